This is an optimization exercise on Yosys and OpenROAD, whose aim is small area, not a production implementation.
Function was checked by simulation only, so behaviour that the tests miss may differ from the original.
Order is by start time. A run may have started before the one above it ended, and the first run may already hold edits.
Some runs may be left out. An edit can pass the tests and still lose a function that they never use.
Power is estimated from default activity; no workload was simulated.

**design/flow/config.mk**
```make
export PLATFORM = sky130hd
export DESIGN_NAME = scaler_SFFT
export DESIGN_NICKNAME = scaler_SFFT
export VERILOG_FILES = /design/flow/design.v
export SDC_FILE = /design/flow/constraint.sdc
export NUM_CORES = 4
export LEC_CHECK = 0
export CAP_MARGIN = 20
export CORE_MARGIN = 2
export CORE_UTILIZATION = 35
export SLEW_MARGIN = 20
```
**design/flow/constraint.sdc**
```tcl
create_clock -name core_clock -period 7.0 [get_ports {iClk}]
set_input_delay 1.4000 -clock core_clock [delete_from_list [all_inputs] [get_ports {iClk}]]
set_output_delay 1.4000 -clock core_clock [all_outputs]
set_load 0.01 [all_outputs]
```
**design/flow/design.v**
```verilog
module parallelcnt (
    input wire iA,
    input wire iB,
    output wire [1:0] PCout
);
    assign PCout = iA + iB;
endmodule
module uNSADD #(
    parameter BINPUT = 2
    ) (
    input wire iClk, 
    input wire iRstN,
    input wire iA, 
    input wire iB, 
    output wire oC
);
    wire [BINPUT-1:0] PCout;
    wire [BINPUT:0] PCout_s;
    reg [9:0] acc_pc;  
    reg [8:0] acc_off;
    reg [8:0] acc_out;
    reg [10:0] subOut;  
    wire [1:0] minOut;
    parallelcnt u_parallelcnt (
        .iA(iA),
        .iB(iB),
        .PCout(PCout)
    );
    assign PCout_s[2:0] = {PCout[1:0], 1'b0};  
    always@(posedge iClk or negedge iRstN) begin
        if(~iRstN) begin
            acc_pc <= 0;
        end else if(acc_off == 9'b011111111) begin
            acc_pc <= 0;
        end else begin 
            acc_pc <= acc_pc + PCout_s;
        end
    end
    always@(posedge iClk or negedge iRstN) begin
        if(~iRstN) begin
            acc_off <= 0;
        end else if(acc_off == 9'b011111111) begin
            acc_off <= 0;
        end else begin
            acc_off <= acc_off + 1;  
        end
    end
    always@(posedge iClk or negedge iRstN) begin
        if(~iRstN) begin
            subOut <= 0;
        end else if(acc_off == 9'b011111111)begin 
            subOut <= 0;
        end else begin 
            subOut <= acc_pc - acc_off;
        end
    end
    assign minOut = {(subOut > acc_out) & ~(subOut[10] == 1), 1'b0};
    always@(posedge iClk or negedge iRstN) begin
        if(~iRstN) begin
            acc_out <= 0;
        end else if(acc_off == 9'b011111111) begin
            acc_out <= 0;
        end else begin
            acc_out <= acc_out + minOut;
        end
    end
    assign oC = minOut[1];
endmodule
module cntwithen #(
    parameter BITWIDTH = 4  
) (
    input wire iClk,  
    input wire iRstN,  
    input wire iEn, 
    input wire iClr, 
    output reg [BITWIDTH - 1:0] oCnt
);
    always@(posedge iClk or negedge iRstN) begin
        if(~iRstN) begin
            oCnt <= 0;
        end else begin
            if(iClr) begin
                oCnt <= 0;
            end else begin
                oCnt <= oCnt + iEn;
            end
        end
    end
endmodule
module lsz # (
    parameter BITWIDTH = 4,
    parameter LOGBITWIDTH = $clog2(BITWIDTH)  
) (
    input wire [BITWIDTH - 1: 0] iGrey,  
    output wire [BITWIDTH - 1: 0] oOneHot,  
    output reg [LOGBITWIDTH - 1: 0] lszIdx  
);
    wire [BITWIDTH - 1: 0] tc;  
    genvar i;
    assign tc[0] = ~iGrey[0]; 
    generate 
        for (i = 1; i < BITWIDTH; i = i + 1) begin : g_tc
            assign tc[i] = tc[i - 1] | ~iGrey[i];
        end
    endgenerate
    genvar j;
    assign oOneHot[0] = tc[0];
    generate 
        for(j = 1; j < BITWIDTH; j = j + 1) begin : g_oOneHot
            assign oOneHot[j] = tc[j - 1] ^ tc[j];
        end
    endgenerate
    always@(*) begin
        case(oOneHot)
            'd1 : lszIdx = 'd0;
            'd2 : lszIdx = 'd1;
            'd4 : lszIdx = 'd2;
            'd8 : lszIdx = 'd3;
            'd16 : lszIdx = 'd4;
            'd32 : lszIdx = 'd5;
            'd64 : lszIdx = 'd6;
            'd128 : lszIdx = 'd7;
            'd256 : lszIdx = 'd8;
            'd512 : lszIdx = 'd9;
            default : lszIdx = 'd0;
        endcase
    end
endmodule
module sobolrng_core #(
    parameter BITWIDTH = 8
) (
    input wire iClk,  
    input wire iRstN,  
    input wire iEn,
    input wire iClr,
    input wire [BITWIDTH - 1: 0] iOneHot,  
    input wire [BITWIDTH*BITWIDTH - 1: 0] dirVec,
    output reg [BITWIDTH - 1: 0] oRand  
);
    wire [BITWIDTH * BITWIDTH - 1: 0] orVec;
    wire [BITWIDTH - 1: 0] vec;
    assign orVec[BITWIDTH - 1: 0] = iOneHot[0] ? dirVec[BITWIDTH - 1: 0] : 0;
    genvar i;
    generate 
        for(i = 1; i < BITWIDTH; i = i + 1) begin : g_orVec
            assign orVec[(i+1)*BITWIDTH-1:i*BITWIDTH] = orVec[i*BITWIDTH-1:(i-1)*BITWIDTH] | (iOneHot[i] ? dirVec[(i+1)*BITWIDTH-1 : i*BITWIDTH] : 0);
        end
    endgenerate
    assign vec = orVec[BITWIDTH*BITWIDTH - 1: (BITWIDTH-1)*BITWIDTH];
    always@(posedge iClk or negedge iRstN) begin
        if(~iRstN) begin
            oRand <= 0;
        end else begin
            if(iClr) begin
                oRand <= 0;
            end else begin
                if(iEn) begin
                    oRand <= oRand ^ vec;
                end else begin 
                    oRand <= oRand;
                end 
            end 
        end
    end
endmodule
module sobolrng #(
    parameter BITWIDTH = 8
) (
    input wire iClk,  
    input wire iRstN,  
    input wire iEn, 
    input wire iClr, 
    output wire [BITWIDTH - 1: 0] sobolseq
);
    wire [BITWIDTH - 1: 0] cntNum;
    wire [BITWIDTH - 1: 0] oneHot;
    wire [BITWIDTH*BITWIDTH - 1: 0] dirVec;
    cntwithen #(
        .BITWIDTH(BITWIDTH)
    ) u_cntwithen (
        .iClk(iClk),
        .iRstN(iRstN),
        .iEn(iEn),
        .iClr(iClr),
        .oCnt(cntNum)
    );
    lsz #(
        .BITWIDTH(BITWIDTH)
    ) u_lsz (
        .iGrey(cntNum),
        .oOneHot(oneHot),
        .lszIdx()
    );
        assign dirVec[1*BITWIDTH-1 : 0*BITWIDTH] = 'd128;
        assign dirVec[2*BITWIDTH-1 : 1*BITWIDTH] = 'd64;
        assign dirVec[3*BITWIDTH-1 : 2*BITWIDTH] = 'd32;
        assign dirVec[4*BITWIDTH-1 : 3*BITWIDTH] = 'd16;
        assign dirVec[5*BITWIDTH-1 : 4*BITWIDTH] = 'd8;
        assign dirVec[6*BITWIDTH-1 : 5*BITWIDTH] = 'd4;
        assign dirVec[7*BITWIDTH-1 : 6*BITWIDTH] = 'd2;
        assign dirVec[8*BITWIDTH-1 : 7*BITWIDTH] = 'd1;
    sobolrng_core #(
        .BITWIDTH(BITWIDTH)
    ) u_sobolrng_core (
        .iClk(iClk),
        .iRstN(iRstN),
        .iEn(iEn),
        .iClr(iClr),
        .iOneHot(oneHot),
        .dirVec(dirVec),
        .oRand(sobolseq)
    );
endmodule
module uMUL_bi #(
    parameter BITWIDTH = 8
) (
    input wire iClk,
    input wire iRstN,
    input wire iEn,
    input wire iA,
    input wire [BITWIDTH - 1: 0] iB,
    input wire loadB,
    input wire iClr,
    output reg oB,
    output reg oMult
);
    reg [BITWIDTH-1:0] iB_buff;  
    wire [BITWIDTH-1:0] sobolseqIn;
    wire [BITWIDTH-1:0] sobolseq;
    wire [BITWIDTH-1:0] sobolseqRan;
    wire andTop;
    wire andBot;
    wire iA_inv = ~iA;
    always@(posedge iClk or negedge iRstN) begin
        if(~iRstN) begin
            iB_buff <= 0;
        end else begin
            if(iEn) begin
                if(loadB) begin
                    iB_buff <= iB;
                end else begin
                    iB_buff <= iB_buff;
                end
            end else begin
                iB_buff <= iB_buff;
            end
        end
    end
    sobolrng #(
        .BITWIDTH(BITWIDTH)
    ) u_sobolrngTop (
        .iClk(iClk),
        .iRstN(iRstN),
        .iEn(iA_inv), 
        .iClr(iClr),
        .sobolseq(sobolseqIn)
    );
    sobolrng #(
        .BITWIDTH(BITWIDTH)
    ) u_sobolrngBot (
        .iClk(iClk),
        .iRstN(iRstN),
        .iEn(iA), 
        .iClr(iClr),
        .sobolseq(sobolseq)
    );
    sobolrng #(
        .BITWIDTH(BITWIDTH)
    ) u_sobolRandom (
        .iClk(iClk),
        .iRstN(iRstN),
        .iEn(iEn),
        .iClr(iClr),
        .sobolseq(sobolseqRan)
    );
    assign andTop = iA_inv & ~(iB_buff > sobolseqIn);
    assign andBot = iA & (iB_buff > sobolseq);
    always@(*) begin
        oMult <= andTop | andBot;
        oB <= (iB_buff > sobolseqRan); 
    end
endmodule
module uButterfly #(
    parameter BITWIDTH = 8,
    parameter BINPUT = 2
) (
    input wire iClk, iRstN, iEn, loadW, iClr,
    input wire iReal0, iImg0, iReal1, iImg1,
    input wire [BITWIDTH-1:0] iwReal, iwImg,   
    output wire oBReal, oBImg,
    output wire oReal0, oImg0, oReal1, oImg1
);
    wire eq_Real1_x_wReal;
    wire eq_Real1_x_wImg;
    wire eq_Img1_x_wReal;
    wire eq_Img1_x_wImg;
    wire scalerReal0;
    wire scalerImg0;
    wire real_eq;
    wire img_eq;
    uMUL_bi #(
        .BITWIDTH(BITWIDTH)
    )u_uMUL_bi_Real1_x_wReal (
        .iClk(iClk),
        .iRstN(iRstN),
        .iEn(iEn),
        .iA(iReal1),
        .iB(iwReal),
        .loadB(loadW),
        .iClr(iClr),
        .oB(oBReal),
        .oMult(eq_Real1_x_wReal)
    );
    uMUL_bi #(
        .BITWIDTH(BITWIDTH)
    ) u_uMUL_bi_Real1_x_wImg (
        .iClk(iClk),
        .iRstN(iRstN),
        .iEn(iEn),
        .iA(iReal1),
        .iB(iwImg),
        .loadB(loadW),
        .iClr(iClr),
        .oB(oBImg),
        .oMult(eq_Real1_x_wImg)
    );
    uMUL_bi #(
        .BITWIDTH(BITWIDTH)
    ) u_uMUL_bi_Img1_x_wReal (
        .iClk(iClk),
        .iRstN(iRstN),
        .iEn(iEn),
        .iA(iImg1),
        .iB(iwReal),
        .loadB(loadW),
        .iClr(iClr),
        .oMult(eq_Img1_x_wReal)
    );
    uMUL_bi #(
        .BITWIDTH(BITWIDTH)
    ) u_uMUL_bi_Img1_x_wImg (
        .iClk(iClk),
        .iRstN(iRstN),
        .iEn(iEn),
        .iA(iImg1),
        .iB(iwImg),
        .loadB(loadW),
        .iClr(iClr),
        .oMult(eq_Img1_x_wImg)
    );
    uNSADD #(
        .BINPUT(BINPUT)
    ) u_uSSUB_realeq (
        .iClk(iClk),
        .iRstN(iRstN),
        .iA(eq_Real1_x_wReal),
        .iB(~eq_Img1_x_wImg),
        .oC(real_eq)
    );
    uNSADD #(
        .BINPUT(BINPUT)
    ) u_uSADD_imgeq (
        .iClk(iClk),
        .iRstN(iRstN),
        .iA(eq_Real1_x_wImg),
        .iB(eq_Img1_x_wReal),
        .oC(img_eq) 
    );
    uNSADD #(
        .BINPUT(BINPUT)
    ) u_uNSADD_oReal0 (
        .iClk(iClk),
        .iRstN(iRstN),
        .iA(iReal0),
        .iB(real_eq),
        .oC(oReal0) 
    );
    uNSADD #(
        .BINPUT(BINPUT)
    ) u_uNSADD_oImg0 (
        .iClk(iClk),
        .iRstN(iRstN),
        .iA(iImg0),
        .iB(img_eq),
        .oC(oImg0) 
    );
    uNSADD #(
        .BINPUT(BINPUT)
    ) u_uNSSUB_oReal1 (
        .iClk(iClk),
        .iRstN(iRstN),
        .iA(iReal0),
        .iB(~real_eq),
        .oC(oReal1) 
    );
    uNSADD #(
        .BINPUT(BINPUT)
    ) u_uNSSUB_oImg1 (
        .iClk(iClk),
        .iRstN(iRstN),
        .iA(iImg0),
        .iB(~img_eq),
        .oC(oImg1) 
    );
endmodule
module scaler_SFFT #(
    parameter BITWIDTH = 8,
    parameter BINPUT = 2,
    parameter NUMINPUTS = 8,
    parameter LOG2N = $clog2(NUMINPUTS)
) (
    input wire iClk, iRstN, iEn, loadW, iClr,
    input wire [NUMINPUTS-1:0] iReal, iImg,
    output wire [NUMINPUTS*LOG2N-1:0] oB,  
    output wire [NUMINPUTS-1:0] oReal, oImg
);
    wire [(NUMINPUTS*LOG2N)-1:0] midReal, midImg;  
    reg [BITWIDTH-1:0] twiddle_mem [0:(NUMINPUTS*LOG2N)-1]; 
    initial begin 
        $readmemb("twiddle_factors.mem", twiddle_mem);
    end
    genvar b,i,j,stage;
    generate
        for(stage=0; stage<LOG2N; stage=stage+1) begin : g_stages
            for(b=2**(stage+1); b != -1; b = -1) begin : g_groupinputs
                for(i=0; i<NUMINPUTS; i=i+b) begin : g_totalinputs
                        for(j=0; j<(b/2); j=j+1) begin : g_step
                            if(stage == 0) begin
                                uButterfly #(
                                    .BITWIDTH(BITWIDTH), .BINPUT(BINPUT)
                                ) u_uButterfly_stage1 (
                                    .iClk(iClk), .iRstN(iRstN), .iEn(iEn), .loadW(loadW), .iClr(iClr),    
                                    .iReal0(iReal[i+j]), .iImg0(iImg[i+j]), .iReal1(iReal[i+j+b/2]), .iImg1(iImg[i+j+b/2]),
                                    .iwReal(twiddle_mem[i+j]), .iwImg(twiddle_mem[i+j+b/2]), .oBReal(oB[i+j]), .oBImg(oB[i+j+b/2]),
                                    .oReal0(midReal[(stage*NUMINPUTS)+i+j]), .oImg0(midImg[(stage*NUMINPUTS)+i+j]), .oReal1(midReal[(stage*NUMINPUTS)+i+j+b/2]), .oImg1(midImg[(stage*NUMINPUTS)+i+j+b/2]) 
                                );  
                            end else begin
                                uButterfly #(
                                    .BITWIDTH(BITWIDTH), .BINPUT(BINPUT)
                                ) u_uButterfly_stages (
                                    .iClk(iClk), .iRstN(iRstN), .iEn(iEn), .loadW(loadW), .iClr(iClr),    
                                    .iReal0(midReal[(stage*NUMINPUTS-NUMINPUTS)+i+j]), .iImg0(midImg[(stage*NUMINPUTS-NUMINPUTS)+i+j]), .iReal1(midReal[(stage*NUMINPUTS-NUMINPUTS)+i+j+b/2]), .iImg1(midImg[(stage*NUMINPUTS-NUMINPUTS)+i+j+b/2]),
                                    .iwReal(twiddle_mem[(stage*NUMINPUTS)+i+j]), .iwImg(twiddle_mem[(stage*NUMINPUTS)+i+j+b/2]), .oBReal(oB[(stage*NUMINPUTS)+i+j]), .oBImg(oB[(stage*NUMINPUTS)+i+j+b/2]),
                                    .oReal0(midReal[(stage*NUMINPUTS)+i+j]), .oImg0(midImg[(stage*NUMINPUTS)+i+j]), .oReal1(midReal[(stage*NUMINPUTS)+i+j+b/2]), .oImg1(midImg[(stage*NUMINPUTS)+i+j+b/2]) 
                                );  
                        end
                    end
                end 
                end       
            end
    endgenerate
    assign oReal = midReal[(NUMINPUTS*LOG2N)-1:(NUMINPUTS*LOG2N)-NUMINPUTS];
    assign oImg = midImg[(NUMINPUTS*LOG2N)-1:(NUMINPUTS*LOG2N)-NUMINPUTS];
endmodule
```
**design/flow/twiddle_factors.mem**
```
11111111 10000000
11111111 10000000
11111111 10000000
11111111 10000000
11111111 10000000
10000000 00000000
11111111 10000000
10000000 00000000
11111111 11011010
10000000 00100101
10000000 00100101
00000000 00100101
```
**design/flow/run.sh**
```bash
#!/bin/bash
# synth_recipe.tcl (not shown) runs the flow's synth.tcl, then flattens the netlist and writes it again
# the make line also repeats each setting of config.mk as NAME=value (left out here)
make -C /OpenROAD-flow-scripts/flow DESIGN_CONFIG=/design/flow/config.mk WORK_HOME=/design/flow/orfs CLKGATE_MAP_FILE= SYNTH_SCRIPT=/design/flow/synth_recipe.tcl finish
```
==> impl_metrics.tcl, run 1 <==
set metrics [dict create \
    status "complete, no violations" \
    cp_cell_sequence "inv_6 > buf_4 > ha_1 > and4b_1 > a2111oi_0 > clkdlybuf4s50_1" \
    drtAntennaViolNets 0 \
    path_clk_slew_ns 0.06 \
    worstPathArrival_ns 4.31 \
    period_minus_slack_ns 5.709 \
    maxCapViolations 0 \
    async_reset_ff_share_pct 100.0 \
    grt_overflow 0 \
    final_max_slew_viol_count 0 \
    rows 302 \
    yosys.area.top_type "dfrtp_1" \
    hold_path.class "in -> async" \
    area.sequential_um2 108700 \
    fillCellCount 66070 \
    synth_top_family_by_area "simple AND/OR/NAND/NOR gates" \
    synth_seq_cells 4345 \
    max_slew_margin_pct 28.86 \
    first_global_vias 166300 \
    drive_gt1_share_pct 5.421 \
    hold_viol_final 0 \
    ys_seq_area_share_pct 45.78 \
    die_area_um2 685200 \
    grt_max_degree 178 \
    die_h_um 827.8 \
    worst_skew_pair.late_latency_ns 1.05 \
    setup_viol 0 \
    hold_buffers 0 \
    synthFlopType "dfrtp_1" \
    rsz0062_at_grt "no" \
    syn_area_um2 237500 \
    vias 163100 \
    post-route-period-util_pct 81.56 \
    core_um2 676400 \
    critPathLaunchType "flip-flop" \
    multi_input_area_um2 119200 \
    crit_type "reg -> out" \
    wire_per_inst_um 13.47 \
    synthCells 24030 \
    drt_iter0_drc 7590 \
    drt-total-wl_um 451500 \
    syn_to_final_growth_pct 11.90 \
    critPathMaxFanout 25 \
    tightest_slew_ns 1.058 \
    ioPinCount 61 \
    finalHoldWorstSlack_ns 0.2831 \
    yosys_warnings 6 \
    cts_tree "done" \
    grt_pass1_wl_um 794400 \
    syn_area_per_cell_um2 9.884 \
    netlist.area_leader.share_pct 45.78 \
    power_mw 96.65 \
    drtPass1Iterations 7 \
    synthTopCellsByArea "dfrtp_1 (46%), ha_1 (12%), xnor2_1 (6.5%)" \
    synth-edff-count 0 \
    crit_family "buffers and inverters" \
    power.density_nw_per_um2 363.7 \
    cts_resized 0 \
    synth-xor-area-share_pct 9.157 \
    final.setup.tns_ns 0 \
    critPathMaxStageDelay_ns 0.67 \
    htree_levels 5 \
    synthAdderAreaFrac_pct 12.77 \
    drc 0 \
    vdd_drop_max_uv 270.1 \
    crit_required_ns 5.60 \
    worstRegToRegCells 17 \
    critPathBufInv 3 \
    die_x_um 827.8 \
    crit_path_top_delay_cell "dfrtp_4" \
    r2r_slack_ns 2.16 \
    clockRootBuffer "clkbuf_16" \
    start_util_pct 35.11 \
    cts_max_path_buffers 4 \
    yosys.area_share.simple_pct 18.27 \
    dpl.hpwl_um 313900 \
    post_cts_buffers 0 \
    placedCellCount 32620 \
    synthMuxAreaShare_pct 0.7539 \
    fin_cells 33530 \
    end_kind "primary output" \
    power_leakage_nw 117.8 \
    via_per_inst 4.865 \
    finClkSkew_ns 0.1006 \
    synth-compound-area-share_pct 9.186 \
    grt_usage_pct 13.20 \
    yosys.cell_types.count 80 \
    gp_congestion 0.7940 \
    cts.sinks 4345 \
    antenna_found_initial 12 \
    fmax_ghz 0.1752 \
    fin_nets 26500 \
    port_buffers 57 \
    tritoncts.num_buffers 482 \
]
how the worst max path moves through the flow:
stage / from / to / slack (ns) / depth (start not counted)
finish: flip-flop / oB[23] / 1.29 / 6
global route: flip-flop / oB[23] / 0.97 / 6
CTS: flip-flop / oB[23] / 1.05 / 6
detailed placement: iImg[3] / flip-flop / 2.13 / 13
global placement: iImg[3] / flip-flop / 2.13 / 13
floorplan: flip-flop / oB[23] / 0.19 / 6
through the flow:
stage	util [%]	cell area [µm²]	setup slack, ns
after floorplan	-	237500	0.1879
after CTS	39.28	265700	1.048
after global placement	36.79	248900	2.129
after detailed placement	36.80	248900	2.133
final	39.29	265800	1.291
after global routing	39.29	265700	0.9713
cell usage in the layout (no fill, tap or decap), types with 75 or more instances in the layout:
cell	n
a2111oi_0	124
a211oi_1	145
a21o_1	319
a21oi_1	1003
and2_1	90
and3_1	248
buf_4	166
clkbuf_1	100
clkbuf_16	484
clkbuf_8	119
clkinv_2	96
dfrtp_1	4344
fa_1	144
ha_1	2194
inv_1	1891
mux2_2	159
nand2_1	839
nand2b_1	118
nand3_1	1101
nand4_1	322
nand4b_1	130
nor2_1	3211
nor2b_1	997
nor3_1	385
nor3b_1	158
nor4_1	263
o21a_1	284
o21ai_0	1011
o21bai_1	76
o22ai_1	97
o31a_1	78
o41ai_1	75
or3_1	561
xnor2_1	1770
xor2_1	713
cell type report:
type | count | area share, %
Clock buffer | 703 | 5.315
Tap cell | 8968 | 4.222
Multi-Input combinational cell | 17150 | 44.86
Antenna cell | 8 | 0.007533
Sequential cell | 4345 | 40.91
Clock inverter | 193 | 1.020
Timing Repair Buffer | 261 | 0.9830
Inverter | 1897 | 2.682
cells by family after synthesis:
| logic type | Yosys count |
|---|---|
| AOI/OAI and AO/OA | 3477 |
| adders and majority gates | 2338 |
| xor gates and xnor gates | 2483 |
| other | 1 |
| DFF | 4345 |
| and+or+nand+nor | 8694 |
| muxes | 159 |
| buffers and inverters | 2531 |
synth_stat cells, drive strengths merged (130+ instances only):
master	count
dfrtp	4345
nor2	3212
ha	2194
inv	1894
xnor2	1770
nand3	1101
o21ai	1015
a21oi	1003
nor2b	997
nand2	839
xor2	713
clkbuf	567
or3	561
nor3	385
nand4	322
a21o	319
o21a	284
nor4	263
and3	248
a2111oi	170
a211oi	162
mux2	159
nor3b	158
fa	144
nand4b	130
power breakdown:
| group | switching, mW | internal [mW] | total (mW) | leakage (nW) |
|---|---|---|---|---|
| Combinational | 17.8 | 16.5 | 34.3 | 53.8 |
| Clock | 10.7 | 15.8 | 26.5 | 8.29 |
| Sequential | 4.74 | 31.1 | 35.8 | 55.7 |
| Total | 33.2 | 63.4 | 96.6 | 118 |
metal layers:
metal	track usage, %	vias up	routed length [µm]
met1	17.69	79070	216200
li1	-	82240	-
met5	0	-	13
met2	22.78	1163	212700
met4	3.095	2	10370
met3	1.580	660	12270
==> inputs of run 2 (changes only) <==
==> design/flow/design.v (replaced) <==
module sfft_nsadd (
    input  wire       iClk,
    input  wire       iRstN,
    input  wire       iWinClr,   
    input  wire       iEven,     
    input  wire       iAp,       
    input  wire       iBp,       
    output wire       oC
);
    reg       c;        
    reg [5:0] u_low;
    reg       l;
    wire [6:0] u = {~c, u_low};
    wire [2:0] s = {2'd0, l} + {2'd0, iAp} + {2'd0, iBp} + {2'd0, ~c} + {2'd0, ~iEven};
    wire up = s[2];               
    wire dn = ~s[2] & ~s[1];      
    wire [6:0] uc, dc;
    assign uc[0] = up;
    assign dc[0] = dn;
    genvar i;
    generate
        for (i = 1; i < 7; i = i + 1) begin : g_chain
            assign uc[i] = uc[i-1] & u[i-1];
            assign dc[i] = dc[i-1] & ~u[i-1];
        end
    endgenerate
    wire [6:0] un = u ^ (uc | dc);
    always @(posedge iClk or negedge iRstN) begin
        if (~iRstN)
            c <= 1'b0;
        else
            c <= ~iWinClr & ~un[6];
    end
    always @(posedge iClk) begin
        u_low <= iWinClr ? 6'h3F : un[5:0];
        l     <= iWinClr | s[0];
    end
    assign oC = c;
endmodule
module sfft_butterfly (
    input  wire       iClk, iRstN,
    input  wire       iWinClr, iEven,
    input  wire       iLoaded, iClr,
    input  wire [8:0] iT,           
    input  wire [8:0] iT170,        
    input  wire [8:0] iT341,        
    input  wire       iReal0, iImg0, iReal1, iImg1,
    input  wire [7:0] iwReal, iwImg,
    output wire       oReal0, oImg0, oReal1, oImg1
);
    function automatic [7:0] sob;
        input [8:0] n;
        integer q;
        reg [7:0] g;
        begin
            g = n[7:0] ^ n[8:1];
            for (q = 0; q < 8; q = q + 1) sob[q] = g[7 - q];
        end
    endfunction
    function automatic gt_top;
        input [7:0] w;
        input [8:0] n;
        begin
            gt_top = w > sob(n);
        end
    endfunction
    function automatic gt_bot;
        input [7:0] w;
        input [8:0] nt;
        input [8:0] t;
        input [8:0] t170;
        input [8:0] t341;
        reg [8:0] nb;
        begin
            nb = t - nt;
            if (w == 8'hFF)        
                gt_bot = ~((nt == t170) | (nt == t341));
            else if (w == 8'h80)   
                gt_bot = ~(nb[0] ^ nb[1]);
            else if (w == 8'h00)
                gt_bot = 1'b0;
            else
                gt_bot = w > sob(nb);
        end
    endfunction
    reg [8:0] ntR, ntI;
    always @(posedge iClk or negedge iRstN) begin
        if (~iRstN) begin
            ntR <= 9'd0;
            ntI <= 9'd0;
        end else if (iClr) begin
            ntR <= 9'd0;
            ntI <= 9'd0;
        end else begin
            ntR <= ntR + {8'd0, ~iReal1};
            ntI <= ntI + {8'd0, ~iImg1};
        end
    end
    wire [7:0] wR = iLoaded ? iwReal : 8'd0;
    wire [7:0] wI = iLoaded ? iwImg  : 8'd0;
    wire eqRR = iReal1 ? gt_bot(wR, ntR, iT, iT170, iT341) : ~gt_top(wR, ntR);
    wire eqRI = iReal1 ? gt_bot(wI, ntR, iT, iT170, iT341) : ~gt_top(wI, ntR);
    wire eqIR = iImg1  ? gt_bot(wR, ntI, iT, iT170, iT341) : ~gt_top(wR, ntI);
    wire eqII = iImg1  ? gt_bot(wI, ntI, iT, iT170, iT341) : ~gt_top(wI, ntI);
    wire real_eq, img_eq;
    reg pRR, pRI, pIR, pII, pR0, pI0, pReq, pIeq;
    always @(posedge iClk) begin
        pRR <= eqRR;  pRI <= eqRI;  pIR <= eqIR;  pII <= eqII;
        pR0 <= iReal0; pI0 <= iImg0; pReq <= real_eq; pIeq <= img_eq;
    end
    sfft_nsadd u_realeq (.iClk(iClk), .iRstN(iRstN), .iWinClr(iWinClr), .iEven(iEven), .iAp(pRR), .iBp(~pII), .oC(real_eq));
    sfft_nsadd u_imgeq  (.iClk(iClk), .iRstN(iRstN), .iWinClr(iWinClr), .iEven(iEven), .iAp(pRI), .iBp(pIR),  .oC(img_eq));
    sfft_nsadd u_oReal0 (.iClk(iClk), .iRstN(iRstN), .iWinClr(iWinClr), .iEven(iEven), .iAp(pR0), .iBp(pReq), .oC(oReal0));
    sfft_nsadd u_oImg0  (.iClk(iClk), .iRstN(iRstN), .iWinClr(iWinClr), .iEven(iEven), .iAp(pI0), .iBp(pIeq), .oC(oImg0));
    sfft_nsadd u_oReal1 (.iClk(iClk), .iRstN(iRstN), .iWinClr(iWinClr), .iEven(iEven), .iAp(pR0), .iBp(~pReq), .oC(oReal1));
    sfft_nsadd u_oImg1  (.iClk(iClk), .iRstN(iRstN), .iWinClr(iWinClr), .iEven(iEven), .iAp(pI0), .iBp(~pIeq), .oC(oImg1));
endmodule
module scaler_SFFT #(
    parameter BITWIDTH = 8,
    parameter BINPUT = 2,
    parameter NUMINPUTS = 8,
    parameter LOG2N = $clog2(NUMINPUTS)
) (
    input wire iClk, iRstN, iEn, loadW, iClr,
    input wire [NUMINPUTS-1:0] iReal, iImg,
    output wire [NUMINPUTS*LOG2N-1:0] oB,  
    output wire [NUMINPUTS-1:0] oReal, oImg
);
    reg [BITWIDTH-1:0] twiddle_mem [0:(NUMINPUTS*LOG2N)-1];
    initial begin
        $readmemb("twiddle_factors.mem", twiddle_mem);
    end
    reg [7:0] win;
    always @(posedge iClk or negedge iRstN) begin
        if (~iRstN) win <= 8'd0;
        else        win <= win + 8'd1;
    end
    wire winClr = (win == 8'hFF) | (win == 8'h00);
    wire even = ~win[0];
    reg loaded;
    always @(posedge iClk or negedge iRstN) begin
        if (~iRstN)              loaded <= 1'b0;
        else if (iEn & loadW)    loaded <= 1'b1;
    end
    reg [8:0] T, nB;
    always @(posedge iClk or negedge iRstN) begin
        if (~iRstN) begin
            T  <= 9'd0;
            nB <= 9'd0;
        end else if (iClr) begin
            T  <= 9'd0;
            nB <= 9'd0;
        end else begin
            T  <= T + 9'd1;
            nB <= nB + {8'd0, iEn};
        end
    end
    wire [8:0] T170 = T - 9'd170;
    wire [8:0] T341 = T - 9'd341;
    wire [7:0] gB = nB[7:0] ^ nB[8:1];
    wire [7:0] xB = {gB[0], gB[1], gB[2], gB[3], gB[4], gB[5], gB[6], gB[7]};
    genvar k;
    generate
        for (k = 0; k < NUMINPUTS*LOG2N; k = k + 1) begin : g_oB
            assign oB[k] = loaded & (twiddle_mem[k] > xB);
        end
    endgenerate
    wire [(NUMINPUTS*LOG2N)-1:0] midReal, midImg;
    genvar b, i, j, stage;
    generate
        for (stage = 0; stage < LOG2N; stage = stage + 1) begin : g_stages
            for (b = 2**(stage+1); b != -1; b = -1) begin : g_groupinputs
                for (i = 0; i < NUMINPUTS; i = i + b) begin : g_totalinputs
                    for (j = 0; j < (b/2); j = j + 1) begin : g_step
                        wire r0, i0, r1, i1;
                        if (stage == 0) begin : g_in
                            assign r0 = iReal[i+j];
                            assign i0 = iImg[i+j];
                            assign r1 = iReal[i+j+b/2];
                            assign i1 = iImg[i+j+b/2];
                        end else begin : g_in
                            assign r0 = midReal[(stage-1)*NUMINPUTS+i+j];
                            assign i0 = midImg[(stage-1)*NUMINPUTS+i+j];
                            assign r1 = midReal[(stage-1)*NUMINPUTS+i+j+b/2];
                            assign i1 = midImg[(stage-1)*NUMINPUTS+i+j+b/2];
                        end
                        sfft_butterfly u_bf (
                            .iClk(iClk), .iRstN(iRstN),
                            .iWinClr(winClr), .iEven(even),
                            .iLoaded(loaded), .iClr(iClr),
                            .iT(T), .iT170(T170), .iT341(T341),
                            .iReal0(r0), .iImg0(i0), .iReal1(r1), .iImg1(i1),
                            .iwReal(twiddle_mem[stage*NUMINPUTS+i+j]),
                            .iwImg(twiddle_mem[stage*NUMINPUTS+i+j+b/2]),
                            .oReal0(midReal[stage*NUMINPUTS+i+j]),
                            .oImg0(midImg[stage*NUMINPUTS+i+j]),
                            .oReal1(midReal[stage*NUMINPUTS+i+j+b/2]),
                            .oImg1(midImg[stage*NUMINPUTS+i+j+b/2])
                        );
                    end
                end
            end
        end
    endgenerate
    assign oReal = midReal[(NUMINPUTS*LOG2N)-1:(NUMINPUTS*LOG2N)-NUMINPUTS];
    assign oImg  = midImg[(NUMINPUTS*LOG2N)-1:(NUMINPUTS*LOG2N)-NUMINPUTS];
endmodule
==> run 2 against run 1 <==
  * Synthesized area shrank 76%
  * Core utilization shrank 0.11 points
  * Clock power shrank 78%
  * Total power shrank 73%
  * Sequential power shrank 72%
  * Final cell count shrank 75%
  * Via count shrank 76%
  * Critical path type unchanged
  * Largest cell class unchanged
==> impl_metrics.tcl, run 2 <==
set metrics [dict create \
    status "complete, no violations" \
    pwr-share-clk_pct 22.0 \
    power_leakage_nw 28.24 \
    placedCellCount 8065 \
    r2r_start "win[0]" \
    synthTopCellsByCount "nand2_1 (716), xnor2_1 (656), dfxtp_1 (598), ha_1 (593), inv_1 (521)" \
    grt_overflow 0 \
    drc 0 \
    finClkSkew_ns 0.03998 \
    syn_area_um2 56460 \
    r2r_slack_ns 2.87 \
    max_slew_margin_pct 32.74 \
    clockRootBuffer "clkbuf_16" \
    wire_per_inst_um 14.15 \
    rsz0062_at_grt "no" \
    first_global_vias 39020 \
    netlist.area_leader.share_pct 21.20 \
    post-route-period-util_pct 74.98 \
    worst_skew_pair.late_latency_ns 0.72 \
    die_h_um 405.6 \
    yosys.area.top_type "dfxtp_1" \
    antenna_found_initial 1 \
    via_per_inst 4.748 \
    synthCells 6012 \
    vdd_drop_max_uv 228.0 \
    cts.sinks 913 \
    setup_viol 0 \
    start_util_pct 35.20 \
    core_um2 160400 \
    synth-edff-count 0 \
    crit_type "reg -> out" \
    fmax_ghz 0.1905 \
    fin_cells 8254 \
    drive_gt1_share_pct 4.350 \
    drt-total-wl_um 116800 \
    fin_nets 6782 \
    finalHoldWorstSlack_ns 0.3732 \
    period_minus_slack_ns 5.249 \
    ioPinCount 61 \
    layout_commonest_cell "nand2_1" \
    die_x_um 405.6 \
    p_sw_mw 9.689 \
    power.density_nw_per_um2 414.7 \
    postLayoutCoreUtil_pct 39.18 \
    setup_slack_ns 1.751 \
    grt_pass1_wl_um 195400 \
    htree_levels 3 \
    placed_cell_area_um2 59190 \
    port_buffers 57 \
    netSwitchingFraction_pct 37.18 \
    synth_seq_cells 913 \
    drtPass1Iterations 5 \
    post_cts_buffers 0 \
    syn_to_final_growth_pct 11.31 \
    dpl.hpwl_um 79190 \
    power_mw 26.06 \
    hold_viol_final 0 \
    p_comb_share_pct 40.1 \
    drtAntennaViolNets 0 \
    p_int_mw 16.37 \
    synthFlopType "dfxtp_1" \
    tritoncts.num_buffers 99 \
    gp_congestion 0.8285 \
    critPathCapture "oB[21]" \
    p_seq_share_pct 37.9 \
    final_area_um2 62840 \
    final_max_slew_viol_count 0 \
    worstPathArrival_ns 3.85 \
    hold_path.class "reg -> reg" \
    drt_iter0_drc 1765 \
    ys_seq_area_share_pct 35.17 \
    crit_required_ns 5.60 \
    hold_buffers 0 \
    syn_area_per_cell_um2 9.391 \
    path_clk_slew_ns 0.06 \
    cts_resized 0 \
    grt_usage_pct 14.36 \
    end_kind "primary output" \
    yosys.cell_types.count 89 \
    worstRegToRegCells 11 \
    tightest_slew_ns 1.007 \
    async_reset_ff_share_pct 34.50 \
    setup.worst_path.start "loaded" \
    rows 147 \
    synth_most_common_cell "nand2_1" \
    synthTopCellsByArea "dfxtp_1 (21%), dfrtp_1 (14%), ha_1 (13%)" \
    die_area_um2 164500 \
    cts_tree "done" \
    place_ws_ns 2.383 \
    final.setup.tns_ns 0 \
    critPathMaxFanout 45 \
    grt_max_degree 131 \
    maxCapViolations 0 \
    critPathLaunchType "flip-flop" \
    most-common-layout-cells "nand2_1 (716), xnor2_1 (655), dfxtp_1 (598), ha_1 (592), inv_1 (518)" \
    vias 39190 \
    yosys_warnings 3 \
    cts_max_path_buffers 3 \
]
## run 2: worst min-delay path by stage
| stage | start | endpoint | slack [ns] | cells after the start |
|---|---|---|---|---|
| 6_report | flip-flop | flip-flop | 0.37 | 0 |
| 5_1_grt | flip-flop | flip-flop | 0.39 | 0 |
| 4_1_cts | flip-flop | flip-flop | 0.37 | 0 |
| 3_5_place_dp | flip-flop | flip-flop | 0.36 | 0 |
| 3_3_place_gp | flip-flop | flip-flop | 0.35 | 0 |
| 2_1_floorplan | flip-flop | flip-flop | 0.35 | 0 |
## run 2: layout make-up
class / count / area [µm²]
fillers: 15860 / 97540
multi-input cells: 4376 / 33750
flip-flops and latches: 913 / 19860
clock buffers: 144 / 3002
well taps: 2160 / 2703
inverters: 521 / 1958
repair buffers: 95 / 912.1
clock inverters: 43 / 650.6
diodes: 2 / 5.005
## run 2: cells by family after synthesis
family / after synthesis / synth area share (%)
XOR/XNOR: 1053 / 16.42
adder cells (fa/ha/maj): 755 / 18.89
flip-flops: 913 / 35.17
AND/OR/NAND/NOR: 1954 / 16.87
buffers and inverters: 725 / 5.166
other: 1 / 0.006642
AO/OA/AOI/OAI: 537 / 6.170
multiplexers: 74 / 1.314
## run 2: power groups by stage
stage / sequential [mW] / combinational (mW) / clock (mW)
2_1_floorplan: 9.16 / 9.02 / 0
3_3_place_gp: 9.89 / 10.1 / 0
3_5_place_dp: 9.96 / 10.5 / 0
4_1_cts: 9.89 / 10.6 / 5.93
5_1_grt: 10.2 / 12.3 / 6.14
6_report: 9.88 / 10.4 / 5.74
## run 2: layer usage
metal | vias to the layer above | track usage [%] | part of all wire (%)
met2 | 498 | 23.85 | 45
met1 | 18690 | 19.48 | 49
met4 | 2 | 3.515 | 2.2
li1 | 19840 | - | -
met3 | 168 | 2.213 | 3.7
met5 | - | 0 | 0.011
## run 2: critical path, cell delays in order (launching register included)
cell and delay, ns:
dfrtp_4 0.77, clkinv_1 0.80, a2111oi_0 0.86, clkdlybuf4s50_1 0.67
==> inputs of run 3 (changes only) <==
--- a/design/flow/design.v
+++ b/design/flow/design.v
@@ -41,5 +41,6 @@
     input  wire       iClk, iRstN,
     input  wire       iWinClr, iEven,
-    input  wire       iLoaded, iClr,
+    input  wire       iLoadedP,     
+    input  wire       iClrP,        
     input  wire [8:0] iT,           
     input  wire [8:0] iT170,        
@@ -84,4 +85,13 @@
         end
     endfunction
+    reg pA_R, pA_I;      
+    reg pR0, pI0;        
+    reg pReq, pIeq;      
+    wire real_eq, img_eq;
+    always @(posedge iClk) begin
+        pA_R <= iReal1;  pA_I <= iImg1;
+        pR0  <= iReal0;  pI0  <= iImg0;
+        pReq <= real_eq; pIeq <= img_eq;
+    end
     reg [8:0] ntR, ntI;
     always @(posedge iClk or negedge iRstN) begin
@@ -89,24 +99,16 @@
             ntR <= 9'd0;
             ntI <= 9'd0;
-        end else if (iClr) begin
+        end else if (iClrP) begin
             ntR <= 9'd0;
             ntI <= 9'd0;
         end else begin
-            ntR <= ntR + {8'd0, ~iReal1};
-            ntI <= ntI + {8'd0, ~iImg1};
-        end
-    end
-    wire [7:0] wR = iLoaded ? iwReal : 8'd0;
-    wire [7:0] wI = iLoaded ? iwImg  : 8'd0;
-    wire eqRR = iReal1 ? gt_bot(wR, ntR, iT, iT170, iT341) : ~gt_top(wR, ntR);
-    wire eqRI = iReal1 ? gt_bot(wI, ntR, iT, iT170, iT341) : ~gt_top(wI, ntR);
-    wire eqIR = iImg1  ? gt_bot(wR, ntI, iT, iT170, iT341) : ~gt_top(wR, ntI);
-    wire eqII = iImg1  ? gt_bot(wI, ntI, iT, iT170, iT341) : ~gt_top(wI, ntI);
-    wire real_eq, img_eq;
-    reg pRR, pRI, pIR, pII, pR0, pI0, pReq, pIeq;
-    always @(posedge iClk) begin
-        pRR <= eqRR;  pRI <= eqRI;  pIR <= eqIR;  pII <= eqII;
-        pR0 <= iReal0; pI0 <= iImg0; pReq <= real_eq; pIeq <= img_eq;
-    end
+            ntR <= ntR + {8'd0, ~pA_R};
+            ntI <= ntI + {8'd0, ~pA_I};
+        end
+    end
+    wire pRR = pA_R ? (iLoadedP & gt_bot(iwReal, ntR, iT, iT170, iT341)) : ~(iLoadedP & gt_top(iwReal, ntR));
+    wire pRI = pA_R ? (iLoadedP & gt_bot(iwImg,  ntR, iT, iT170, iT341)) : ~(iLoadedP & gt_top(iwImg,  ntR));
+    wire pIR = pA_I ? (iLoadedP & gt_bot(iwReal, ntI, iT, iT170, iT341)) : ~(iLoadedP & gt_top(iwReal, ntI));
+    wire pII = pA_I ? (iLoadedP & gt_bot(iwImg,  ntI, iT, iT170, iT341)) : ~(iLoadedP & gt_top(iwImg,  ntI));
     sfft_nsadd u_realeq (.iClk(iClk), .iRstN(iRstN), .iWinClr(iWinClr), .iEven(iEven), .iAp(pRR), .iBp(~pII), .oC(real_eq));
     sfft_nsadd u_imgeq  (.iClk(iClk), .iRstN(iRstN), .iWinClr(iWinClr), .iEven(iEven), .iAp(pRI), .iBp(pIR),  .oC(img_eq));
@@ -143,4 +145,14 @@
         else if (iEn & loadW)    loaded <= 1'b1;
     end
+    reg clrP, loadedP;
+    always @(posedge iClk or negedge iRstN) begin
+        if (~iRstN) begin
+            clrP    <= 1'b1;
+            loadedP <= 1'b0;
+        end else begin
+            clrP    <= iClr;
+            loadedP <= loaded;
+        end
+    end
     reg [8:0] T, nB;
     always @(posedge iClk or negedge iRstN) begin
@@ -148,10 +160,7 @@
             T  <= 9'd0;
             nB <= 9'd0;
-        end else if (iClr) begin
-            T  <= 9'd0;
-            nB <= 9'd0;
         end else begin
-            T  <= T + 9'd1;
-            nB <= nB + {8'd0, iEn};
+            T  <= clrP ? 9'd0 : T + 9'd1;
+            nB <= iClr ? 9'd0 : nB + {8'd0, iEn};
         end
     end
@@ -188,5 +197,5 @@
                             .iClk(iClk), .iRstN(iRstN),
                             .iWinClr(winClr), .iEven(even),
-                            .iLoaded(loaded), .iClr(iClr),
+                            .iLoadedP(loadedP), .iClrP(clrP),
                             .iT(T), .iT170(T170), .iT341(T341),
                             .iReal0(r0), .iImg0(i0), .iReal1(r1), .iImg1(i1),
==> design/flow/flow/run.sh (new file) <==
#!/bin/bash
# Standard ORFS synthesis, then an area-oriented re-mapping of the
# combinational logic (flip-flops untouched), then the standard layout.
set -euo pipefail
WORK=$(pwd)
FLOWDIR=$WORK/flow
RES=$WORK/orfs/results/${FLOW_PLATFORM}/scaler_SFFT/base

bash standard.sh synth > $WORK/std_synth.log 2>&1

cp $RES/1_2_yosys.v $WORK/1_2_yosys.std.v
DU=""
for c in $(sed -n '/DONT_USE_CELLS/,/^#/p' $FLOW_HOME/platforms/${FLOW_PLATFORM}/config.mk | grep -o 'sky130_fd_sc_hd__[a-z0-9_]*'); do
  DU="$DU -dont_use $c"
done
export REMAP_LIB=$FLOW_HOME/platforms/${FLOW_PLATFORM}/lib/sky130_fd_sc_hd__tt_025C_1v80.lib
export REMAP_IN=$WORK/1_2_yosys.std.v
export REMAP_OUT=$WORK/1_2_yosys.remap.v
export REMAP_SCRIPT=$FLOWDIR/area.abc
export REMAP_DONT_USE="$DU"
yosys -c $FLOWDIR/remap.tcl > $WORK/remap.log 2>&1
cp $REMAP_OUT $RES/1_2_yosys.v
touch $RES/1_2_yosys.v

bash standard.sh > $WORK/layout.log 2>&1
==> design/flow/flow/area.abc (new file) <==
&get -n
&st
&dch -f
&nf -a -R 1000
&put
topo
==> design/flow/flow/remap.tcl (new file) <==
# Re-map the combinational logic of the standard synthesis for area.
# The flip-flop cells are kept as they are (same instances, names and types).
yosys read_liberty -ignore_miss_func $::env(REMAP_LIB)
yosys blackbox sky130_fd_sc_hd__df*
yosys read_verilog $::env(REMAP_IN)
yosys hierarchy -top $::env(FLOW_TOP)
yosys flatten
yosys opt_clean
yosys stat
yosys abc -script $::env(REMAP_SCRIPT) -liberty $::env(REMAP_LIB) {*}$::env(REMAP_DONT_USE)
yosys opt_clean -purge
yosys hilomap -singleton -hicell sky130_fd_sc_hd__conb_1 HI -locell sky130_fd_sc_hd__conb_1 LO
yosys insbuf -buf sky130_fd_sc_hd__buf_4 A X
yosys opt_clean -purge
yosys stat -liberty $::env(REMAP_LIB)
yosys write_verilog -noattr -noexpr -nohex -nodec -selected $::env(REMAP_OUT)
==> design/flow/standard.sh (new file) <==
#!/bin/bash
# synth_recipe.tcl (not shown) runs the flow's synth.tcl, then flattens the netlist and writes it again
# the make line also repeats each setting of config.mk as NAME=value (left out here)
make -C /OpenROAD-flow-scripts/flow DESIGN_CONFIG=/design/flow/config.mk WORK_HOME=/design/flow/orfs CLKGATE_MAP_FILE= SYNTH_SCRIPT=/design/flow/synth_recipe.tcl "${@:-finish}"
removed: design/flow/run.sh
==> run 3 against run 2 <==
  * Die area shrank 20%
  * Worst setup slack worse by 0.55 ns
  * Worst hold slack improved by 0.0016 ns
  * Still clean
  * Total power decreased by 10%
  * Clock skew down 0.0035 ns
  * Synthesized cell count is 12% lower
==> impl_metrics.tcl, run 3 <==
set metrics [dict create \
    period_minus_slack_ns 5.800 \
    ioPinCount 61 \
    postLayoutCoreUtil_pct 39.97 \
    die_x_um 361.8 \
    wire_per_inst_um 14.01 \
    synthCells 5293 \
    placed_cell_area_um2 47670 \
    syn_area_um2 44810 \
    drtPass1Iterations 6 \
    path_clk_slew_ns 0.06 \
    status "complete, no violations" \
    cts_tree "done" \
    fmax_ghz 0.1724 \
    syn_area_per_cell_um2 8.465 \
    crit_type "reg -> reg" \
    cts_max_path_buffers 3 \
    most-common-layout-cells "a21oi_1 (699), dfxtp_1 (576), nor2_1 (570), o21ai_0 (444), xnor2_1 (442)" \
    gp_congestion 0.8461 \
    cts_resized 0 \
    crit_required_ns 7.61 \
    post_cts_buffers 0 \
    grt_usage_pct 15.16 \
    first_global_vias 33800 \
    r2r_slack_ns 1.20 \
    finClkSkew_ns 0.03647 \
    clockRootBuffer "clkbuf_16" \
    die_h_um 361.8 \
    fin_nets 5476 \
    final_area_um2 50910 \
    core_um2 127400 \
    maxCapViolations 0 \
    vias 37450 \
    die_area_um2 130900 \
    drt-total-wl_um 100800 \
    port_buffers 57 \
    antenna_found_initial 0 \
    power_leakage_nw 19.08 \
    end_kind "flip-flop" \
    vdd_drop_max_uv 291.2 \
    grt_pass1_wl_um 167900 \
    finalHoldWorstSlack_ns 0.3748 \
    drtAntennaViolNets 0 \
    fillCellCount 12640 \
    grt_max_degree 173 \
    final.setup.tns_ns 0 \
    hold_path.class "reg -> reg" \
    worstPathArrival_ns 6.41 \
    grt_overflow 0 \
    hold_viol_final 0 \
    htree_levels 3 \
    drt_iter0_drc 2315 \
    rsz0062_at_grt "no" \
    drive_gt1_share_pct 3.705 \
    worst_skew_pair.late_latency_ns 0.70 \
    start_util_pct 35.18 \
    cts.sinks 851 \
    critPathLaunchType "flip-flop" \
    critPathMaxFanout 29 \
    yosys_warnings 3 \
    post-route-period-util_pct 82.86 \
    multi_input_area_um2 25660 \
    final_max_slew_viol_count 0 \
    drc 0 \
    power.density_nw_per_um2 458.4 \
    tritoncts.num_buffers 93 \
    area.sequential_um2 18420 \
    max_slew_margin_pct 25.38 \
    layout_commonest_cell "a21oi_1" \
    dpl.hpwl_um 66390 \
    syn_to_final_growth_pct 13.62 \
    rows 131 \
    tightest_slew_ns 1.119 \
    setup_viol 0 \
    via_per_inst 5.204 \
    hold_buffers 0 \
]
## run 3: path summary, 6_finish.rpt
kind                           start                    endpoint  cells after the start
min reg2reg                flip-flop                   flip-flop                      0
min in group asynchronous      iRstN  asynchronous set/reset pin                      1
max in group asynchronous      iRstN                     loadedP                      2
max                             T[1]                   flip-flop                     23
max reg2reg                     T[1]                   flip-flop                     23
min                        flip-flop                   flip-flop                      0
## run 3: metrics by stage
stage / power (mW) / worst slack [ns] / cells
CTS: 23.56 / 0.9682 / 7195
global placement: 17.82 / 1.074 / 7022
global route: 25.49 / 0.5604 / 7195
finish: 23.34 / 1.200 / 7196
floorplan: 16.40 / 0.7491 / 5295
detailed placement: 18.22 / 1.043 / 7022
## run 3: power by group
group / total [mW] / internal [mW] / switching [mW]
registers: 9.38 / 7.03 / 2.35
logic: 8.75 / 4.36 / 4.39
clock network: 5.21 / 3.13 / 2.07
total: 23.3 / 14.5 / 8.81
## run 3: per-layer routing
metal	global-route usage, %	up-vias	share of wire, %
met5	0	-	0
met4	4.632	0	2.8
met3	2.444	179	3.5
met2	25.19	494	45
met1	20.14	17250	49
li1	-	19530	-
## run 3: worst max-delay path, cell delays in order, from the launching register on
cell and delay, ns:
dfrtp_2 0.40, buf_4 0.33, o21ai_0 0.60, nand2b_1 0.27, xnor2_2 0.58, buf_4 0.33
xor2_1 0.09, nand3_1 0.08, a311oi_1 0.05, nand4_1 0.17, nor2b_1 0.05, or3_1 0.34
a22oi_1 0.36, xnor2_1 0.20, nand2_1 0.10, a21oi_1 0.22, nand2_1 0.14, or3_1 0.38
or3_1 0.37, nor2_1 0.18, nor2_1 0.06, a21oi_1 0.14, o21ai_0 0.09, a21oi_1 0.17
## run 3: area by class of cell
class / instances / area share (%)
multi-input cells: 4259 / 50.39
clock buffers: 142 / 5.434
clock inverters: 31 / 0.9167
flip-flops and latches: 851 / 36.19
repair buffers: 101 / 1.878
inverters: 149 / 1.099
diodes: 1 / 0.004915
well taps: 1662 / 4.085
==> inputs of run 4 (changes only) <==
--- a/design/flow/design.v
+++ b/design/flow/design.v
@@ -95,9 +95,6 @@
     end
     reg [8:0] ntR, ntI;
-    always @(posedge iClk or negedge iRstN) begin
-        if (~iRstN) begin
-            ntR <= 9'd0;
-            ntI <= 9'd0;
-        end else if (iClrP) begin
+    always @(posedge iClk) begin
+        if (iClrP) begin
             ntR <= 9'd0;
             ntI <= 9'd0;
@@ -147,21 +144,22 @@
     reg clrP, loadedP;
     always @(posedge iClk or negedge iRstN) begin
-        if (~iRstN) begin
-            clrP    <= 1'b1;
-            loadedP <= 1'b0;
-        end else begin
-            clrP    <= iClr;
-            loadedP <= loaded;
-        end
-    end
-    reg [8:0] T, nB;
-    always @(posedge iClk or negedge iRstN) begin
-        if (~iRstN) begin
-            T  <= 9'd0;
+        if (~iRstN)
+            clrP <= 1'b1;
+        else
+            clrP <= iClr;
+    end
+    always @(posedge iClk) begin
+        loadedP <= loaded;
+    end
+    reg [8:0] T;
+    always @(posedge iClk) begin
+        T <= clrP ? 9'd0 : T + 9'd1;
+    end
+    reg [8:0] nB;
+    always @(posedge iClk or negedge iRstN) begin
+        if (~iRstN)
             nB <= 9'd0;
-        end else begin
-            T  <= clrP ? 9'd0 : T + 9'd1;
+        else
             nB <= iClr ? 9'd0 : nB + {8'd0, iEn};
-        end
     end
     wire [8:0] T170 = T - 9'd170;
--- a/design/flow/flow/run.sh
+++ b/design/flow/flow/run.sh
@@ -1,9 +1,12 @@
 #!/bin/bash
 # Standard ORFS synthesis, then an area-oriented re-mapping of the
-# combinational logic (flip-flops untouched), then the standard layout.
+# combinational logic (flip-flops untouched), then the standard layout
+# with a leaner clock tree (settings in flow/extra.mk).
 set -euo pipefail
 WORK=$(pwd)
 FLOWDIR=$WORK/flow
 RES=$WORK/orfs/results/${FLOW_PLATFORM}/scaler_SFFT/base
+
+cat $FLOWDIR/extra.mk >> $WORK/config.mk
 
 bash standard.sh synth > $WORK/std_synth.log 2>&1
==> design/flow/flow/area.abc (replaced) <==
strash
ifraig
dch -f
amap
topo
==> design/flow/flow/extra.mk (new file) <==
export CTS_ARGS = -sink_clustering_enable -repair_clock_nets -dont_use_dummy_load -buf_list {sky130_fd_sc_hd__clkbuf_8 sky130_fd_sc_hd__clkbuf_16} -sink_clustering_size 20 -sink_clustering_max_diameter 100
export BUFFER_PORTS_ARGS = -buffer_cell sky130_fd_sc_hd__buf_1
--- a/design/flow/config.mk
+++ b/design/flow/config.mk
@@ -8,4 +8,6 @@
 export CAP_MARGIN = 20
 export CORE_MARGIN = 2
-export CORE_UTILIZATION = 35
+export CORE_UTILIZATION = 60
 export SLEW_MARGIN = 20
+export CTS_ARGS = -sink_clustering_enable -repair_clock_nets -dont_use_dummy_load -buf_list {sky130_fd_sc_hd__clkbuf_8 sky130_fd_sc_hd__clkbuf_16} -sink_clustering_size 20 -sink_clustering_max_diameter 100
+export BUFFER_PORTS_ARGS = -buffer_cell sky130_fd_sc_hd__buf_1
==> run 4 against run 3 <==
  * Worst setup slack worse by 0.26 ns
  * Final area is 9.4% lower
  * Worst hold slack better by 0.0044 ns
  * Via count increased by 11%
  * Synthesized area is 3.2% lower
  * Sequential cell count did not move
  * Final cell count fell by 1.9%
  * Global-route usage up 13 points
  * Core utilization increased by 25 points
  * Maximum frequency fell by 4.4%
  * Register-to-register slack got worse by 0.26 ns
==> impl_metrics.tcl, run 4 <==
set metrics [dict create \
    status "complete, no violations" \
    die_h_um 272.8 \
    die_x_um 272.8 \
    crit_required_ns 7.51 \
    critPathMaxFanout 11 \
    fmax_ghz 0.1649 \
    antenna_found_initial 1 \
    grt_pass1_wl_um 174000 \
    fillCellCount 6448 \
    power.density_nw_per_um2 437.5 \
    core_um2 71490 \
    finClkSkew_ns 0.06626 \
    final.setup.tns_ns 0 \
    grt_overflow 0 \
    gp_congestion 0.9580 \
    vias 41510 \
    worstPathArrival_ns 6.57 \
    max_slew_margin_pct 32.32 \
    layout_commonest_cell "nor2_1" \
    rows 98 \
    drt-met1-wl_um 48800 \
    setup_viol 0 \
    port_buffers 57 \
    wire_per_inst_um 14.82 \
    drt-total-wl_um 104600 \
    maxCapViolations 0 \
    syn_to_final_growth_pct 6.346 \
    power_leakage_nw 15.96 \
    fin_nets 6129 \
    vdd_drop_max_uv 288.9 \
    first_global_vias 36450 \
    yosys_warnings 3 \
    dpl.hpwl_um 71910 \
    drc 0 \
    drive_gt1_share_pct 1.589 \
    hold_buffers 0 \
    post_cts_buffers 0 \
    diodes 0 \
    clockRootBuffer "clkbuf_16" \
    most-common-layout-cells "nor2_1 (908), dfxtp_1 (759), clkinv_1 (709), nand2_1 (636), o21ai_0 (499)" \
    grt_usage_pct 27.69 \
    period_minus_slack_ns 6.065 \
    drtPass1Iterations 9 \
    multi_input_area_um2 22970 \
    crit_path_top_delay_cell "dfxtp_1" \
    final_max_slew_viol_count 0 \
    drt_iter0_drc 3196 \
    rsz0062_at_grt "no" \
    critPathMaxStageDelay_ns 0.56 \
    tritoncts.num_buffers 49 \
    htree_levels 2 \
    cts_resized 0 \
    path_clk_slew_ns 0.08 \
    cpMostUsedCell "clkinv_1" \
    grt_max_degree 168 \
    hold_path.class "reg -> reg" \
    end_kind "flip-flop" \
    wl_met3_um 5805 \
    area.sequential_um2 17500 \
    highest_layer "met5" \
    syn_area_um2 43360 \
    met2_length_um 46460 \
    power_mw 20.17 \
    critPathLaunchType "flip-flop" \
    synthCells 5998 \
    die_area_um2 74430 \
    ioPinCount 61 \
    via_per_inst 5.884 \
    cts_max_path_buffers 3 \
    hold_viol_final 0 \
    crit_type "reg -> reg" \
    tightest_slew_ns 1.015 \
    start_util_pct 60.65 \
    cts_tree "done" \
    syn_area_per_cell_um2 7.229 \
    drtAntennaViolNets 0 \
    worst_skew_pair.late_latency_ns 0.63 \
    post-route-period-util_pct 86.64 \
    cts.sinks 851 \
]
-- run 4: changes by cell type in the layout (fill, tap and decap cells not counted), moves of 200 or more --
| cell | previous run | this run |
|---|---|---|
| clkinv_1 | 148 | 709 |
| xnor2_1 | 442 | 2 |
| nor2_1 | 570 | 908 |
| o22ai_1 | 8 | 336 |
| nand2_1 | 348 | 636 |
| o21ai_1 | 0 | 244 |
| a21oi_1 | 699 | 491 |
| xor2_1 | 204 | 4 |
-- run 4: worst paths after layout --
kind | startpoint | to | slack (ns) | depth (start not counted)
setup / recovery | T[4] | flip-flop | 0.94 | 30
hold / removal | flip-flop | flip-flop | 0.38 | 0
setup reg to reg | T[4] | flip-flop | 0.94 | 30
hold reg to reg | flip-flop | flip-flop | 0.38 | 0
max in group asynchronous | iRstN | asynchronous set/reset pin | 4.67 | 2
min in group asynchronous | iRstN | asynchronous set/reset pin | 0.90 | 1
-- run 4: cell type report --
class / instances / area share [%]
clock buffers: 49 / 2.659
inverters: 712 / 5.880
multi-input cells: 4401 / 49.81
flip-flops and latches: 851 / 37.96
well taps: 950 / 2.578
repair buffers: 93 / 1.113
-- run 4: layer usage --
layer	track usage [%]	vias to the layer above
met5	0	-
met4	9.355	2
met3	4.007	227
met2	46.04	967
met1	36.94	18370
li1	-	21950
-- run 4: critical path: cells and delay by family (launching register included) --
family / cells / cell delay, ns
AND/OR/NAND/NOR: 11 / 1.58
AO/OA/AOI/OAI: 13 / 2.76
buffers and inverters: 6 / 1.09
flip-flops: 1 / 0.56
-- run 4: where the power goes --
part | internal [mW] | leakage [nW] | switching [mW]
sequential | 6.97 | 7.39 | 1.99
combinational | 3.49 | 7.97 | 4.92
clock | 1.24 | 0.604 | 1.57
-- run 4: per-stage QoR --
stage               setup slack (ns)  utilization, %  std cells  instance area (µm²)  hold slack (ns)
floorplan                     -4.402               -       6000                43440           0.3544
global placement               1.302           62.79       7007                44880           0.3611
detailed placement             1.094           62.79       7007                44880           0.3614
CTS                            1.074           64.50       7056                46110           0.3824
global route                  0.1665           64.50       7056                46110           0.4109
finish                        0.9353           64.50       7056                46110           0.3792
==> inputs of run 5 (changes only) <==
==> design/flow/flow/extra.mk (replaced) <==
export CTS_ARGS = -sink_clustering_enable -repair_clock_nets -dont_use_dummy_load -buf_list {sky130_fd_sc_hd__clkbuf_8} -sink_clustering_size 16 -sink_clustering_max_diameter 100
export BUFFER_PORTS_ARGS = -buffer_cell sky130_fd_sc_hd__buf_1
==> design/flow/config.mk (replaced) <==
export PLATFORM = sky130hd
export DESIGN_NAME = scaler_SFFT
export DESIGN_NICKNAME = scaler_SFFT
export VERILOG_FILES = /design/flow/design.v
export SDC_FILE = /design/flow/constraint.sdc
export NUM_CORES = 4
export LEC_CHECK = 0
export CAP_MARGIN = 20
export CORE_MARGIN = 2
export CORE_UTILIZATION = 60
export SLEW_MARGIN = 20
export CTS_ARGS = -sink_clustering_enable -repair_clock_nets -dont_use_dummy_load -buf_list {sky130_fd_sc_hd__clkbuf_8} -sink_clustering_size 16 -sink_clustering_max_diameter 100
export BUFFER_PORTS_ARGS = -buffer_cell sky130_fd_sc_hd__buf_1
==> run 5 against run 4 <==
  * Count of clock-buffer cells in the layout grew 10
  * Die area did not move
  * Synthesized area is the same
  * Sequential share of layout area grew 0.34 points
  * Sequential power hardly changed
  * Critical path depth stayed put
  * Combinational power about the same
  * Highest routed layer is now met4
==> impl_metrics.tcl, run 5 <==
set metrics [dict create \
    first_global_vias 36440 \
    die_h_um 272.8 \
    cpMostUsedCell "clkinv_1" \
    gp_congestion 0.9580 \
    grt_pass1_wl_um 173800 \
    die_x_um 272.8 \
    yosys_warnings 3 \
    critPathLaunchType "flip-flop" \
    post-route-period-util_pct 86.59 \
    syn_area_um2 43360 \
    path_clk_slew_ns 0.10 \
    cts_resized 0 \
    met3_usage_pct 3.260 \
    hold_path.class "reg -> reg" \
    final_max_slew_viol_count 0 \
    finClkSkew_ns 0.05274 \
    rows 98 \
    final.setup.tns_ns 0 \
    place_ws_ns 1.094 \
    layout_commonest_cell "nor2_1" \
    worstPathArrival_ns 6.66 \
    drtPass1Iterations 7 \
    tritoncts.num_buffers 59 \
    vias 41490 \
    fmax_ghz 0.1650 \
    ioPinCount 61 \
    post_cts_buffers 0 \
    maxCapViolations 0 \
    met2_usage_pct 46.14 \
    cts_tree "done" \
    grtUsageMet1_pct 37.13 \
    setup.worst_path.start "T[4]" \
    power_leakage_nw 15.78 \
    finalHoldWorstSlack_ns 0.3865 \
    rsz0062_at_grt "no" \
    via_per_inst 5.871 \
    htree_levels 2 \
    critPathMaxStageDelay_ns 0.58 \
    drt-total-wl_um 104600 \
    vdd_drop_max_uv 292.4 \
    drtAntennaViolNets 0 \
    hold_buffers 0 \
    worst_skew_pair.late_latency_ns 0.72 \
    port_buffers 57 \
    fin_nets 6139 \
    start_util_pct 60.65 \
    antenna_found_initial 1 \
    synthCells 5998 \
    grt_usage_pct 27.66 \
    r2r_start "T[4]" \
    tightest_slew_ns 1.016 \
    grt_max_degree 168 \
    syn_to_final_growth_pct 5.396 \
    gr-max-usage-layer "met2" \
    core_um2 71490 \
    fin_cells 7067 \
    drt_iter0_drc 3155 \
    grt_overflow 0 \
    max_slew_margin_pct 32.29 \
    status "complete, no violations" \
    most-common-layout-cells "nor2_1 (908), dfxtp_1 (759), clkinv_1 (709), nand2_1 (636), o21ai_0 (499)" \
    cts.sinks 851 \
    end_kind "flip-flop" \
    drc 0 \
    crit_type "reg -> reg" \
    crit_required_ns 7.60 \
    syn_area_per_cell_um2 7.229 \
    crit_path_top_delay_cell "dfxtp_1" \
    drive_gt1_share_pct 1.750 \
    cts_max_path_buffers 3 \
    hold_viol_final 0 \
    wire_per_inst_um 14.80 \
    setup_viol 0 \
    dpl.hpwl_um 71910 \
    die_area_um2 74430 \
    power.density_nw_per_um2 429.3 \
    period_minus_slack_ns 6.061 \
    clockRootBuffer "clkbuf_8" \
    setup_slack_ns 0.9388 \
    placedCellCount 7007 \
    power_mw 19.62 \
    critPathMaxFanout 11 \
]
## run 5: critical path: cells and delay by family (launching register included)
family | cells | cell delay [ns]
compound gates | 13 | 2.74
buf+inv | 6 | 1.08
flops | 1 | 0.58
simple gates | 11 | 1.57
## run 5: path summary, 6_finish.rpt
path / endpoint / slack [ns] / depth (start not counted)
max: flip-flop / 0.94 / 30
min: flip-flop / 0.39 / 0
max reg2reg: flip-flop / 0.94 / 30
min reg2reg: flip-flop / 0.39 / 0
max in group asynchronous: asynchronous set/reset pin / 4.74 / 2
min in group asynchronous: asynchronous set/reset pin / 0.79 / 1
## run 5: cell type report
type                            instances  area, µm²
Sequential cell                       851      17500
Timing Repair Buffer                   93      513.0
Multi-Input combinational cell       4401      22970
Fill cell                            6501      25790
Tap cell                              950       1189
Inverter                              712       2711
Clock buffer                           59      812.0
Antenna cell                            1      2.502
## run 5: power by group
part / internal (mW) / switching, mW
Sequential: 6.97 / 1.99
Clock: 0.752 / 1.51
Combinational: 3.49 / 4.91
## run 5: layer usage
layer	vias to the layer above	share of wire, %
li1	21960	-
met1	18260	47
met2	1026	44
met3	247	5.4
met4	0	3.5
met5	-	0
## run 5: per-stage QoR
stage,area (µm²),utilization (%)
3_5_place_dp,44880,62.79
2_1_floorplan,43440,-
3_3_place_gp,44880,62.79
4_1_cts,45700,63.92
5_1_grt,45700,63.93
6_report,45700,63.93
==> inputs of run 6 (changes only) <==
==> design/flow/flow/area.abc (replaced) <==
&get -n
&deepsyn -T 300
&put
ifraig
dch -f
amap
topo
==> run 6 against run 5 <==
  * Synthesized area shrank 1.9%
  * Via count is 4.1% lower
  * Total power decreased by 2.8%
  * Critical path depth is 4 lower
==> impl_metrics.tcl, run 6 <==
set metrics [dict create \
    status "complete, no violations" \
    critPathMaxFanout 15 \
    finClkSkew_ns 0.06721 \
    final_max_slew_viol_count 0 \
    cts_tree "done" \
    gp_congestion 0.9075 \
    r2r_start "T[2]" \
    place_ws_ns 1.207 \
    core_um2 70150 \
    tritoncts.num_buffers 59 \
    grt_max_degree 124 \
    clockRootBuffer "clkbuf_8" \
    tightest_slew_ns 1.070 \
    setup_viol 0 \
    layout_commonest_cell "nor2_1" \
    die_area_um2 73060 \
    crit_family "simple AND/OR/NAND/NOR gates" \
    drt_iter0_drc 2980 \
    fin_nets 5854 \
    syn_area_per_cell_um2 7.451 \
    synthCells 5710 \
    crit_type "reg -> reg" \
    rows 97 \
    final.setup.tns_ns 0 \
    drtAntennaViolNets 0 \
    hold_viol_final 0 \
    drtPass1Iterations 6 \
    cpMostUsedCell "nor2_1" \
    max_slew_margin_pct 28.69 \
    most-common-layout-cells "nor2_1 (916), dfxtp_1 (759), clkinv_1 (632), a21oi_1 (530), nand2_1 (492)" \
    placed_cell_area_um2 44080 \
    path_clk_slew_ns 0.12 \
    maxCapViolations 0 \
    syn_to_final_growth_pct 5.535 \
    drive_gt1_share_pct 1.886 \
    crit_path_top_delay_cell "dfxtp_1" \
    setup.worst_path.start "T[2]" \
    wire_per_inst_um 14.66 \
    end_kind "flip-flop" \
    hold_buffers 0 \
    drt-total-wl_um 99310 \
    setup_slack_ns 1.048 \
    first_global_vias 35020 \
    critPathLaunchType "flip-flop" \
    period_minus_slack_ns 5.952 \
    fin_cells 6774 \
    rsz0062_at_grt "no" \
    grt_usage_pct 26.47 \
    post_cts_buffers 0 \
    placedCellCount 6712 \
    dpl.hpwl_um 67300 \
    via_per_inst 5.875 \
    port_buffers 57 \
    critPathMaxStageDelay_ns 0.57 \
    vias 39790 \
    worstPathArrival_ns 6.54 \
    htree_levels 2 \
    cts.sinks 851 \
    power.density_nw_per_um2 424.8 \
    fmax_ghz 0.1680 \
    post-route-period-util_pct 85.03 \
    antenna_found_initial 1 \
    grt_pass1_wl_um 165100 \
    syn_area_um2 42550 \
    worst_skew_pair.late_latency_ns 0.73 \
    die_x_um 270.3 \
    yosys_warnings 3 \
    fillCellCount 6432 \
    start_util_pct 60.65 \
    hold_path.class "reg -> reg" \
    crit_required_ns 7.59 \
    power_leakage_nw 15.87 \
    cts_resized 0 \
    vdd_drop_max_uv 287.9 \
    die_h_um 270.3 \
    ioPinCount 61 \
    drc 0 \
    cts_max_path_buffers 3 \
    final_area_um2 44900 \
    grt_overflow 0 \
    critPathBufInv 6 \
]
-- run 6: cell type report --
type | instances | area [µm²] | area share (%)
diodes | 3 | 7.507 | 0.01672
inverters | 635 | 2422 | 5.395
well taps | 940 | 1176 | 2.619
clock buffers | 59 | 812.0 | 1.809
multi-input cells | 4190 | 22450 | 49.99
flip-flops and latches | 851 | 17500 | 38.98
repair buffers | 96 | 535.5 | 1.193
-- run 6: final timing paths --
check / end / slack [ns] / cells past startpoint
worst max register to register: flip-flop / 1.05 / 26
worst min register to register: flip-flop / 0.39 / 0
worst min-delay path: flip-flop / 0.39 / 0
worst max-delay path: flip-flop / 1.05 / 26
max in group asynchronous: win[0] / 5.12 / 2
min in group asynchronous: asynchronous set/reset pin / 0.81 / 1
-- run 6: where the power goes --
group / switching [mW] / internal [mW]
clock: 1.51 / 0.752
sequential: 1.86 / 6.97
combinational: 4.51 / 3.48
-- run 6: layer usage --
layer	wire length (µm)	up-vias	GRT usage (%)
met4	2821	0	7.997
met5	0	-	0
li1	-	21030	-
met3	5362	218	3.014
met1	46870	17610	35.61
met2	44250	936	44.73
-- run 6: stage by stage --
stage	hold slack, ns	util, %	power, mW
after detailed placement	0.3665	62.84	16.87
after global routing	0.4062	64.00	21.06
after global placement	0.3692	62.84	16.51
final	0.3890	64.01	19.07
after CTS	0.3881	64.00	19.17
after floorplan	0.3544	-	15.28
==> inputs of run 7 (changes only) <==
--- a/design/flow/design.v
+++ b/design/flow/design.v
@@ -157,9 +157,11 @@
     end
     reg [8:0] nB;
-    always @(posedge iClk or negedge iRstN) begin
-        if (~iRstN)
+    always @(posedge iClk) begin
+        if (iClr)
             nB <= 9'd0;
+        else if (clrP)
+            nB <= {8'd0, iEn};
         else
-            nB <= iClr ? 9'd0 : nB + {8'd0, iEn};
+            nB <= nB + {8'd0, iEn};
     end
     wire [8:0] T170 = T - 9'd170;
==> design/flow/flow/area.abc (replaced) <==
&get -n
&deepsyn -T 200
&put
ifraig
dch -f
amap
topo
strash
&get -n
&deepsyn -T 200
&put
ifraig
dch -f
amap
topo
==> design/flow/flow/extra.mk (replaced) <==
export CTS_ARGS = -sink_clustering_enable -repair_clock_nets -dont_use_dummy_load -buf_list {sky130_fd_sc_hd__clkbuf_8} -sink_clustering_size 12 -sink_clustering_max_diameter 100
export BUFFER_PORTS_ARGS = -buffer_cell sky130_fd_sc_hd__buf_1
--- a/design/flow/config.mk
+++ b/design/flow/config.mk
@@ -10,4 +10,4 @@
 export CORE_UTILIZATION = 60
 export SLEW_MARGIN = 20
-export CTS_ARGS = -sink_clustering_enable -repair_clock_nets -dont_use_dummy_load -buf_list {sky130_fd_sc_hd__clkbuf_8} -sink_clustering_size 16 -sink_clustering_max_diameter 100
+export CTS_ARGS = -sink_clustering_enable -repair_clock_nets -dont_use_dummy_load -buf_list {sky130_fd_sc_hd__clkbuf_8} -sink_clustering_size 12 -sink_clustering_max_diameter 100
 export BUFFER_PORTS_ARGS = -buffer_cell sky130_fd_sc_hd__buf_1
==> run 7 against run 6 <==
  * Still clean on timing, DRC and antenna
  * Core utilization increased by 0.37 points
  * Register-to-register slack improved by 0.34 ns
  * Die area decreased by 0.12%
  * Worst hold slack got worse by 0.0052 ns
  * Clock skew increased by 0.0085 ns
  * Via count increased by 0.61%
  * Non-clock buffer count decreased by 5
  * First-iteration DRC count decreased by 16%
==> impl_metrics.tcl, run 7 <==
set metrics [dict create \
    status "complete, no violations" \
    wl_met3_um 5257 \
    cts_max_path_buffers 3 \
    port_buffers 57 \
    end_kind "flip-flop" \
    setup.worst_path.start "T[1]" \
    fmax_ghz 0.1783 \
    htree_levels 3 \
    drc 0 \
    antenna_found_initial 1 \
    layout_commonest_cell "nor2_1" \
    rsz0062_at_grt "no" \
    cts_tree "done" \
    grt_pass1_wl_um 166800 \
    synthCells 5720 \
    grt_max_degree 196 \
    area.sequential_um2 17460 \
    maxCapViolations 0 \
    setup_viol 0 \
    drtPass1Iterations 9 \
    core_um2 70030 \
    hold_path.class "reg -> reg" \
    vdd_drop_max_uv 246.8 \
    syn_area_per_cell_um2 7.429 \
    gp_congestion 0.8976 \
    critPathMaxFanout 11 \
    syn_area_um2 42490 \
    fillCellCount 6284 \
    drt-total-wl_um 99200 \
    via_per_inst 5.889 \
    drive_gt1_share_pct 2.117 \
    tritoncts.num_buffers 80 \
    drtAntennaViolNets 0 \
    vias 40040 \
    die_h_um 270.1 \
    fin_nets 5880 \
    post-route-period-util_pct 80.13 \
    highest_layer "met4" \
    yosys_warnings 3 \
    dpl.hpwl_um 65490 \
    grt_overflow 0 \
    crit_type "reg -> reg" \
    crit_required_ns 7.56 \
    die_area_um2 72970 \
    start_util_pct 60.68 \
    hold_viol_final 0 \
    path_clk_slew_ns 0.08 \
    worstPathArrival_ns 6.17 \
    rows 97 \
    die_x_um 270.1 \
    tightest_slew_ns 0.9535 \
    setup_slack_ns 1.391 \
    multi_input_area_um2 22450 \
    finalHoldWorstSlack_ns 0.3838 \
    drt_iter0_drc 2492 \
    r2r_start "T[1]" \
    cts.sinks 851 \
    fin_cells 6798 \
    cts_resized 0 \
    worst_skew_pair.late_latency_ns 0.71 \
    met2_length_um 44390 \
    post_cts_buffers 0 \
    ioPinCount 61 \
    syn_to_final_growth_pct 6.095 \
    final_max_slew_viol_count 0 \
    hold_buffers 0 \
    most-common-layout-cells "nor2_1 (872), dfxtp_1 (768), clkinv_1 (628), nand2_1 (540), a21oi_1 (527)" \
    placedCellCount 6716 \
    power_leakage_nw 15.88 \
    max_slew_margin_pct 36.43 \
    critPathLaunchType "flip-flop" \
    clockRootBuffer "clkbuf_8" \
    place_ws_ns 1.485 \
    power.density_nw_per_um2 430.1 \
    drt-met1-wl_um 46100 \
    grt_usage_pct 26.70 \
    wire_per_inst_um 14.59 \
    r2r_slack_ns 1.39 \
    finClkSkew_ns 0.07570 \
    period_minus_slack_ns 5.609 \
    worstRegToRegCells 23 \
    first_global_vias 35800 \
    power_mw 19.39 \
]
==> run 7: changes by cell type in the layout (fill, tap and decap cells not counted), moves of 13 or more <==
cell,change
nand2_1,+48
nor2_1,-44
o21ai_0,+40
nor3_1,-22
clkbuf_8,+21
o221ai_1,-15
o211ai_1,+14
nor4_1,+13
o22ai_1,+13
==> run 7: final cells by class <==
| cell class | instances | area share, % |
|---|---|---|
| inverters | 630 | 5.290 |
| clock buffers | 80 | 2.442 |
| well taps | 940 | 2.609 |
| flip-flops and latches | 851 | 38.72 |
| multi-input cells | 4205 | 49.78 |
| diodes | 1 | 0.005550 |
| repair buffers | 91 | 1.149 |
==> run 7: worst max-delay path: stages (launching register included) <==
cell and delay [ns]:
dfxtp_1 0.50, clkinv_1 0.56, o22ai_1 0.48, o22ai_1 0.16, nand2_1 0.10, o21ai_0 0.11, a21oi_1 0.34, clkinv_1 0.21
a21oi_1 0.19, or2_0 0.13, a31oi_1 0.07, or4_1 0.42, a31oi_1 0.19, a31oi_1 0.08, nor2b_1 0.18, nor2_1 0.15
xnor2_1 0.18, o22ai_1 0.16, nor4_1 0.44, nand2_1 0.13, o21ai_0 0.30, o21ai_0 0.18, a21oi_1 0.17, o21ai_1 0.08
==> run 7: worst min path at each step <==
stage / cells past startpoint / end / slack, ns / startpoint
after detailed placement: 0 / flip-flop / 0.36 / flip-flop
after floorplan: 0 / flip-flop / 0.35 / flip-flop
final: 0 / flip-flop / 0.38 / flip-flop
after CTS: 0 / flip-flop / 0.38 / flip-flop
after global routing: 0 / flip-flop / 0.38 / flip-flop
after global placement: 0 / flip-flop / 0.36 / flip-flop
==> run 7: routing by layer <==
| metal | global-route usage (%) | up-vias |
|---|---|---|
| li1 | - | 21100 |
| met4 | 9.620 | 0 |
| met2 | 45.06 | 865 |
| met5 | 0 | - |
| met1 | 34.93 | 17830 |
| met3 | 3.663 | 240 |
==> run 7: where the power goes <==
| group | total [mW] | internal (mW) | switching [mW] |
|---|---|---|---|
| registers | 8.80 | 6.97 | 1.82 |
| clock network | 2.61 | 1.02 | 1.59 |
| logic | 7.99 | 3.45 | 4.54 |
==> run 7: through the flow <==
| step | instance area [µm²] | util (%) | TNS (ns) |
|---|---|---|---|
| after floorplan | 42540 | - | -1229.26 |
| after global placement | 43950 | 62.77 | 0 |
| after detailed placement | 43950 | 62.77 | 0 |
| after CTS | 45050 | 64.34 | 0 |
| after global routing | 45080 | 64.38 | 0 |
| final | 45080 | 64.38 | 0 |

[separate check: timing with driven ports]
In the flow no input, the clock included, has a driving cell. The finished layouts below were timed again as built, in two steps. Step 1 assumes that a clkbuf_16 drives the clock port and a buf_2 every other input. Step 2 adds t to the input delays and takes it off the output delays; t is the mean of the earliest and latest rising clock arrival at the registers after step 1. Input paths then give back, and output paths get back, about the clock's delay inside the block. a / b / c = ideal / step 1 / step 2; a / b = the first two.
| run | shift t [ns] | setup WS [ns] | hold slack, ns |
|---|---|---|---|
| run 1 | 1.124 | 1.291 / 1.170 / 2.160 | 0.283 / 0.283 / 0.486 |
| run 2 | 0.778 | 1.751 / 1.678 / 2.455 | 0.373 / 0.373 / 0.373 |
| run 3 | 0.746 | 1.200 / 1.200 / 1.200 | 0.375 / 0.375 / 0.375 |
| run 4 | 0.670 | 0.935 / 0.935 / 0.935 | 0.379 / 0.379 / 0.379 |
| run 5 | 0.758 | 0.939 / 0.939 / 0.939 | 0.387 / 0.387 / 0.387 |
| run 6 | 0.756 | 1.048 / 1.048 / 1.048 | 0.389 / 0.389 / 0.389 |
| run 7 | 0.732 | 1.391 / 1.391 / 1.391 | 0.384 / 0.384 / 0.384 |
After both steps every run listed still meets setup and hold.
